This design comes from an exercise in tuning for small area on the open sky130 flow, not from production work.
Function was checked by simulation only, so behaviour that the tests miss may differ from the original.
Runs are listed by start time; runs that overlapped did not see each other's results, and the first one shown may already differ from the original design.
Not every run is shown, and edits may drop behaviour that the tests do not exercise.
Power is estimated from default activity; no workload was simulated.

==> design/flow/design.v <==
`timescale 1ns / 1ps
module cla_32bit(
    input i_clk,
    input [31:0]    in1,
    input [31:0]    in2,
    output [32:0]   out
    );
    reg [32:0] s0, s1, s2, s3, s4, s5, s6, s7, s8, s9;
    always @(posedge i_clk) begin
        s0 <= {1'b0, in1} + {1'b0, in2};
        s1 <= s0;
        s2 <= s1;
        s3 <= s2;
        s4 <= s3;
        s5 <= s4;
        s6 <= s5;
        s7 <= s6;
        s8 <= s7;
        s9 <= s8;
    end
    assign out = s9;
endmodule
==> design/flow/run.sh <==
#!/bin/bash
# synth_recipe.tcl (not shown) runs the flow's synth.tcl, then flattens the netlist and writes it again
# the make line also repeats each setting of config.mk as NAME=value (left out here)
make -C /OpenROAD-flow-scripts/flow DESIGN_CONFIG=/design/flow/config.mk WORK_HOME=/design/flow/orfs CLKGATE_MAP_FILE= SYNTH_SCRIPT=/design/flow/synth_recipe.tcl finish
==> design/flow/config.mk <==
export PLATFORM = sky130hd
export DESIGN_NAME = cla_32bit
export DESIGN_NICKNAME = cla_32bit
export VERILOG_FILES = /design/flow/design.v
export SDC_FILE = /design/flow/constraint.sdc
export NUM_CORES = 4
export LEC_CHECK = 0
export CAP_MARGIN = 20
export CORE_MARGIN = 2
export CORE_UTILIZATION = 40
export SLEW_MARGIN = 20
==> design/flow/constraint.sdc <==
create_clock -name core_clock -period 2.5 [get_ports {i_clk}]
set_input_delay 0.5000 -clock core_clock [delete_from_list [all_inputs] [get_ports {i_clk}]]
set_output_delay 0.5000 -clock core_clock [all_outputs]
set_load 0.01 [all_outputs]
==> results.py, run 1 <==
metrics = {
    "logic_synthesis": {
        "synth_most_common_cell": "sky130_fd_sc_hd__dfxtp_1",
        "synth.top_cells.by_area": "sky130_fd_sc_hd__dfxtp_1 (78%), sky130_fd_sc_hd__ha_1 (4.7%), sky130_fd_sc_hd__a21oi_1 (1.9%)",
        "synthesized_area_per_cell_um2": 14.2,
        "synth_edf_count": 0,
        "post_synth_inst_count": 600,
        "synthesis.area_um2": 8520,
        "netlist.top_cell.by_area": "sky130_fd_sc_hd__dfxtp_1",
        "yosys_warnings": 1,
        "yosys_register_bits": 330,
        "yosys.area.top_type_share_pct": 77.5,
        "async_set_or_reset_register_ratio_after_synthesis_pct": 0,
        "synth_nets": 698,
        "yosys.cell_types.count": 52,
        "ys_seq_area_share_pct": 77.5,
        "synth_common_cells": "sky130_fd_sc_hd__dfxtp_1 (330), sky130_fd_sc_hd__a21oi_1 (32), sky130_fd_sc_hd__ha_1 (32)",
        "synth-main-ff-cell": "sky130_fd_sc_hd__dfxtp_1",
    },
    "sta": {
        "finalCritPeriodShare_pct": 93.4,
        "setup_viol": 0,
        "worstMarginPinSlew_ns": 0.428,
        "slew-limit-headroom_pct": 71.5,
        "clock-skew-final_ns": 0.00582,
        "finalWorstPathRequiredPeriod_ns": 2.34,
        "timing_max_transition_violations_final": 0,
        "max_clock_freq_mhz": 428,
        "grt_setup_unrepaired": "no",
        "report.final.hold_viol_count": 0,
    },
    "cts": {
        "cts.sink_count": 330,
        "cts_hold_repair.buffers": 0,
        "tritoncts": "yes",
        "cts_made_buffers": 27,
        "depth_of_the_cts_h_tree": 1,
        "clock_tree.root_cell": "sky130_fd_sc_hd__clkbuf_16",
        "cts_max_path_buffers": 3,
        "clk-insertion-delay-late_ns": 0.51,
        "path_clk_slew_ns": 0.06,
    },
    "critical_path": {
        "timing.critical_path.arrival_ns": 2.79,
        "worstPathRequired_ns": 2.96,
        "critical_path.endpoint_type": "register",
        "r2r_end": "s1[27]$_DFF_P_",
        "reg2reg_from": "s0[27]$_DFF_P_",
        "length_in_cells_of_the_worst_reg_to_reg_path": 0,
        "cp_cell_sequence": "clkdlybuf4s50_1 -> ha_1 -> and2_4 -> a311o_1 -> o41ai_4 -> mux2_2 -> a221oi_1 -> and3b_1",
        "critical-path-slowest-cell": "sky130_fd_sc_hd__clkdlybuf4s50_1",
        "critical-path-top-delay-family": "compound AO/OA/AOI/OAI gates",
        "timing.critical_path.fanout_max": 3,
        "worstSetupPathType": "primary input to register",
        "worst_setup_path_start_kind": "primary input",
        "path_buf_inv": 1,
        "critical_path.max_stage_delay_ns": 0.41,
        "timing.reg2reg.setup_slack_ns": 2.08,
    },
    "floorplan": {
        "die_x_um": 150,
        "die-height_um": 150,
        "design.core.area_um2": 21000,
        "initial_core_util_pct": 40.7,
        "rows": 53,
        "pin_count": 98,
        "die_area_um2": 22500,
    },
    "cells_and_area": {
        "filler_cell_count": 1789,
        "stdcell_count": 1106,
        "area_growth_pct": 34.0,
        "post_route_cells_drive_above_1_share_pct": 18.7,
        "final_design_area_no_fill_um2": 11400,
        "num_antenna_cells": 0,
        "nNetsFinal": 911,
        "multiInputGateArea_um2": 1850,
        "sequential_cell_area_um2": 6610,
    },
    "outcome": {
        "run_status": "no timing/DRC/antenna violations",
    },
    "global_routing": {
        "grt_start_max_net_pins": 17,
        "grt_antenna_before_repair": 0,
        "first_global_vias": 4528,
        "grt_first_pass_wirelength_um": 20900,
        "gr_ovfl_total": 0,
        "gr-usage-all-layers_pct": 11.3,
    },
    "detailed_routing": {
        "drt_pre_antenna_iters": 4,
        "totalWireLength_um": 12500,
        "postRouteAntennaNets": 0,
        "drtIter0Drc": 215,
        "dr_drc_count": 0,
        "via_per_inst": 4.22,
        "num_vias": 4663,
        "drt-wirelength-per-cell_um": 11.3,
    },
    "placement": {
        "dp.cells": 1058,
        "placed_cell_area_um2": 10500,
        "place_hpwl_um": 9080,
        "placement.io_buffers": 97,
        "gpl.final_weighted_congestion": 0.829,
    },
    "power_and_ir_drop": {
        "power_density_nw_per_um2": 1040,
        "worst_ir_drop_vdd_uv": 590,
        "power.leakage_nw": 4.91,
    },
    "worst_hold_path": {
        "hold_path_class": "primary input to register",
        "min_delay_path_depth": 2,
        "holdCritStartpoint": "in1[0]",
        "worst_hold_path.endpoint": "s0[0]$_DFF_P_",
    },
    "run": {
        "max_cap_violations": 0,
    },
}
## how the worst max path moves through the flow
stage                     cells past startpoint  startpoint              to  slack [ns]
after detailed placement                     10      in1[0]  s0[28]$_DFF_P_       -0.63
after CTS                                    10      in1[0]  s0[28]$_DFF_P_        0.05
final                                         8     in1[26]  s0[31]$_DFF_P_        0.16
after floorplan                               8      in1[0]  s0[28]$_DFF_P_       0.006
after global placement                       10      in1[0]  s0[28]$_DFF_P_       -0.54
after global routing                          8     in1[26]  s0[31]$_DFF_P_        0.01
## area by class of cell
cell class	count	share of cell area, %
Timing Repair Buffer	193	14.9
Sequential cell	330	57.9
Tap cell	275	3.02
Multi-Input combinational cell	254	16.2
Clock inverter	12	1.27
Inverter	7	0.230
Clock buffer	35	6.53
## power breakdown
part	leakage, nW	switching [W]	internal, W
registers	2.78	0.000227	0.00645
clock network	0.441	0.00167	0.00241
logic	1.69	0.000479	0.000660
total	4.91	0.00237	0.00953
## state kept, by name, summed over array words and instances (netlist names)
register / cells
s0: 33
s1: 33
s2: 33
s3: 33
s4: 33
s5: 33
s6: 33
s7: 33
s8: 33
s9: 33
## kinds of logic after synthesis
family / Yosys count / synth area share, %
flops: 330 / 77.5
compound gates: 109 / 8.75
simple gates: 84 / 4.88
fa+ha+maj: 33 / 4.93
xor+xnor: 27 / 2.78
buf+inv: 16 / 0.984
mux: 1 / 0.132
## routing by layer
| layer | GRT usage (%) | routed length [um] | vias to the layer above |
|---|---|---|---|
| li1 | - | - | 2473 |
| met1 | 14.6 | 5930 | 2045 |
| met2 | 18.7 | 5610 | 118 |
| met3 | 1.74 | 565 | 27 |
| met4 | 5.24 | 360 | 0 |
| met5 | 0 | 0 | - |
## stage by stage
step | setup slack [ns] | power [W] | setup TNS (ns) | util (%) | hold WS, ns
floorplan | 0.00640 | 0.00723 | 0 | - | 0.310
global placement | -0.536 | 0.00790 | -6.25 | 50.1 | 0.309
detailed placement | -0.631 | 0.00795 | -7.46 | 50.1 | 0.312
CTS | 0.0542 | 0.0121 | 0 | 54.3 | 0.323
global route | 0.0113 | 0.0125 | 0 | 54.5 | 0.247
finish | 0.164 | 0.0119 | 0 | 54.5 | 0.263
## placed cells by master (no fill, tap or decap), drive strengths merged, types with 9 or more instances in the layout
master,n
dfxtp,330
buf,96
clkdlybuf4s50,95
clkbuf,35
a21oi,34
ha,32
nor2,22
nand2,18
xnor2,16
a21o,16
o21ai,13
nand3,11
xor2,11
nor3,9
inv,9
## what timing repair did
action,CTS,global route
setup endpoints to repair,2,5
pin swaps,2,7
buffers inserted,0,1
resized for setup,2,6
==> run 2: changes to the inputs <==
==> design/flow/design.v (replaced) <==
`timescale 1ns / 1ps
module cla_32bit(input i_clk, input [31:0] in1, input [31:0] in2, output [32:0] out);
  wire [31:0] a = in1, b = in2;
  wire [32:0] sum;
  wire [31:0] p = a ^ b, g = a & b;
  wire G1 = g[1] | (p[1] & g[0]);
  wire P1 = p[1] & p[0];
  wire G2 = g[3] | (p[3] & g[2]);
  wire P2 = p[3] & p[2];
  wire G3 = g[5] | (p[5] & g[4]);
  wire P3 = p[5] & p[4];
  wire G4 = g[7] | (p[7] & g[6]);
  wire P4 = p[7] & p[6];
  wire G5 = g[9] | (p[9] & g[8]);
  wire P5 = p[9] & p[8];
  wire G6 = g[11] | (p[11] & g[10]);
  wire P6 = p[11] & p[10];
  wire G7 = g[13] | (p[13] & g[12]);
  wire P7 = p[13] & p[12];
  wire G8 = g[15] | (p[15] & g[14]);
  wire P8 = p[15] & p[14];
  wire G9 = g[17] | (p[17] & g[16]);
  wire P9 = p[17] & p[16];
  wire G10 = g[19] | (p[19] & g[18]);
  wire P10 = p[19] & p[18];
  wire G11 = g[21] | (p[21] & g[20]);
  wire P11 = p[21] & p[20];
  wire G12 = g[23] | (p[23] & g[22]);
  wire P12 = p[23] & p[22];
  wire G13 = g[25] | (p[25] & g[24]);
  wire P13 = p[25] & p[24];
  wire G14 = g[27] | (p[27] & g[26]);
  wire P14 = p[27] & p[26];
  wire G15 = g[29] | (p[29] & g[28]);
  wire P15 = p[29] & p[28];
  wire G16 = g[31] | (p[31] & g[30]);
  wire P16 = p[31] & p[30];
  wire G17 = G2 | (P2 & G1);
  wire P17 = P2 & P1;
  wire G18 = G4 | (P4 & G3);
  wire P18 = P4 & P3;
  wire G19 = G6 | (P6 & G5);
  wire P19 = P6 & P5;
  wire G20 = G8 | (P8 & G7);
  wire P20 = P8 & P7;
  wire G21 = G10 | (P10 & G9);
  wire P21 = P10 & P9;
  wire G22 = G12 | (P12 & G11);
  wire P22 = P12 & P11;
  wire G23 = G14 | (P14 & G13);
  wire P23 = P14 & P13;
  wire G24 = G16 | (P16 & G15);
  wire P24 = P16 & P15;
  wire G25 = G18 | (P18 & G17);
  wire P25 = P18 & P17;
  wire G26 = G20 | (P20 & G19);
  wire P26 = P20 & P19;
  wire G27 = G22 | (P22 & G21);
  wire P27 = P22 & P21;
  wire G28 = G24 | (P24 & G23);
  wire P28 = P24 & P23;
  wire G29 = G26 | (P26 & G25);
  wire P29 = P26 & P25;
  wire G30 = G28 | (P28 & G27);
  wire P30 = P28 & P27;
  wire G31 = G30 | (P30 & G29);
  wire P31 = P30 & P29;
  wire G32 = G27 | (P27 & G29);
  wire P32 = P27 & P29;
  wire G33 = G19 | (P19 & G25);
  wire P33 = P19 & P25;
  wire G34 = G21 | (P21 & G29);
  wire P34 = P21 & P29;
  wire G35 = G23 | (P23 & G32);
  wire P35 = P23 & P32;
  wire G36 = G3 | (P3 & G17);
  wire P36 = P3 & P17;
  wire G37 = G5 | (P5 & G25);
  wire P37 = P5 & P25;
  wire G38 = G7 | (P7 & G33);
  wire P38 = P7 & P33;
  wire G39 = G9 | (P9 & G29);
  wire P39 = P9 & P29;
  wire G40 = G11 | (P11 & G34);
  wire P40 = P11 & P34;
  wire G41 = G13 | (P13 & G32);
  wire P41 = P13 & P32;
  wire G42 = G15 | (P15 & G35);
  wire P42 = P15 & P35;
  wire G43 = g[2] | (p[2] & G1);
  wire P43 = p[2] & P1;
  wire G44 = g[4] | (p[4] & G17);
  wire P44 = p[4] & P17;
  wire G45 = g[6] | (p[6] & G36);
  wire P45 = p[6] & P36;
  wire G46 = g[8] | (p[8] & G25);
  wire P46 = p[8] & P25;
  wire G47 = g[10] | (p[10] & G37);
  wire P47 = p[10] & P37;
  wire G48 = g[12] | (p[12] & G33);
  wire P48 = p[12] & P33;
  wire G49 = g[14] | (p[14] & G38);
  wire P49 = p[14] & P38;
  wire G50 = g[16] | (p[16] & G29);
  wire P50 = p[16] & P29;
  wire G51 = g[18] | (p[18] & G39);
  wire P51 = p[18] & P39;
  wire G52 = g[20] | (p[20] & G34);
  wire P52 = p[20] & P34;
  wire G53 = g[22] | (p[22] & G40);
  wire P53 = p[22] & P40;
  wire G54 = g[24] | (p[24] & G32);
  wire P54 = p[24] & P32;
  wire G55 = g[26] | (p[26] & G41);
  wire P55 = p[26] & P41;
  wire G56 = g[28] | (p[28] & G35);
  wire P56 = p[28] & P35;
  wire G57 = g[30] | (p[30] & G42);
  wire P57 = p[30] & P42;
  assign sum[0] = p[0];
  assign sum[1] = p[1] ^ g[0];
  assign sum[2] = p[2] ^ G1;
  assign sum[3] = p[3] ^ G43;
  assign sum[4] = p[4] ^ G17;
  assign sum[5] = p[5] ^ G44;
  assign sum[6] = p[6] ^ G36;
  assign sum[7] = p[7] ^ G45;
  assign sum[8] = p[8] ^ G25;
  assign sum[9] = p[9] ^ G46;
  assign sum[10] = p[10] ^ G37;
  assign sum[11] = p[11] ^ G47;
  assign sum[12] = p[12] ^ G33;
  assign sum[13] = p[13] ^ G48;
  assign sum[14] = p[14] ^ G38;
  assign sum[15] = p[15] ^ G49;
  assign sum[16] = p[16] ^ G29;
  assign sum[17] = p[17] ^ G50;
  assign sum[18] = p[18] ^ G39;
  assign sum[19] = p[19] ^ G51;
  assign sum[20] = p[20] ^ G34;
  assign sum[21] = p[21] ^ G52;
  assign sum[22] = p[22] ^ G40;
  assign sum[23] = p[23] ^ G53;
  assign sum[24] = p[24] ^ G32;
  assign sum[25] = p[25] ^ G54;
  assign sum[26] = p[26] ^ G41;
  assign sum[27] = p[27] ^ G55;
  assign sum[28] = p[28] ^ G35;
  assign sum[29] = p[29] ^ G56;
  assign sum[30] = p[30] ^ G42;
  assign sum[31] = p[31] ^ G57;
  assign sum[32] = G31;
  reg [32:0] s0, s1, s2, s3, s4, s5, s6, s7, s8, s9;
  always @(posedge i_clk) begin
    s0 <= sum; s1 <= s0; s2 <= s1; s3 <= s2; s4 <= s3;
    s5 <= s4; s6 <= s5; s7 <= s6; s8 <= s7; s9 <= s8;
  end
  assign out = s9;
endmodule
==> design/flow/flow/run.sh (new file) <==
#!/bin/bash
# Standard ORFS layout (standard.sh, standard synthesis unchanged) with:
#  - port buffers of the smallest buffer cell instead of the default delay buffer
#  - CTS with larger sink clusters of clkbuf_4/clkbuf_8 and no dummy loads
# Each tool's full output stays in orfs/logs/; make's own output goes to make.log here.
set -euo pipefail
bash standard.sh \
  "BUFFER_PORTS_ARGS=-buffer_cell sky130_fd_sc_hd__buf_1" \
  "CTS_ARGS=-sink_clustering_enable -repair_clock_nets -dont_use_dummy_load -sink_clustering_size 20 -sink_clustering_max_diameter 60 -buf_list {sky130_fd_sc_hd__clkbuf_4 sky130_fd_sc_hd__clkbuf_8}" \
  finish > make.log 2>&1
==> design/flow/standard.sh (new file) <==
#!/bin/bash
# synth_recipe.tcl (not shown) runs the flow's synth.tcl, then flattens the netlist and writes it again
# the make line also repeats each setting of config.mk as NAME=value (left out here)
make -C /OpenROAD-flow-scripts/flow DESIGN_CONFIG=/design/flow/config.mk WORK_HOME=/design/flow/orfs CLKGATE_MAP_FILE= SYNTH_SCRIPT=/design/flow/synth_recipe.tcl "${@:-finish}"
--- a/design/flow/config.mk
+++ b/design/flow/config.mk
@@ -7,5 +7,7 @@
 export LEC_CHECK = 0
+export ABC_AREA = 1
 export CAP_MARGIN = 20
 export CORE_MARGIN = 2
-export CORE_UTILIZATION = 40
+export CORE_UTILIZATION = 70
+export GPL_TIMING_DRIVEN = 0
 export SLEW_MARGIN = 20
removed: design/flow/run.sh
==> run 2 against run 1 <==
  * Still clean on timing, DRC and antenna
  * Total power down 23%
  * Global-route usage up 3.2 points
  * Clock-buffer cell count down 15
  * Design area down 23%
  * Via count down 26%
  * Sequential share of layout area up 17 points
  * Non-clock buffer count down 96
  * First-iteration DRC count down 44%
  * Clock power down about 50%
  * Critical path type unchanged
  * Largest cell class unchanged
  * Largest power group unchanged
==> results.py, run 2 <==
metrics = {
    "critical_path": {
        "cp_cell_sequence": "buf_1 -> ha_1 -> fa_1 -> nand2_1 -> nand2_1 -> nand3_1 -> nand2_2 -> nand2_1 -> nand2_2 -> nand2_2 -> nand2_2 -> nand2_2 -> nand2_2 -> nand2_1 -> nand2_1 -> fa_1 -> xor2_1",
        "timing.critical_path.fanout_max": 3,
        "worstSetupPathType": "primary input to register",
        "length_in_cells_of_the_worst_reg_to_reg_path": 0,
        "critical-path-slowest-cell": "sky130_fd_sc_hd__fa_1",
        "critical_path.max_stage_delay_ns": 0.39,
        "timing.critical_path.arrival_ns": 2.63,
        "worst_setup_path_start_kind": "primary input",
        "reg2reg_from": "s0[3]$_DFF_P_",
        "cp-startpoint": "in1[0]",
        "critical_path.endpoint_type": "register",
        "timing.reg2reg.setup_slack_ns": 2.05,
        "critPathMostFrequentCell": "sky130_fd_sc_hd__nand2_2",
        "path_buf_inv": 1,
        "r2r_end": "s1[3]$_DFF_P_",
        "critical-path-top-delay-family": "adder cells",
        "critical_path.endpoint": "s0[31]$_DFF_P_",
        "crit_cells": 17,
        "worstPathRequired_ns": 2.90,
    },
    "cells_and_area": {
        "nNetsFinal": 741,
        "post_route_cells_drive_above_1_share_pct": 5.26,
        "stdcell_count": 770,
        "area_growth_pct": 10.2,
        "most-common-layout-cells": "sky130_fd_sc_hd__dfxtp_1 (330), sky130_fd_sc_hd__buf_1 (97), sky130_fd_sc_hd__inv_1 (41)",
        "mostFrequentLayoutCell": "sky130_fd_sc_hd__dfxtp_1",
        "num_antenna_cells": 0,
        "final_util_pct": 78.1,
    },
    "sta": {
        "setup_viol": 0,
        "worstMarginPinSlew_ns": 0.236,
        "timing_max_transition_violations_final": 0,
        "finalWorstPathRequiredPeriod_ns": 2.23,
        "slew-limit-headroom_pct": 84.2,
        "report.final.hold_viol_count": 0,
        "finalCritPeriodShare_pct": 89.4,
        "clock-skew-final_ns": 0.0327,
        "grt_setup_unrepaired": "no",
        "max_clock_freq_mhz": 448,
        "layout_setup_ws_ns": 0.266,
    },
    "detailed_routing": {
        "postRouteAntennaNets": 0,
        "drt-wirelength-per-cell_um": 11.2,
        "drtIter0Drc": 120,
        "dr_drc_count": 0,
        "num_vias": 3452,
        "drt_pre_antenna_iters": 4,
        "via_per_inst": 4.48,
        "totalWireLength_um": 8640,
    },
    "placement": {
        "place_ws_ns": -0.233,
        "gpl.final_weighted_congestion": 0.747,
        "dp.cells": 750,
        "placement.io_buffers": 97,
        "place_hpwl_um": 5620,
    },
    "floorplan": {
        "pin_count": 98,
        "die-height_um": 111,
        "die_x_um": 111,
        "initial_core_util_pct": 70.9,
        "rows": 39,
        "die_area_um2": 12300,
        "design.core.area_um2": 11300,
    },
    "power_and_ir_drop": {
        "clock_power_share_pct": 22.2,
        "power_density_nw_per_um2": 1050,
        "internal_power_w": 0.00734,
        "power.leakage_nw": 3.84,
        "power.net_switching_w": 0.00186,
        "power.share.combinational_pct": 5.3,
        "switching_share_pct": 20.2,
        "pwr-share-seq_pct": 72.5,
        "worst_ir_drop_vdd_uv": 704,
    },
    "global_routing": {
        "gr_ovfl_total": 0,
        "grt_start_max_net_pins": 21,
        "first_global_vias": 3532,
        "grt_first_pass_wirelength_um": 14900,
        "grt_antenna_before_repair": 0,
        "gr-usage-all-layers_pct": 14.5,
    },
    "logic_synthesis": {
        "synth_edf_count": 0,
        "synth_most_common_cell": "sky130_fd_sc_hd__dfxtp_1",
        "yosys.area.top_type_share_pct": 82.7,
        "synth.top_cells.by_area": "sky130_fd_sc_hd__dfxtp_1 (83%), sky130_fd_sc_hd__ha_1 (4.9%), sky130_fd_sc_hd__fa_1 (4.0%)",
        "synth_common_cells": "sky130_fd_sc_hd__dfxtp_1 (330), sky130_fd_sc_hd__inv_1 (41), sky130_fd_sc_hd__ha_1 (31), sky130_fd_sc_hd__nand2_1 (31), sky130_fd_sc_hd__fa_1 (16)",
        "async_set_or_reset_register_ratio_after_synthesis_pct": 0,
        "synthesized_area_per_cell_um2": 15.7,
        "post_synth_inst_count": 510,
        "synth_nets": 622,
        "netlist.top_cell.by_area": "sky130_fd_sc_hd__dfxtp_1",
        "yosys.cell_types.count": 20,
        "synthesis.area_um2": 7990,
        "yosys_warnings": 1,
        "synth-main-ff-cell": "sky130_fd_sc_hd__dfxtp_1",
        "ys_seq_area_share_pct": 82.7,
        "yosys_register_bits": 330,
    },
    "cts": {
        "depth_of_the_cts_h_tree": 1,
        "cts_post_setup_buffers_inserted": 0,
        "tritoncts": "yes",
        "postCtsResizedCells": 0,
        "cts_made_buffers": 20,
        "path_clk_slew_ns": 0.10,
        "clk-insertion-delay-late_ns": 0.48,
        "cts_hold_repair.buffers": 0,
        "cts_max_path_buffers": 3,
        "clock_tree.root_cell": "sky130_fd_sc_hd__clkbuf_8",
        "cts.sink_count": 330,
    },
    "worst_hold_path": {
        "hold_path_class": "primary input to register",
    },
    "outcome": {
        "run_status": "no timing/DRC/antenna violations",
    },
    "run": {
        "max_cap_violations": 0,
    },
}
==> run 2: changes by cell type after synthesis, sizes merged, moves of 8 or more <==
cell / delta
a21oi: -25
inv: +34
nor2: -11
a21o: -14
fa: +15
o21ai: -13
nand2: +21
o211ai: -8
nor3: -9
==> run 2: final cells by class <==
cell class                 count  area (um^2)
inverter                      41          154
clock buffer                  20          275
fill                         637         2460
multi-input combinational    139         1230
tap                          143          179
timing repair buffer          97          364
sequential                   330         6610
==> run 2: metal layers <==
metal | track usage [%] | share of wire (%) | vias up | wire, um
met5 | 0 | 0 | - | 0
met4 | 4.58 | 1.8 | 0 | 153
met3 | 2.68 | 5.4 | 17 | 470
met2 | 26.2 | 49 | 105 | 4210
met1 | 17.7 | 44 | 1533 | 3800
li1 | - | - | 1797 | -
==> run 2: power groups by stage <==
stage | registers (W) | clock network (W) | logic [W]
3_5_place_dp | 0.00681 | 0 | 0.000487
2_1_floorplan | 0.00676 | 0 | 0.000238
6_report | 0.00668 | 0.00204 | 0.000486
3_3_place_gp | 0.00672 | 0 | 0.000465
5_1_grt | 0.00679 | 0.00232 | 0.000552
4_1_cts | 0.00671 | 0.00213 | 0.000492
==> run 2: worst min path at each step <==
| stage | startpoint | end | slack [ns] | depth (start not counted) |
|---|---|---|---|---|
| 2_1_floorplan | s0[0]$_DFF_P_ | s1[0]$_DFF_P_ | 0.31 | 0 |
| 3_3_place_gp | s8[29]$_DFF_P_ | s9[29]$_DFF_P_ | 0.31 | 0 |
| 3_5_place_dp | s1[12]$_DFF_P_ | s2[12]$_DFF_P_ | 0.31 | 0 |
| 4_1_cts | in2[0] | s0[0]$_DFF_P_ | 0.27 | 2 |
| 5_1_grt | in2[0] | s0[0]$_DFF_P_ | 0.25 | 2 |
| 6_report | in2[0] | s0[0]$_DFF_P_ | 0.29 | 2 |
==> run 2: per-stage QoR <==
step,area (um^2),setup TNS [ns],hold WS (ns),power (W)
final,8810,0,0.286,0.00921
after global routing,8810,0,0.246,0.00966
after CTS,8810,0,0.267,0.00933
after detailed placement,8530,-0.850,0.312,0.00729
after global placement,8530,-0.612,0.310,0.00719
after floorplan,7990,0,0.310,0.00700
==> run 2: logic make-up (layout without fill, tap and decap cells) <==
family	count (synthesis)	in the layout	share of synthesized area [%]
compound gates	19	19	1.64
xor+xnor	15	15	1.64
fa+ha+maj	47	47	8.86
buf+inv	41	158	1.93
flops	330	330	82.7
simple gates	58	58	3.24
==> run 3: changes to the inputs <==
==> design/flow/design.v (replaced) <==
`timescale 1ns / 1ps
module cla_32bit(input i_clk, input [31:0] in1, input [31:0] in2, output [32:0] out);
  wire [31:0] a = in1, b = in2;
  wire [31:0] p = a ^ b, g = a & b;
  wire [32:0] sum;
  wire GG0 = (g[0] & p[1]) | (g[1]);
  wire PP0 = p[0] & p[1];
  wire GG1 = (g[2] & p[3]) | (g[3]);
  wire PP1 = p[2] & p[3];
  wire GG2 = (g[4] & p[5]) | (g[5]);
  wire PP2 = p[4] & p[5];
  wire GG3 = (g[6] & p[7]) | (g[7]);
  wire PP3 = p[6] & p[7];
  wire GG4 = (g[8] & p[9]) | (g[9]);
  wire PP4 = p[8] & p[9];
  wire GG5 = (g[10] & p[11]) | (g[11]);
  wire PP5 = p[10] & p[11];
  wire GG6 = (g[12] & p[13]) | (g[13]);
  wire PP6 = p[12] & p[13];
  wire GG7 = (g[14] & p[15]) | (g[15]);
  wire PP7 = p[14] & p[15];
  wire GG8 = (g[16] & p[17]) | (g[17]);
  wire PP8 = p[16] & p[17];
  wire GG9 = (g[18] & p[19]) | (g[19]);
  wire PP9 = p[18] & p[19];
  wire GG10 = (g[20] & p[21]) | (g[21]);
  wire PP10 = p[20] & p[21];
  wire GG11 = (g[22] & p[23]) | (g[23]);
  wire PP11 = p[22] & p[23];
  wire GG12 = (g[24] & p[25]) | (g[25]);
  wire PP12 = p[24] & p[25];
  wire GG13 = (g[26] & p[27]) | (g[27]);
  wire PP13 = p[26] & p[27];
  wire GG14 = (g[28] & p[29]) | (g[29]);
  wire PP14 = p[28] & p[29];
  wire GG15 = (g[30] & p[31]) | (g[31]);
  wire PP15 = p[30] & p[31];
  wire G1 = GG1 | (PP1 & GG0);
  wire P1 = PP1 & PP0;
  wire G2 = GG3 | (PP3 & GG2);
  wire P2 = PP3 & PP2;
  wire G3 = GG5 | (PP5 & GG4);
  wire P3 = PP5 & PP4;
  wire G4 = GG7 | (PP7 & GG6);
  wire P4 = PP7 & PP6;
  wire G5 = GG9 | (PP9 & GG8);
  wire P5 = PP9 & PP8;
  wire G6 = GG11 | (PP11 & GG10);
  wire P6 = PP11 & PP10;
  wire G7 = GG13 | (PP13 & GG12);
  wire P7 = PP13 & PP12;
  wire G8 = GG15 | (PP15 & GG14);
  wire P8 = PP15 & PP14;
  wire G9 = G2 | (P2 & G1);
  wire P9 = P2 & P1;
  wire G10 = G4 | (P4 & G3);
  wire P10 = P4 & P3;
  wire G11 = G6 | (P6 & G5);
  wire P11 = P6 & P5;
  wire G12 = G8 | (P8 & G7);
  wire P12 = P8 & P7;
  wire G13 = G10 | (P10 & G9);
  wire P13 = P10 & P9;
  wire G14 = G12 | (P12 & G11);
  wire P14 = P12 & P11;
  wire G15 = G14 | (P14 & G13);
  wire P15 = P14 & P13;
  wire G16 = G11 | (P11 & G13);
  wire P16 = P11 & P13;
  wire G17 = G3 | (P3 & G9);
  wire P17 = P3 & P9;
  wire G18 = G5 | (P5 & G13);
  wire P18 = P5 & P13;
  wire G19 = G7 | (P7 & G16);
  wire P19 = P7 & P16;
  wire G20 = GG2 | (PP2 & G1);
  wire P20 = PP2 & P1;
  wire G21 = GG4 | (PP4 & G9);
  wire P21 = PP4 & P9;
  wire G22 = GG6 | (PP6 & G17);
  wire P22 = PP6 & P17;
  wire G23 = GG8 | (PP8 & G13);
  wire P23 = PP8 & P13;
  wire G24 = GG10 | (PP10 & G18);
  wire P24 = PP10 & P18;
  wire G25 = GG12 | (PP12 & G16);
  wire P25 = PP12 & P16;
  wire G26 = GG14 | (PP14 & G19);
  wire P26 = PP14 & P19;
  wire ci0 = 1'b0;
  assign sum[0] = a[0] ^ b[0] ^ ci0;
  wire c1 = (a[0] & b[0]) | (a[0] & ci0) | (b[0] & ci0);
  assign sum[1] = a[1] ^ b[1] ^ c1;
  wire ci1 = GG0;
  assign sum[2] = a[2] ^ b[2] ^ ci1;
  wire c3 = (a[2] & b[2]) | (a[2] & ci1) | (b[2] & ci1);
  assign sum[3] = a[3] ^ b[3] ^ c3;
  wire ci2 = G1;
  assign sum[4] = a[4] ^ b[4] ^ ci2;
  wire c5 = (a[4] & b[4]) | (a[4] & ci2) | (b[4] & ci2);
  assign sum[5] = a[5] ^ b[5] ^ c5;
  wire ci3 = G20;
  assign sum[6] = a[6] ^ b[6] ^ ci3;
  wire c7 = (a[6] & b[6]) | (a[6] & ci3) | (b[6] & ci3);
  assign sum[7] = a[7] ^ b[7] ^ c7;
  wire ci4 = G9;
  assign sum[8] = a[8] ^ b[8] ^ ci4;
  wire c9 = (a[8] & b[8]) | (a[8] & ci4) | (b[8] & ci4);
  assign sum[9] = a[9] ^ b[9] ^ c9;
  wire ci5 = G21;
  assign sum[10] = a[10] ^ b[10] ^ ci5;
  wire c11 = (a[10] & b[10]) | (a[10] & ci5) | (b[10] & ci5);
  assign sum[11] = a[11] ^ b[11] ^ c11;
  wire ci6 = G17;
  assign sum[12] = a[12] ^ b[12] ^ ci6;
  wire c13 = (a[12] & b[12]) | (a[12] & ci6) | (b[12] & ci6);
  assign sum[13] = a[13] ^ b[13] ^ c13;
  wire ci7 = G22;
  assign sum[14] = a[14] ^ b[14] ^ ci7;
  wire c15 = (a[14] & b[14]) | (a[14] & ci7) | (b[14] & ci7);
  assign sum[15] = a[15] ^ b[15] ^ c15;
  wire ci8 = G13;
  assign sum[16] = a[16] ^ b[16] ^ ci8;
  wire c17 = (a[16] & b[16]) | (a[16] & ci8) | (b[16] & ci8);
  assign sum[17] = a[17] ^ b[17] ^ c17;
  wire ci9 = G23;
  assign sum[18] = a[18] ^ b[18] ^ ci9;
  wire c19 = (a[18] & b[18]) | (a[18] & ci9) | (b[18] & ci9);
  assign sum[19] = a[19] ^ b[19] ^ c19;
  wire ci10 = G18;
  assign sum[20] = a[20] ^ b[20] ^ ci10;
  wire c21 = (a[20] & b[20]) | (a[20] & ci10) | (b[20] & ci10);
  assign sum[21] = a[21] ^ b[21] ^ c21;
  wire ci11 = G24;
  assign sum[22] = a[22] ^ b[22] ^ ci11;
  wire c23 = (a[22] & b[22]) | (a[22] & ci11) | (b[22] & ci11);
  assign sum[23] = a[23] ^ b[23] ^ c23;
  wire ci12 = G16;
  assign sum[24] = a[24] ^ b[24] ^ ci12;
  wire c25 = (a[24] & b[24]) | (a[24] & ci12) | (b[24] & ci12);
  assign sum[25] = a[25] ^ b[25] ^ c25;
  wire ci13 = G25;
  assign sum[26] = a[26] ^ b[26] ^ ci13;
  wire c27 = (a[26] & b[26]) | (a[26] & ci13) | (b[26] & ci13);
  assign sum[27] = a[27] ^ b[27] ^ c27;
  wire ci14 = G19;
  assign sum[28] = a[28] ^ b[28] ^ ci14;
  wire c29 = (a[28] & b[28]) | (a[28] & ci14) | (b[28] & ci14);
  assign sum[29] = a[29] ^ b[29] ^ c29;
  wire ci15 = G26;
  assign sum[30] = a[30] ^ b[30] ^ ci15;
  wire c31 = (a[30] & b[30]) | (a[30] & ci15) | (b[30] & ci15);
  assign sum[31] = a[31] ^ b[31] ^ c31;
  assign sum[32] = G15;
  reg [32:0] s0, s1, s2, s3, s4, s5, s6, s7, s8, s9;
  always @(posedge i_clk) begin
    s0 <= sum; s1 <= s0; s2 <= s1; s3 <= s2; s4 <= s3;
    s5 <= s4; s6 <= s5; s7 <= s6; s8 <= s7; s9 <= s8;
  end
  assign out = s9;
endmodule
==> run 3 against run 2 <==
  * Synthesized cell count down 5.5%
  * Clock power about the same
  * Register-to-register slack about the same
  * Still clean on timing, DRC and antenna
  * Critical path type unchanged
  * Cell count down 4.0%
  * Worst setup slack better by 0.018 ns
  * Utilization up 1.4 points
  * Wire length down 6.3%
  * Non-clock buffer count unchanged
  * Design area down 1.3%
  * Global-route usage down 0.46 points
  * Largest cell class unchanged
  * Via count down 4.3%
  * Critical path depth unchanged
  * Largest power group unchanged
==> results.py, run 3 <==
metrics = {
    "floorplan": {
        "die-height_um": 110,
        "rows": 38,
        "pin_count": 98,
        "die_area_um2": 12100,
        "initial_core_util_pct": 72.1,
        "design.core.area_um2": 10900,
        "die_x_um": 110,
    },
    "detailed_routing": {
        "drtIter0Drc": 126,
        "via_per_inst": 4.47,
        "drt-wirelength-per-cell_um": 11.0,
        "dr_drc_count": 0,
        "postRouteAntennaNets": 0,
        "totalWireLength_um": 8100,
        "num_vias": 3303,
        "drt_pre_antenna_iters": 4,
    },
    "worst_hold_path": {
        "hold_path_class": "primary input to register",
    },
    "critical_path": {
        "critical_path.endpoint_type": "register",
        "cp_cell_sequence": "buf_1 -> ha_1 -> fa_2 -> nand2_1 -> nand2_1 -> nand3_1 -> nand2_2 -> nand2_1 -> nand2_2 -> nand2_2 -> nand2_4 -> nand2_2 -> nand2_2 -> nand2_1 -> nand2_1 -> fa_1 -> xor2_1",
        "worstPathRequired_ns": 2.90,
        "critical_path.max_stage_delay_ns": 0.38,
        "timing.critical_path.fanout_max": 4,
        "critical-path-slowest-cell": "sky130_fd_sc_hd__fa_1",
        "worst_setup_path_start_kind": "primary input",
        "worstSetupPathType": "primary input to register",
        "timing.critical_path.arrival_ns": 2.61,
    },
    "logic_synthesis": {
        "synth_edf_count": 0,
        "synth_adder_area_share_pct": 8.99,
        "synth_nets": 594,
        "dominant_combinational_cell_family_by_area_after_synthesis": "adder cells",
        "yosys-mux-area-fraction_pct": 0,
        "post_synth_xor_area_fraction_pct": 1.67,
        "synth_simple_gate_area_share_pct": 3.43,
        "synth_common_cells": "sky130_fd_sc_hd__dfxtp_1 (330), sky130_fd_sc_hd__nand2_1 (32), sky130_fd_sc_hd__ha_1 (31)",
        "ys_seq_area_share_pct": 83.8,
        "async_set_or_reset_register_ratio_after_synthesis_pct": 0,
        "post_synth_inst_count": 482,
        "yosys_warnings": 1,
        "yosys_register_bits": 330,
        "synth_compound_area_share_pct": 1.48,
        "synth_most_common_cell": "sky130_fd_sc_hd__dfxtp_1",
        "synth.top_cells.by_area": "sky130_fd_sc_hd__dfxtp_1 (84%), sky130_fd_sc_hd__ha_1 (4.9%), sky130_fd_sc_hd__fa_1 (4.1%)",
        "synthesis.area_um2": 7880,
        "netlist.top_cell.by_area": "sky130_fd_sc_hd__dfxtp_1",
        "yosys.area.top_type_share_pct": 83.8,
        "synth-main-ff-cell": "sky130_fd_sc_hd__dfxtp_1",
        "synthesized_area_per_cell_um2": 16.4,
        "yosys.cell_types.count": 19,
    },
    "cts": {
        "postCtsResizedCells": 0,
        "tritoncts": "yes",
        "depth_of_the_cts_h_tree": 1,
        "path_clk_slew_ns": 0.11,
        "clk-insertion-delay-late_ns": 0.50,
        "cts_hold_repair.buffers": 0,
        "cts_post_setup_buffers_inserted": 0,
        "cts_made_buffers": 20,
        "clock_tree.root_cell": "sky130_fd_sc_hd__clkbuf_8",
        "cts.sink_count": 330,
        "cts_max_path_buffers": 3,
    },
    "power_and_ir_drop": {
        "internal_power_w": 0.00733,
        "power.share.combinational_pct": 5.0,
        "clock_power_share_pct": 22.2,
        "power.leakage_nw": 3.72,
        "power.net_switching_w": 0.00182,
        "pwr-share-seq_pct": 72.9,
        "p_total_w": 0.00915,
        "switching_share_pct": 19.9,
        "worst_ir_drop_vdd_uv": 725,
        "power_density_nw_per_um2": 1050,
    },
    "placement": {
        "place_hpwl_um": 5610,
        "placement.io_buffers": 97,
        "placed_cell_area_um2": 8420,
        "gpl.final_weighted_congestion": 0.788,
        "place_ws_ns": -0.255,
    },
    "cells_and_area": {
        "mostFrequentLayoutCell": "sky130_fd_sc_hd__dfxtp_1",
        "filler_cell_count": 558,
        "most-common-layout-cells": "sky130_fd_sc_hd__dfxtp_1 (330), sky130_fd_sc_hd__buf_1 (97), sky130_fd_sc_hd__nand2_1 (32)",
        "nNetsFinal": 713,
        "final_design_area_no_fill_um2": 8700,
        "area_growth_pct": 10.4,
        "num_antenna_cells": 0,
        "post_route_cells_drive_above_1_share_pct": 5.51,
        "final_util_pct": 79.5,
    },
    "outcome": {
        "run_status": "no timing/DRC/antenna violations",
    },
    "sta": {
        "holdWs_ns": 0.236,
        "setup_viol": 0,
        "worstMarginPinSlew_ns": 0.276,
        "finalCritPeriodShare_pct": 88.7,
        "slew-limit-headroom_pct": 81.6,
        "finalWorstPathRequiredPeriod_ns": 2.22,
        "timing_max_transition_violations_final": 0,
        "clock-skew-final_ns": 0.0295,
        "grt_setup_unrepaired": "no",
        "max_clock_freq_mhz": 451,
        "layout_setup_ws_ns": 0.284,
        "report.final.hold_viol_count": 0,
    },
    "global_routing": {
        "gr-usage-all-layers_pct": 14.0,
        "grt_antenna_before_repair": 0,
        "first_global_vias": 3252,
        "gr_ovfl_total": 0,
        "grt_first_pass_wirelength_um": 13300,
        "grt_start_max_net_pins": 21,
    },
    "run": {
        "max_cap_violations": 0,
    },
}
run 3: cell count changes after synthesis, moves of 2 or more:
| cell | before | now |
|---|---|---|
| sky130_fd_sc_hd__inv_1 | 41 | 13 |
| sky130_fd_sc_hd__xnor2_1 | 9 | 0 |
| sky130_fd_sc_hd__xor2_1 | 6 | 15 |
| sky130_fd_sc_hd__a31o_2 | 0 | 3 |
| sky130_fd_sc_hd__a31oi_1 | 3 | 0 |
| sky130_fd_sc_hd__nand2_2 | 8 | 6 |
| sky130_fd_sc_hd__nand3_1 | 5 | 7 |
| sky130_fd_sc_hd__nor2_2 | 3 | 1 |
run 3: metrics by stage:
step | TNS, ns | instances
after CTS | 0 | 739
final | 0 | 739
after global placement | -0.469 | 719
after detailed placement | -1.13 | 719
after global routing | 0 | 739
after floorplan | 0 | 482
run 3: worst paths after layout:
path	startpoint	end	slack, ns	cells past startpoint
worst max register to register	s0[31]$_DFF_P_	s1[31]$_DFF_P_	2.04	0
worst min register to register	s2[27]$_DFF_P_	s3[27]$_DFF_P_	0.30	0
worst max-delay path	in1[0]	s0[31]$_DFF_P_	0.28	17
worst min-delay path	in1[0]	s0[0]$_DFF_P_	0.24	2
run 3: metal layers:
metal | wire length (um) | share of wire (%) | track usage, %
met2 | 3750 | 46 | 23.9
met3 | 479 | 5.9 | 3.47
met5 | 0 | 0 | 0
met4 | 238 | 2.9 | 6.61
met1 | 3630 | 45 | 16.9
run 3: power by group through the flow:
stage	combinational (W)	clock (W)	sequential, W
floorplan	0.000207	0	0.00676
global placement	0.000439	0	0.00673
detailed placement	0.000459	0	0.00682
CTS	0.000460	0.00213	0.00670
global route	0.000531	0.00229	0.00678
finish	0.000453	0.00203	0.00667
run 3: layout make-up:
cell class	instances	area [um^2]	share of cell area (%)
Timing Repair Buffer	97	364	4.19
Multi-Input combinational cell	139	1230	14.1
Sequential cell	330	6610	75.9
Clock buffer	20	275	3.16
Inverter	13	48.8	0.561
Tap cell	140	175	2.01
run 3: critical path: cells and delay by family:
kind                       cells  cell delay (ns)
and+or+nand+nor               12             0.95
adders and majority gates      3             0.93
xor gates and xnor gates       1             0.17
buffers and inverters          1             0.07
run 3: logic make-up (layout without fill, tap and decap cells):
logic type	after synthesis	in the layout
buffers and inverters	13	130
XOR/XNOR	15	15
adder cells (fa/ha/maj)	47	47
AND/OR/NAND/NOR	59	59
AO/OA/AOI/OAI	18	18
flip-flops	330	330
==> run 4: changes to the inputs <==
==> design/flow/design.v (replaced) <==
`timescale 1ns / 1ps
module cla_32bit(
    input i_clk,
    input [31:0]    in1,
    input [31:0]    in2,
    output [32:0]   out
    );
    reg [32:0] s0, s1, s2, s3, s4, s5, s6, s7, s8, s9;
    always @(posedge i_clk) begin
        s0 <= {1'b0, in1} + {1'b0, in2};
        s1 <= s0;
        s2 <= s1;
        s3 <= s2;
        s4 <= s3;
        s5 <= s4;
        s6 <= s5;
        s7 <= s6;
        s8 <= s7;
        s9 <= s8;
    end
    assign out = s9;
endmodule
==> design/flow/flow/run.sh (replaced) <==
#!/bin/bash
# Layout flow: the standard ORFS layout (standard.sh) with
#  - the standard synthesis run unchanged, then its adder logic (everything but the registers)
#    replaced by the hand-mapped adder in add33.v (splice.py); registers are kept as synthesised
#  - port buffers of the smallest buffer cell instead of the default delay buffer
#  - CTS with larger sink clusters of clkbuf_4/clkbuf_8 and no dummy loads
# make's output goes to synth.log / make.log here; each tool's full log stays in orfs/logs/.
set -euo pipefail
ARGS=(
  "BUFFER_PORTS_ARGS=-buffer_cell sky130_fd_sc_hd__buf_1"
  "CTS_ARGS=-sink_clustering_enable -repair_clock_nets -dont_use_dummy_load -sink_clustering_size 20 -sink_clustering_max_diameter 60 -buf_list {sky130_fd_sc_hd__clkbuf_4 sky130_fd_sc_hd__clkbuf_8}"
)
R=orfs/results/${FLOW_PLATFORM:-sky130hd}/cla_32bit/base
bash standard.sh "${ARGS[@]}" synth > synth.log 2>&1
cp "$R/1_2_yosys.v" standard_synth.v
python3 flow/splice.py "$R/1_2_yosys.v" flow/add33.v > splice.log 2>&1
rm -f "$R/1_synth.odb" "$R/1_synth.sdc"
bash standard.sh "${ARGS[@]}" finish > make.log 2>&1
==> design/flow/flow/add33.v (new file) <==
module add33(input [31:0] in1, input [31:0] in2, output [32:0] sum);
  wire w_G1;
  wire w_G10;
  wire w_G11;
  wire w_G12;
  wire w_G13;
  wire w_G14;
  wire w_G15;
  wire w_G16;
  wire w_G17;
  wire w_G17_n;
  wire w_G18;
  wire w_G19;
  wire w_G1_n;
  wire w_G2;
  wire w_G20;
  wire w_G21;
  wire w_G22;
  wire w_G23;
  wire w_G24;
  wire w_G25;
  wire w_G25_n;
  wire w_G26;
  wire w_G27;
  wire w_G28;
  wire w_G29;
  wire w_G29_n;
  wire w_G3;
  wire w_G30;
  wire w_G31;
  wire w_G32;
  wire w_G32_n;
  wire w_G33;
  wire w_G33_n;
  wire w_G34;
  wire w_G35;
  wire w_G35_n;
  wire w_G36;
  wire w_G37;
  wire w_G38;
  wire w_G39;
  wire w_G4;
  wire w_G40;
  wire w_G41;
  wire w_G41_n;
  wire w_G42;
  wire w_G43;
  wire w_G44;
  wire w_G45;
  wire w_G46;
  wire w_G47;
  wire w_G48;
  wire w_G49;
  wire w_G5;
  wire w_G50;
  wire w_G51;
  wire w_G52;
  wire w_G53;
  wire w_G54;
  wire w_G55;
  wire w_G56;
  wire w_G57;
  wire w_G6;
  wire w_G7;
  wire w_G8;
  wire w_G9;
  wire w_P10;
  wire w_P11;
  wire w_P12;
  wire w_P13;
  wire w_P14;
  wire w_P15;
  wire w_P16;
  wire w_P18;
  wire w_P19;
  wire w_P2;
  wire w_P20;
  wire w_P21;
  wire w_P22;
  wire w_P23;
  wire w_P24;
  wire w_P26;
  wire w_P27;
  wire w_P28;
  wire w_P3;
  wire w_P30;
  wire w_P4;
  wire w_P5;
  wire w_P6;
  wire w_P7;
  wire w_P8;
  wire w_P9;
  wire w_g0;
  wire w_g1;
  wire w_g10;
  wire w_g11;
  wire w_g12;
  wire w_g13;
  wire w_g14;
  wire w_g15;
  wire w_g16;
  wire w_g17;
  wire w_g18;
  wire w_g19;
  wire w_g2;
  wire w_g20;
  wire w_g21;
  wire w_g22;
  wire w_g23;
  wire w_g24;
  wire w_g25;
  wire w_g26;
  wire w_g27;
  wire w_g28;
  wire w_g29;
  wire w_g3;
  wire w_g30;
  wire w_g31;
  wire w_g4;
  wire w_g5;
  wire w_g6;
  wire w_g7;
  wire w_g8;
  wire w_g9;
  wire w_p0;
  wire w_p1;
  wire w_p10;
  wire w_p11;
  wire w_p12;
  wire w_p13;
  wire w_p14;
  wire w_p15;
  wire w_p16;
  wire w_p17;
  wire w_p18;
  wire w_p19;
  wire w_p2;
  wire w_p20;
  wire w_p21;
  wire w_p22;
  wire w_p23;
  wire w_p24;
  wire w_p25;
  wire w_p26;
  wire w_p27;
  wire w_p28;
  wire w_p29;
  wire w_p3;
  wire w_p30;
  wire w_p31;
  wire w_p4;
  wire w_p5;
  wire w_p6;
  wire w_p7;
  wire w_p8;
  wire w_p9;
  sky130_fd_sc_hd__ha_1 c_h0 (.A(in1[0]), .B(in2[0]), .COUT(w_g0), .SUM(w_p0));
  sky130_fd_sc_hd__ha_1 c_h1 (.A(in1[1]), .B(in2[1]), .COUT(w_g1), .SUM(w_p1));
  sky130_fd_sc_hd__ha_1 c_h2 (.A(in1[2]), .B(in2[2]), .COUT(w_g2), .SUM(w_p2));
  sky130_fd_sc_hd__ha_1 c_h3 (.A(in1[3]), .B(in2[3]), .COUT(w_g3), .SUM(w_p3));
  sky130_fd_sc_hd__nand2_1 c_g4 (.A(in1[4]), .B(in2[4]), .Y(w_g4));
  sky130_fd_sc_hd__xnor2_1 c_p4 (.A(in1[4]), .B(in2[4]), .Y(w_p4));
  sky130_fd_sc_hd__nand2_1 c_g5 (.A(in1[5]), .B(in2[5]), .Y(w_g5));
  sky130_fd_sc_hd__xnor2_1 c_p5 (.A(in1[5]), .B(in2[5]), .Y(w_p5));
  sky130_fd_sc_hd__ha_1 c_h6 (.A(in1[6]), .B(in2[6]), .COUT(w_g6), .SUM(w_p6));
  sky130_fd_sc_hd__ha_1 c_h7 (.A(in1[7]), .B(in2[7]), .COUT(w_g7), .SUM(w_p7));
  sky130_fd_sc_hd__ha_1 c_h8 (.A(in1[8]), .B(in2[8]), .COUT(w_g8), .SUM(w_p8));
  sky130_fd_sc_hd__ha_1 c_h9 (.A(in1[9]), .B(in2[9]), .COUT(w_g9), .SUM(w_p9));
  sky130_fd_sc_hd__nand2_1 c_g10 (.A(in1[10]), .B(in2[10]), .Y(w_g10));
  sky130_fd_sc_hd__xnor2_1 c_p10 (.A(in1[10]), .B(in2[10]), .Y(w_p10));
  sky130_fd_sc_hd__nand2_1 c_g11 (.A(in1[11]), .B(in2[11]), .Y(w_g11));
  sky130_fd_sc_hd__xnor2_1 c_p11 (.A(in1[11]), .B(in2[11]), .Y(w_p11));
  sky130_fd_sc_hd__nand2_1 c_g12 (.A(in1[12]), .B(in2[12]), .Y(w_g12));
  sky130_fd_sc_hd__xnor2_1 c_p12 (.A(in1[12]), .B(in2[12]), .Y(w_p12));
  sky130_fd_sc_hd__nand2_1 c_g13 (.A(in1[13]), .B(in2[13]), .Y(w_g13));
  sky130_fd_sc_hd__xnor2_1 c_p13 (.A(in1[13]), .B(in2[13]), .Y(w_p13));
  sky130_fd_sc_hd__nand2_1 c_g14 (.A(in1[14]), .B(in2[14]), .Y(w_g14));
  sky130_fd_sc_hd__xnor2_1 c_p14 (.A(in1[14]), .B(in2[14]), .Y(w_p14));
  sky130_fd_sc_hd__nand2_1 c_g15 (.A(in1[15]), .B(in2[15]), .Y(w_g15));
  sky130_fd_sc_hd__xnor2_1 c_p15 (.A(in1[15]), .B(in2[15]), .Y(w_p15));
  sky130_fd_sc_hd__ha_1 c_h16 (.A(in1[16]), .B(in2[16]), .COUT(w_g16), .SUM(w_p16));
  sky130_fd_sc_hd__ha_1 c_h17 (.A(in1[17]), .B(in2[17]), .COUT(w_g17), .SUM(w_p17));
  sky130_fd_sc_hd__ha_1 c_h18 (.A(in1[18]), .B(in2[18]), .COUT(w_g18), .SUM(w_p18));
  sky130_fd_sc_hd__ha_1 c_h19 (.A(in1[19]), .B(in2[19]), .COUT(w_g19), .SUM(w_p19));
  sky130_fd_sc_hd__nand2_1 c_g20 (.A(in1[20]), .B(in2[20]), .Y(w_g20));
  sky130_fd_sc_hd__xnor2_1 c_p20 (.A(in1[20]), .B(in2[20]), .Y(w_p20));
  sky130_fd_sc_hd__nand2_1 c_g21 (.A(in1[21]), .B(in2[21]), .Y(w_g21));
  sky130_fd_sc_hd__xnor2_1 c_p21 (.A(in1[21]), .B(in2[21]), .Y(w_p21));
  sky130_fd_sc_hd__ha_1 c_h22 (.A(in1[22]), .B(in2[22]), .COUT(w_g22), .SUM(w_p22));
  sky130_fd_sc_hd__ha_1 c_h23 (.A(in1[23]), .B(in2[23]), .COUT(w_g23), .SUM(w_p23));
  sky130_fd_sc_hd__nand2_1 c_g24 (.A(in1[24]), .B(in2[24]), .Y(w_g24));
  sky130_fd_sc_hd__xnor2_1 c_p24 (.A(in1[24]), .B(in2[24]), .Y(w_p24));
  sky130_fd_sc_hd__nand2_1 c_g25 (.A(in1[25]), .B(in2[25]), .Y(w_g25));
  sky130_fd_sc_hd__xnor2_1 c_p25 (.A(in1[25]), .B(in2[25]), .Y(w_p25));
  sky130_fd_sc_hd__ha_1 c_h26 (.A(in1[26]), .B(in2[26]), .COUT(w_g26), .SUM(w_p26));
  sky130_fd_sc_hd__ha_1 c_h27 (.A(in1[27]), .B(in2[27]), .COUT(w_g27), .SUM(w_p27));
  sky130_fd_sc_hd__ha_1 c_h28 (.A(in1[28]), .B(in2[28]), .COUT(w_g28), .SUM(w_p28));
  sky130_fd_sc_hd__ha_1 c_h29 (.A(in1[29]), .B(in2[29]), .COUT(w_g29), .SUM(w_p29));
  sky130_fd_sc_hd__ha_1 c_h30 (.A(in1[30]), .B(in2[30]), .COUT(w_g30), .SUM(w_p30));
  sky130_fd_sc_hd__ha_1 c_h31 (.A(in1[31]), .B(in2[31]), .COUT(w_g31), .SUM(w_p31));
  sky130_fd_sc_hd__a21oi_1 c_G1 (.A1(w_p1), .A2(w_g0), .B1(w_g1), .Y(w_G1));
  sky130_fd_sc_hd__a21oi_1 c_G2 (.A1(w_p3), .A2(w_g2), .B1(w_g3), .Y(w_G2));
  sky130_fd_sc_hd__nand2_1 c_P2 (.A(w_p3), .B(w_p2), .Y(w_P2));
  sky130_fd_sc_hd__o21a_1 c_G3 (.A1(w_p5), .A2(w_g4), .B1(w_g5), .X(w_G3));
  sky130_fd_sc_hd__or2_1 c_P3 (.A(w_p5), .B(w_p4), .X(w_P3));
  sky130_fd_sc_hd__a21oi_1 c_G4 (.A1(w_p7), .A2(w_g6), .B1(w_g7), .Y(w_G4));
  sky130_fd_sc_hd__nand2_1 c_P4 (.A(w_p7), .B(w_p6), .Y(w_P4));
  sky130_fd_sc_hd__a21o_1 c_G5 (.A1(w_p9), .A2(w_g8), .B1(w_g9), .X(w_G5));
  sky130_fd_sc_hd__and2_1 c_P5 (.A(w_p9), .B(w_p8), .X(w_P5));
  sky130_fd_sc_hd__o21ai_0 c_G6 (.A1(w_p11), .A2(w_g10), .B1(w_g11), .Y(w_G6));
  sky130_fd_sc_hd__nor2_1 c_P6 (.A(w_p11), .B(w_p10), .Y(w_P6));
  sky130_fd_sc_hd__o21ai_0 c_G7 (.A1(w_p13), .A2(w_g12), .B1(w_g13), .Y(w_G7));
  sky130_fd_sc_hd__nor2_1 c_P7 (.A(w_p13), .B(w_p12), .Y(w_P7));
  sky130_fd_sc_hd__o21ai_0 c_G8 (.A1(w_p15), .A2(w_g14), .B1(w_g15), .Y(w_G8));
  sky130_fd_sc_hd__nor2_1 c_P8 (.A(w_p15), .B(w_p14), .Y(w_P8));
  sky130_fd_sc_hd__a21oi_1 c_G9 (.A1(w_p17), .A2(w_g16), .B1(w_g17), .Y(w_G9));
  sky130_fd_sc_hd__nand2_1 c_P9 (.A(w_p17), .B(w_p16), .Y(w_P9));
  sky130_fd_sc_hd__a21oi_1 c_G10 (.A1(w_p19), .A2(w_g18), .B1(w_g19), .Y(w_G10));
  sky130_fd_sc_hd__nand2_1 c_P10 (.A(w_p19), .B(w_p18), .Y(w_P10));
  sky130_fd_sc_hd__o21a_1 c_G11 (.A1(w_p21), .A2(w_g20), .B1(w_g21), .X(w_G11));
  sky130_fd_sc_hd__or2_1 c_P11 (.A(w_p21), .B(w_p20), .X(w_P11));
  sky130_fd_sc_hd__a21oi_1 c_G12 (.A1(w_p23), .A2(w_g22), .B1(w_g23), .Y(w_G12));
  sky130_fd_sc_hd__nand2_1 c_P12 (.A(w_p23), .B(w_p22), .Y(w_P12));
  sky130_fd_sc_hd__o21ai_0 c_G13 (.A1(w_p25), .A2(w_g24), .B1(w_g25), .Y(w_G13));
  sky130_fd_sc_hd__nor2_1 c_P13 (.A(w_p25), .B(w_p24), .Y(w_P13));
  sky130_fd_sc_hd__a21o_1 c_G14 (.A1(w_p27), .A2(w_g26), .B1(w_g27), .X(w_G14));
  sky130_fd_sc_hd__and2_1 c_P14 (.A(w_p27), .B(w_p26), .X(w_P14));
  sky130_fd_sc_hd__a21oi_1 c_G15 (.A1(w_p29), .A2(w_g28), .B1(w_g29), .Y(w_G15));
  sky130_fd_sc_hd__nand2_1 c_P15 (.A(w_p29), .B(w_p28), .Y(w_P15));
  sky130_fd_sc_hd__a21oi_1 c_G16 (.A1(w_p31), .A2(w_g30), .B1(w_g31), .Y(w_G16));
  sky130_fd_sc_hd__nand2_1 c_P16 (.A(w_p31), .B(w_p30), .Y(w_P16));
  sky130_fd_sc_hd__o21ai_0 c_G17 (.A1(w_P2), .A2(w_G1), .B1(w_G2), .Y(w_G17));
  sky130_fd_sc_hd__o21ai_0 c_G18 (.A1(w_P4), .A2(w_G3), .B1(w_G4), .Y(w_G18));
  sky130_fd_sc_hd__nor2_1 c_P18 (.A(w_P4), .B(w_P3), .Y(w_P18));
  sky130_fd_sc_hd__a21oi_1 c_G19 (.A1(w_P6), .A2(w_G5), .B1(w_G6), .Y(w_G19));
  sky130_fd_sc_hd__nand2_1 c_P19 (.A(w_P6), .B(w_P5), .Y(w_P19));
  sky130_fd_sc_hd__a21oi_1 c_G20 (.A1(w_P8), .A2(w_G7), .B1(w_G8), .Y(w_G20));
  sky130_fd_sc_hd__nand2_1 c_P20 (.A(w_P8), .B(w_P7), .Y(w_P20));
  sky130_fd_sc_hd__o21ai_0 c_G21 (.A1(w_P10), .A2(w_G9), .B1(w_G10), .Y(w_G21));
  sky130_fd_sc_hd__nor2_1 c_P21 (.A(w_P10), .B(w_P9), .Y(w_P21));
  sky130_fd_sc_hd__o21ai_0 c_G22 (.A1(w_P12), .A2(w_G11), .B1(w_G12), .Y(w_G22));
  sky130_fd_sc_hd__nor2_1 c_P22 (.A(w_P12), .B(w_P11), .Y(w_P22));
  sky130_fd_sc_hd__a21oi_1 c_G23 (.A1(w_P14), .A2(w_G13), .B1(w_G14), .Y(w_G23));
  sky130_fd_sc_hd__nand2_1 c_P23 (.A(w_P14), .B(w_P13), .Y(w_P23));
  sky130_fd_sc_hd__o21a_1 c_G24 (.A1(w_P16), .A2(w_G15), .B1(w_G16), .X(w_G24));
  sky130_fd_sc_hd__or2_1 c_P24 (.A(w_P16), .B(w_P15), .X(w_P24));
  sky130_fd_sc_hd__a21oi_1 c_G25 (.A1(w_P18), .A2(w_G17), .B1(w_G18), .Y(w_G25));
  sky130_fd_sc_hd__o21a_1 c_G26 (.A1(w_P20), .A2(w_G19), .B1(w_G20), .X(w_G26));
  sky130_fd_sc_hd__or2_1 c_P26 (.A(w_P20), .B(w_P19), .X(w_P26));
  sky130_fd_sc_hd__a21o_1 c_G27 (.A1(w_P22), .A2(w_G21), .B1(w_G22), .X(w_G27));
  sky130_fd_sc_hd__and2_1 c_P27 (.A(w_P22), .B(w_P21), .X(w_P27));
  sky130_fd_sc_hd__o21ai_0 c_G28 (.A1(w_P24), .A2(w_G23), .B1(w_G24), .Y(w_G28));
  sky130_fd_sc_hd__nor2_1 c_P28 (.A(w_P24), .B(w_P23), .Y(w_P28));
  sky130_fd_sc_hd__o21ai_0 c_G29 (.A1(w_P26), .A2(w_G25), .B1(w_G26), .Y(w_G29));
  sky130_fd_sc_hd__a21oi_1 c_G30 (.A1(w_P28), .A2(w_G27), .B1(w_G28), .Y(w_G30));
  sky130_fd_sc_hd__nand2_1 c_P30 (.A(w_P28), .B(w_P27), .Y(w_P30));
  sky130_fd_sc_hd__inv_1 i_G29 (.A(w_G29), .Y(w_G29_n));
  sky130_fd_sc_hd__o21ai_0 c_G31 (.A1(w_P30), .A2(w_G29_n), .B1(w_G30), .Y(w_G31));
  sky130_fd_sc_hd__a21oi_1 c_G32 (.A1(w_P27), .A2(w_G29), .B1(w_G27), .Y(w_G32));
  sky130_fd_sc_hd__o21ai_0 c_G33 (.A1(w_P19), .A2(w_G25), .B1(w_G19), .Y(w_G33));
  sky130_fd_sc_hd__a21oi_1 c_G34 (.A1(w_P21), .A2(w_G29), .B1(w_G21), .Y(w_G34));
  sky130_fd_sc_hd__o21ai_0 c_G35 (.A1(w_P23), .A2(w_G32), .B1(w_G23), .Y(w_G35));
  sky130_fd_sc_hd__inv_1 i_G17 (.A(w_G17), .Y(w_G17_n));
  sky130_fd_sc_hd__o21ai_0 c_G36 (.A1(w_P3), .A2(w_G17_n), .B1(w_G3), .Y(w_G36));
  sky130_fd_sc_hd__inv_1 i_G25 (.A(w_G25), .Y(w_G25_n));
  sky130_fd_sc_hd__a21oi_1 c_G37 (.A1(w_P5), .A2(w_G25_n), .B1(w_G5), .Y(w_G37));
  sky130_fd_sc_hd__a21oi_1 c_G38 (.A1(w_P7), .A2(w_G33), .B1(w_G7), .Y(w_G38));
  sky130_fd_sc_hd__o21ai_0 c_G39 (.A1(w_P9), .A2(w_G29_n), .B1(w_G9), .Y(w_G39));
  sky130_fd_sc_hd__o21ai_0 c_G40 (.A1(w_P11), .A2(w_G34), .B1(w_G11), .Y(w_G40));
  sky130_fd_sc_hd__inv_1 i_G32 (.A(w_G32), .Y(w_G32_n));
  sky130_fd_sc_hd__a21oi_1 c_G41 (.A1(w_P13), .A2(w_G32_n), .B1(w_G13), .Y(w_G41));
  sky130_fd_sc_hd__inv_1 i_G35 (.A(w_G35), .Y(w_G35_n));
  sky130_fd_sc_hd__o21ai_0 c_G42 (.A1(w_P15), .A2(w_G35_n), .B1(w_G15), .Y(w_G42));
  sky130_fd_sc_hd__inv_1 i_G1 (.A(w_G1), .Y(w_G1_n));
  sky130_fd_sc_hd__a21oi_1 c_G43 (.A1(w_p2), .A2(w_G1_n), .B1(w_g2), .Y(w_G43));
  sky130_fd_sc_hd__o21ai_0 c_G44 (.A1(w_p4), .A2(w_G17_n), .B1(w_g4), .Y(w_G44));
  sky130_fd_sc_hd__a21oi_1 c_G45 (.A1(w_p6), .A2(w_G36), .B1(w_g6), .Y(w_G45));
  sky130_fd_sc_hd__a21oi_1 c_G46 (.A1(w_p8), .A2(w_G25_n), .B1(w_g8), .Y(w_G46));
  sky130_fd_sc_hd__o21ai_0 c_G47 (.A1(w_p10), .A2(w_G37), .B1(w_g10), .Y(w_G47));
  sky130_fd_sc_hd__inv_1 i_G33 (.A(w_G33), .Y(w_G33_n));
  sky130_fd_sc_hd__o21ai_0 c_G48 (.A1(w_p12), .A2(w_G33_n), .B1(w_g12), .Y(w_G48));
  sky130_fd_sc_hd__o21ai_0 c_G49 (.A1(w_p14), .A2(w_G38), .B1(w_g14), .Y(w_G49));
  sky130_fd_sc_hd__a21oi_1 c_G50 (.A1(w_p16), .A2(w_G29), .B1(w_g16), .Y(w_G50));
  sky130_fd_sc_hd__a21oi_1 c_G51 (.A1(w_p18), .A2(w_G39), .B1(w_g18), .Y(w_G51));
  sky130_fd_sc_hd__o21ai_0 c_G52 (.A1(w_p20), .A2(w_G34), .B1(w_g20), .Y(w_G52));
  sky130_fd_sc_hd__a21oi_1 c_G53 (.A1(w_p22), .A2(w_G40), .B1(w_g22), .Y(w_G53));
  sky130_fd_sc_hd__o21ai_0 c_G54 (.A1(w_p24), .A2(w_G32), .B1(w_g24), .Y(w_G54));
  sky130_fd_sc_hd__inv_1 i_G41 (.A(w_G41), .Y(w_G41_n));
  sky130_fd_sc_hd__a21oi_1 c_G55 (.A1(w_p26), .A2(w_G41_n), .B1(w_g26), .Y(w_G55));
  sky130_fd_sc_hd__a21oi_1 c_G56 (.A1(w_p28), .A2(w_G35), .B1(w_g28), .Y(w_G56));
  sky130_fd_sc_hd__a21oi_1 c_G57 (.A1(w_p30), .A2(w_G42), .B1(w_g30), .Y(w_G57));
  sky130_fd_sc_hd__xor2_1 c_s1 (.A(w_p1), .B(w_g0), .X(sum[1]));
  sky130_fd_sc_hd__xnor2_1 c_s2 (.A(w_p2), .B(w_G1), .Y(sum[2]));
  sky130_fd_sc_hd__xnor2_1 c_s3 (.A(w_p3), .B(w_G43), .Y(sum[3]));
  sky130_fd_sc_hd__xnor2_1 c_s4 (.A(w_p4), .B(w_G17), .Y(sum[4]));
  sky130_fd_sc_hd__xnor2_1 c_s5 (.A(w_p5), .B(w_G44), .Y(sum[5]));
  sky130_fd_sc_hd__xor2_1 c_s6 (.A(w_p6), .B(w_G36), .X(sum[6]));
  sky130_fd_sc_hd__xnor2_1 c_s7 (.A(w_p7), .B(w_G45), .Y(sum[7]));
  sky130_fd_sc_hd__xnor2_1 c_s8 (.A(w_p8), .B(w_G25), .Y(sum[8]));
  sky130_fd_sc_hd__xnor2_1 c_s9 (.A(w_p9), .B(w_G46), .Y(sum[9]));
  sky130_fd_sc_hd__xor2_1 c_s10 (.A(w_p10), .B(w_G37), .X(sum[10]));
  sky130_fd_sc_hd__xnor2_1 c_s11 (.A(w_p11), .B(w_G47), .Y(sum[11]));
  sky130_fd_sc_hd__xnor2_1 c_s12 (.A(w_p12), .B(w_G33), .Y(sum[12]));
  sky130_fd_sc_hd__xnor2_1 c_s13 (.A(w_p13), .B(w_G48), .Y(sum[13]));
  sky130_fd_sc_hd__xor2_1 c_s14 (.A(w_p14), .B(w_G38), .X(sum[14]));
  sky130_fd_sc_hd__xnor2_1 c_s15 (.A(w_p15), .B(w_G49), .Y(sum[15]));
  sky130_fd_sc_hd__xor2_1 c_s16 (.A(w_p16), .B(w_G29), .X(sum[16]));
  sky130_fd_sc_hd__xnor2_1 c_s17 (.A(w_p17), .B(w_G50), .Y(sum[17]));
  sky130_fd_sc_hd__xor2_1 c_s18 (.A(w_p18), .B(w_G39), .X(sum[18]));
  sky130_fd_sc_hd__xnor2_1 c_s19 (.A(w_p19), .B(w_G51), .Y(sum[19]));
  sky130_fd_sc_hd__xor2_1 c_s20 (.A(w_p20), .B(w_G34), .X(sum[20]));
  sky130_fd_sc_hd__xnor2_1 c_s21 (.A(w_p21), .B(w_G52), .Y(sum[21]));
  sky130_fd_sc_hd__xor2_1 c_s22 (.A(w_p22), .B(w_G40), .X(sum[22]));
  sky130_fd_sc_hd__xnor2_1 c_s23 (.A(w_p23), .B(w_G53), .Y(sum[23]));
  sky130_fd_sc_hd__xor2_1 c_s24 (.A(w_p24), .B(w_G32), .X(sum[24]));
  sky130_fd_sc_hd__xnor2_1 c_s25 (.A(w_p25), .B(w_G54), .Y(sum[25]));
  sky130_fd_sc_hd__xnor2_1 c_s26 (.A(w_p26), .B(w_G41), .Y(sum[26]));
  sky130_fd_sc_hd__xnor2_1 c_s27 (.A(w_p27), .B(w_G55), .Y(sum[27]));
  sky130_fd_sc_hd__xor2_1 c_s28 (.A(w_p28), .B(w_G35), .X(sum[28]));
  sky130_fd_sc_hd__xnor2_1 c_s29 (.A(w_p29), .B(w_G56), .Y(sum[29]));
  sky130_fd_sc_hd__xor2_1 c_s30 (.A(w_p30), .B(w_G42), .X(sum[30]));
  sky130_fd_sc_hd__xnor2_1 c_s31 (.A(w_p31), .B(w_G57), .Y(sum[31]));
  assign sum[0] = w_p0;
  assign sum[32] = w_G31;
endmodule
==> design/flow/flow/splice.py (new file) <==
#!/usr/bin/env python3
"""Replace the adder logic of the standard synthesis netlist with the hand-mapped one.

usage: splice.py NETLIST ADDER_NETLIST
NETLIST is the standard synthesis result (1_2_yosys.v, top cla_32bit). Every register
(sky130_fd_sc_hd__dfxtp_*) is kept exactly as synthesised; every other cell is dropped, and
the cells of module add33 in ADDER_NETLIST are added in their place, reading the in1/in2 ports
and driving the D nets of the first register rank s0[0..32]. The file is rewritten in place."""
import re, sys

path, adder_path = sys.argv[1], sys.argv[2]
text = open(path).read()
inst_re = re.compile(r"^\s*(sky130_fd_sc_hd__\w+)\s+(\\\S+|\S+)\s*\((.*?)\);\s*$", re.S | re.M)
head_end = text.index("endmodule")
body = text[:head_end]

insts = list(inst_re.finditer(body))
assert insts, "no cell instances found"
keep, dropped = [], 0
d_net = {}
for m in insts:
    cell, name, pins = m.group(1), m.group(2), m.group(3)
    if cell.startswith("sky130_fd_sc_hd__dfxtp_"):
        keep.append(m.group(0).rstrip())
        r = re.fullmatch(r"\\s0\[(\d+)\]\$_DFF_P_", name)
        if r:
            d = re.search(r"\.D\((.*?)\)", pins, re.S).group(1).strip()
            d_net[int(r.group(1))] = d
    else:
        dropped += 1
assert sorted(d_net) == list(range(33)), f"s0 D nets not found: {sorted(d_net)}"
assert "assign" not in body, "unexpected assign in netlist"

# header: everything before the first instance (port and wire declarations)
header = body[:insts[0].start()]

# adder cells, with nets renamed into the top module
adder = open(adder_path).read()
a_insts = re.findall(r"^\s*(sky130_fd_sc_hd__\w+)\s+(\S+)\s*\((.*?)\);", adder, re.M)
a_assign = re.findall(r"^\s*assign\s+(\S+)\s*=\s*(\S+);", adder, re.M)
alias = {}
for lhs, rhs in a_assign:
    m = re.fullmatch(r"sum\[(\d+)\]", lhs)
    assert m, lhs
    alias[rhs] = d_net[int(m.group(1))]
new_wires = set()
def mapnet(n):
    n = n.strip()
    if n in alias:
        return alias[n]
    m = re.fullmatch(r"sum\[(\d+)\]", n)
    if m:
        return d_net[int(m.group(1))]
    if re.fullmatch(r"in[12]\[\d+\]", n):
        return n
    w = "hm_" + n
    new_wires.add(w)
    return w
lines = []
for cell, name, pins in a_insts:
    conns = re.findall(r"\.(\w+)\((.*?)\)", pins)
    lines.append(f"  {cell} hm_{name} (" + ", ".join(f".{p}({mapnet(n)} )" if mapnet(n).startswith('\\') else f".{p}({mapnet(n)})" for p, n in conns) + ");")
# D nets driven by an assign in the adder (sum = wire) are now the wire itself: check none left
for rhs, dn in alias.items():
    # the adder cell that drove rhs must now drive dn directly: rename
    pass
out = header + "\n".join(f"  wire {w};" for w in sorted(new_wires)) + "\n" + "\n".join(keep) + "\n" + "\n".join(lines) + "\nendmodule\n"
open(path, "w").write(out)
print(f"splice: kept {len(keep)} registers, dropped {dropped} cells, added {len(lines)} adder cells")
==> run 4 against run 3 <==
  * Critical endpoint unchanged
  * Global-route usage fell by 0.52 points
  * Critical path depth fell by 5
  * Area after synthesis fell by 2.0%
  * Non-clock buffer count did not move
  * Cell count rose by 1.9%
  * Still clean on timing, DRC and antenna
  * Synthesized cell count rose by 2.9%
==> results.py, run 4 <==
metrics = {
    "outcome": {
        "run_status": "no timing/DRC/antenna violations",
    },
    "critical_path": {
        "critical_path.endpoint_type": "register",
        "worstSetupPathType": "primary input to register",
        "cp_cell_sequence": "buf_1 -> ha_1 -> and2_1 -> nand2_1 -> or2_1 -> o21ai_2 -> a21oi_2 -> o21ai_1 -> inv_1 -> o21ai_0 -> a21oi_1 -> xnor2_1",
        "cp-startpoint": "in1[8]",
        "worstPathRequired_ns": 2.88,
        "timing.critical_path.fanout_max": 5,
        "worst_setup_path_start_kind": "primary input",
        "critical_path.max_stage_delay_ns": 0.33,
        "critical-path-slowest-cell": "sky130_fd_sc_hd__ha_1",
        "reg2reg_from": "s0[9]$_DFF_P_",
        "timing.critical_path.arrival_ns": 2.68,
    },
    "cts": {
        "cts_made_buffers": 20,
        "cts_max_path_buffers": 3,
        "clock_tree.root_cell": "sky130_fd_sc_hd__clkbuf_8",
        "cts_post_setup_buffers_inserted": 0,
        "depth_of_the_cts_h_tree": 1,
        "cts.sink_count": 330,
        "tritoncts": "yes",
        "clk-insertion-delay-late_ns": 0.48,
        "path_clk_slew_ns": 0.10,
    },
    "floorplan": {
        "die_x_um": 109,
        "rows": 38,
        "initial_core_util_pct": 71.6,
        "die_area_um2": 11900,
        "pin_count": 98,
        "design.core.area_um2": 10800,
        "die-height_um": 109,
    },
    "detailed_routing": {
        "drt-wirelength-per-cell_um": 10.6,
        "via_per_inst": 4.45,
        "totalWireLength_um": 7980,
        "drt_pre_antenna_iters": 4,
        "drtIter0Drc": 109,
        "num_vias": 3353,
        "dr_drc_count": 0,
        "postRouteAntennaNets": 0,
    },
    "sta": {
        "finalWorstPathRequiredPeriod_ns": 2.30,
        "slew-limit-headroom_pct": 77.0,
        "totalNegativeSetupSlack_ns": 0,
        "setup_viol": 0,
        "timing_max_transition_violations_final": 0,
        "report.final.hold_viol_count": 0,
        "max_clock_freq_mhz": 434,
        "clock-skew-final_ns": 0.0354,
        "finalCritPeriodShare_pct": 92.2,
        "worstMarginPinSlew_ns": 0.342,
    },
    "global_routing": {
        "grt_start_max_net_pins": 21,
        "first_global_vias": 3169,
        "grt_antenna_before_repair": 0,
        "gr-usage-all-layers_pct": 13.5,
        "grt_first_pass_wirelength_um": 13000,
        "gr_ovfl_total": 0,
    },
    "logic_synthesis": {
        "synthesized_area_per_cell_um2": 15.6,
        "synthesis.area_um2": 7730,
        "post_synth_inst_count": 496,
        "synth_nets": 581,
        "yosys_warnings": 1,
    },
    "power_and_ir_drop": {
        "p_total_w": 0.00919,
        "power.leakage_nw": 3.53,
        "power_density_nw_per_um2": 1070,
        "worst_ir_drop_vdd_uv": 771,
    },
    "cells_and_area": {
        "final_util_pct": 79.3,
        "area_growth_pct": 10.8,
        "filler_cell_count": 602,
        "sequential_cell_area_um2": 6610,
        "most-common-layout-cells": "sky130_fd_sc_hd__dfxtp_1 (330), sky130_fd_sc_hd__buf_1 (97), sky130_fd_sc_hd__xnor2_1 (32)",
        "post_route_cells_drive_above_1_share_pct": 4.08,
        "num_antenna_cells": 0,
        "nNetsFinal": 700,
        "multiInputGateArea_um2": 1110,
        "mostFrequentLayoutCell": "sky130_fd_sc_hd__dfxtp_1",
    },
    "placement": {
        "gpl.final_weighted_congestion": 0.791,
        "placement.io_buffers": 97,
        "place_hpwl_um": 5560,
    },
    "worst_hold_path": {
        "holdCritStartpoint": "in1[0]",
        "hold_path_class": "primary input to register",
    },
    "run": {
        "max_cap_violations": 0,
    },
}
[run 4: layout make-up]
type | count | area share (%)
well taps | 140 | 2.05
repair buffers | 97 | 4.25
multi-input cells | 158 | 13.0
inverters | 8 | 0.351
flip-flops and latches | 330 | 77.2
clock buffers | 20 | 3.22
[run 4: through the flow]
stage / cells / hold WS, ns / setup slack, ns / cell area, um^2
6_report: 753 / 0.272 / 0.196 / 8560
3_5_place_dp: 733 / 0.312 / -0.612 / 8270
3_3_place_gp: 733 / 0.310 / -0.536 / 8270
2_1_floorplan: 496 / 0.310 / 0.0515 / 7730
4_1_cts: 753 / 0.241 / 0.0355 / 8550
5_1_grt: 753 / 0.237 / -0.0110 / 8560
[run 4: repair_timing]
item,4_1_cts,5_1_grt
hold buffers,0,0
resized for setup,1,2
endpoints found under the setup margin,2,3
[run 4: worst paths after layout]
check                                      end  cells past startpoint  slack, ns
worst max-delay path            s0[31]$_DFF_P_                     12       0.20
worst min-delay path             s0[0]$_DFF_P_                      2       0.27
worst max register to register   s1[9]$_DFF_P_                      0       2.05
worst min register to register   s1[7]$_DFF_P_                      0       0.29
[run 4: routing by layer]
layer	vias up	GRT usage (%)	share of wire (%)	routed length (um)
met4	0	5.04	0.99	79
li1	1799	-	-	-
met3	8	3.53	6.8	544
met5	-	0	0	0
met2	112	23.0	45	3580
met1	1434	16.6	47	3770
[run 4: critical path, delay by kind of cell]
| family | cells | cell delay (ns) |
|---|---|---|
| simple gates | 3 | 0.49 |
| compound gates | 5 | 1.08 |
| buf+inv | 2 | 0.15 |
| xor+xnor | 1 | 0.13 |
| fa+ha+maj | 1 | 0.33 |
[run 4: power breakdown]
group          internal, W  leakage, nW  switching (W)  total [W]
combinational     0.000206        0.601       0.000287   0.000493
sequential         0.00643         2.78       0.000243    0.00667
clock             0.000726        0.144        0.00130    0.00202
==> run 5: changes to the inputs <==
--- a/design/flow/flow/run.sh
+++ b/design/flow/flow/run.sh
@@ -10,3 +10,3 @@
   "BUFFER_PORTS_ARGS=-buffer_cell sky130_fd_sc_hd__buf_1"
-  "CTS_ARGS=-sink_clustering_enable -repair_clock_nets -dont_use_dummy_load -sink_clustering_size 20 -sink_clustering_max_diameter 60 -buf_list {sky130_fd_sc_hd__clkbuf_4 sky130_fd_sc_hd__clkbuf_8}"
+  "CTS_ARGS=-sink_clustering_enable -repair_clock_nets -dont_use_dummy_load -sink_clustering_size 22 -sink_clustering_max_diameter 60 -buf_list {sky130_fd_sc_hd__clkbuf_8}"
 )
==> design/flow/flow/add33.v (replaced) <==
module add33(input [31:0] in1, input [31:0] in2, output [32:0] sum);
  wire w_G1;
  wire w_G10;
  wire w_G11;
  wire w_G12;
  wire w_G13;
  wire w_G14;
  wire w_G15;
  wire w_G16;
  wire w_G17;
  wire w_G17_n;
  wire w_G18;
  wire w_G19;
  wire w_G1_n;
  wire w_G20;
  wire w_G21_n;
  wire w_G22_n;
  wire w_G23_n;
  wire w_G24_n;
  wire w_G25;
  wire w_G25_n;
  wire w_G26_n;
  wire w_G27;
  wire w_G28;
  wire w_G29;
  wire w_G29_n;
  wire w_G2_n;
  wire w_G30_n;
  wire w_G31;
  wire w_G32;
  wire w_G32_n;
  wire w_G33_n;
  wire w_G34;
  wire w_G35;
  wire w_G36;
  wire w_G37;
  wire w_G38;
  wire w_G39_n;
  wire w_G3_n;
  wire w_G40_n;
  wire w_G41_n;
  wire w_G42_n;
  wire w_G43_n;
  wire w_G44_n;
  wire w_G45_n;
  wire w_G46_n;
  wire w_G47_n;
  wire w_G48;
  wire w_G49_n;
  wire w_G4_n;
  wire w_G50;
  wire w_G51;
  wire w_G52_n;
  wire w_G53;
  wire w_G54_n;
  wire w_G55;
  wire w_G56_n;
  wire w_G57;
  wire w_G5_n;
  wire w_G6_n;
  wire w_G7_n;
  wire w_G8_n;
  wire w_G9;
  wire w_P10;
  wire w_P11;
  wire w_P12;
  wire w_P13;
  wire w_P14;
  wire w_P15;
  wire w_P16;
  wire w_P18;
  wire w_P19;
  wire w_P20;
  wire w_P21_n;
  wire w_P22_n;
  wire w_P23_n;
  wire w_P24_n;
  wire w_P26_n;
  wire w_P27;
  wire w_P28;
  wire w_P2_n;
  wire w_P30_n;
  wire w_P3_n;
  wire w_P4_n;
  wire w_P5_n;
  wire w_P6_n;
  wire w_P7_n;
  wire w_P8_n;
  wire w_P9;
  wire w_g0;
  wire w_g1;
  wire w_g10;
  wire w_g11;
  wire w_g12_n;
  wire w_g13_n;
  wire w_g14;
  wire w_g15;
  wire w_g16_n;
  wire w_g17_n;
  wire w_g18_n;
  wire w_g19_n;
  wire w_g2;
  wire w_g20;
  wire w_g20_n;
  wire w_g21_n;
  wire w_g22_n;
  wire w_g23_n;
  wire w_g24;
  wire w_g25;
  wire w_g26_n;
  wire w_g27_n;
  wire w_g28;
  wire w_g28_n;
  wire w_g29_n;
  wire w_g3;
  wire w_g30_n;
  wire w_g31_n;
  wire w_g4;
  wire w_g5;
  wire w_g6;
  wire w_g7;
  wire w_g8;
  wire w_g9;
  wire w_p0;
  wire w_p1;
  wire w_p10;
  wire w_p11;
  wire w_p12_n;
  wire w_p13_n;
  wire w_p14;
  wire w_p15;
  wire w_p16_n;
  wire w_p17_n;
  wire w_p18_n;
  wire w_p19_n;
  wire w_p2;
  wire w_p20;
  wire w_p20_n;
  wire w_p21_n;
  wire w_p22_n;
  wire w_p23_n;
  wire w_p24;
  wire w_p25;
  wire w_p26_n;
  wire w_p27_n;
  wire w_p28;
  wire w_p28_n;
  wire w_p29_n;
  wire w_p3;
  wire w_p30_n;
  wire w_p31_n;
  wire w_p4;
  wire w_p5;
  wire w_p6;
  wire w_p7;
  wire w_p8;
  wire w_p9;
  sky130_fd_sc_hd__ha_1 u0 (.A(in1[0]), .B(in2[0]), .COUT(w_g0), .SUM(w_p0));
  sky130_fd_sc_hd__ha_1 u1 (.A(in1[1]), .B(in2[1]), .COUT(w_g1), .SUM(w_p1));
  sky130_fd_sc_hd__ha_1 u2 (.A(in1[2]), .B(in2[2]), .COUT(w_g2), .SUM(w_p2));
  sky130_fd_sc_hd__ha_1 u3 (.A(in1[3]), .B(in2[3]), .COUT(w_g3), .SUM(w_p3));
  sky130_fd_sc_hd__ha_1 u4 (.A(in1[4]), .B(in2[4]), .COUT(w_g4), .SUM(w_p4));
  sky130_fd_sc_hd__ha_1 u5 (.A(in1[5]), .B(in2[5]), .COUT(w_g5), .SUM(w_p5));
  sky130_fd_sc_hd__ha_1 u6 (.A(in1[6]), .B(in2[6]), .COUT(w_g6), .SUM(w_p6));
  sky130_fd_sc_hd__ha_1 u7 (.A(in1[7]), .B(in2[7]), .COUT(w_g7), .SUM(w_p7));
  sky130_fd_sc_hd__ha_1 u8 (.A(in1[8]), .B(in2[8]), .COUT(w_g8), .SUM(w_p8));
  sky130_fd_sc_hd__ha_1 u9 (.A(in1[9]), .B(in2[9]), .COUT(w_g9), .SUM(w_p9));
  sky130_fd_sc_hd__ha_1 u10 (.A(in1[10]), .B(in2[10]), .COUT(w_g10), .SUM(w_p10));
  sky130_fd_sc_hd__ha_1 u11 (.A(in1[11]), .B(in2[11]), .COUT(w_g11), .SUM(w_p11));
  sky130_fd_sc_hd__xnor2_1 u12 (.A(in1[12]), .B(in2[12]), .Y(w_p12_n));
  sky130_fd_sc_hd__nand2_1 u13 (.A(in1[12]), .B(in2[12]), .Y(w_g12_n));
  sky130_fd_sc_hd__xnor2_1 u14 (.A(in1[13]), .B(in2[13]), .Y(w_p13_n));
  sky130_fd_sc_hd__nand2_1 u15 (.A(in1[13]), .B(in2[13]), .Y(w_g13_n));
  sky130_fd_sc_hd__ha_1 u16 (.A(in1[14]), .B(in2[14]), .COUT(w_g14), .SUM(w_p14));
  sky130_fd_sc_hd__ha_1 u17 (.A(in1[15]), .B(in2[15]), .COUT(w_g15), .SUM(w_p15));
  sky130_fd_sc_hd__xnor2_1 u18 (.A(in1[16]), .B(in2[16]), .Y(w_p16_n));
  sky130_fd_sc_hd__nand2_1 u19 (.A(in1[16]), .B(in2[16]), .Y(w_g16_n));
  sky130_fd_sc_hd__xnor2_1 u20 (.A(in1[17]), .B(in2[17]), .Y(w_p17_n));
  sky130_fd_sc_hd__nand2_1 u21 (.A(in1[17]), .B(in2[17]), .Y(w_g17_n));
  sky130_fd_sc_hd__xnor2_1 u22 (.A(in1[18]), .B(in2[18]), .Y(w_p18_n));
  sky130_fd_sc_hd__nand2_1 u23 (.A(in1[18]), .B(in2[18]), .Y(w_g18_n));
  sky130_fd_sc_hd__xnor2_1 u24 (.A(in1[19]), .B(in2[19]), .Y(w_p19_n));
  sky130_fd_sc_hd__nand2_1 u25 (.A(in1[19]), .B(in2[19]), .Y(w_g19_n));
  sky130_fd_sc_hd__xor2_1 u26 (.A(in1[20]), .B(in2[20]), .X(w_p20));
  sky130_fd_sc_hd__nand2_1 u27 (.A(in1[20]), .B(in2[20]), .Y(w_g20_n));
  sky130_fd_sc_hd__xnor2_1 u28 (.A(in1[21]), .B(in2[21]), .Y(w_p21_n));
  sky130_fd_sc_hd__nand2_1 u29 (.A(in1[21]), .B(in2[21]), .Y(w_g21_n));
  sky130_fd_sc_hd__xnor2_1 u30 (.A(in1[22]), .B(in2[22]), .Y(w_p22_n));
  sky130_fd_sc_hd__nand2_1 u31 (.A(in1[22]), .B(in2[22]), .Y(w_g22_n));
  sky130_fd_sc_hd__xnor2_1 u32 (.A(in1[23]), .B(in2[23]), .Y(w_p23_n));
  sky130_fd_sc_hd__nand2_1 u33 (.A(in1[23]), .B(in2[23]), .Y(w_g23_n));
  sky130_fd_sc_hd__ha_1 u34 (.A(in1[24]), .B(in2[24]), .COUT(w_g24), .SUM(w_p24));
  sky130_fd_sc_hd__ha_1 u35 (.A(in1[25]), .B(in2[25]), .COUT(w_g25), .SUM(w_p25));
  sky130_fd_sc_hd__xnor2_1 u36 (.A(in1[26]), .B(in2[26]), .Y(w_p26_n));
  sky130_fd_sc_hd__nand2_1 u37 (.A(in1[26]), .B(in2[26]), .Y(w_g26_n));
  sky130_fd_sc_hd__xnor2_1 u38 (.A(in1[27]), .B(in2[27]), .Y(w_p27_n));
  sky130_fd_sc_hd__nand2_1 u39 (.A(in1[27]), .B(in2[27]), .Y(w_g27_n));
  sky130_fd_sc_hd__xor2_1 u40 (.A(in1[28]), .B(in2[28]), .X(w_p28));
  sky130_fd_sc_hd__nand2_1 u41 (.A(in1[28]), .B(in2[28]), .Y(w_g28_n));
  sky130_fd_sc_hd__xnor2_1 u42 (.A(in1[29]), .B(in2[29]), .Y(w_p29_n));
  sky130_fd_sc_hd__nand2_1 u43 (.A(in1[29]), .B(in2[29]), .Y(w_g29_n));
  sky130_fd_sc_hd__xnor2_1 u44 (.A(in1[30]), .B(in2[30]), .Y(w_p30_n));
  sky130_fd_sc_hd__nand2_1 u45 (.A(in1[30]), .B(in2[30]), .Y(w_g30_n));
  sky130_fd_sc_hd__xnor2_1 u46 (.A(in1[31]), .B(in2[31]), .Y(w_p31_n));
  sky130_fd_sc_hd__nand2_1 u47 (.A(in1[31]), .B(in2[31]), .Y(w_g31_n));
  sky130_fd_sc_hd__a21oi_1 u48 (.A1(w_p1), .A2(w_g0), .B1(w_g1), .Y(w_G1_n));
  sky130_fd_sc_hd__a21oi_1 u49 (.A1(w_p3), .A2(w_g2), .B1(w_g3), .Y(w_G2_n));
  sky130_fd_sc_hd__nand2_1 u50 (.A(w_p3), .B(w_p2), .Y(w_P2_n));
  sky130_fd_sc_hd__a21oi_1 u51 (.A1(w_p5), .A2(w_g4), .B1(w_g5), .Y(w_G3_n));
  sky130_fd_sc_hd__nand2_1 u52 (.A(w_p5), .B(w_p4), .Y(w_P3_n));
  sky130_fd_sc_hd__a21oi_1 u53 (.A1(w_p7), .A2(w_g6), .B1(w_g7), .Y(w_G4_n));
  sky130_fd_sc_hd__nand2_1 u54 (.A(w_p7), .B(w_p6), .Y(w_P4_n));
  sky130_fd_sc_hd__a21oi_1 u55 (.A1(w_p9), .A2(w_g8), .B1(w_g9), .Y(w_G5_n));
  sky130_fd_sc_hd__nand2_1 u56 (.A(w_p9), .B(w_p8), .Y(w_P5_n));
  sky130_fd_sc_hd__a21oi_1 u57 (.A1(w_p11), .A2(w_g10), .B1(w_g11), .Y(w_G6_n));
  sky130_fd_sc_hd__nand2_1 u58 (.A(w_p11), .B(w_p10), .Y(w_P6_n));
  sky130_fd_sc_hd__o21a_1 u59 (.A1(w_p13_n), .A2(w_g12_n), .B1(w_g13_n), .X(w_G7_n));
  sky130_fd_sc_hd__or2_1 u60 (.A(w_p13_n), .B(w_p12_n), .X(w_P7_n));
  sky130_fd_sc_hd__a21oi_1 u61 (.A1(w_p15), .A2(w_g14), .B1(w_g15), .Y(w_G8_n));
  sky130_fd_sc_hd__nand2_1 u62 (.A(w_p15), .B(w_p14), .Y(w_P8_n));
  sky130_fd_sc_hd__o21ai_0 u63 (.A1(w_p17_n), .A2(w_g16_n), .B1(w_g17_n), .Y(w_G9));
  sky130_fd_sc_hd__nor2_1 u64 (.A(w_p17_n), .B(w_p16_n), .Y(w_P9));
  sky130_fd_sc_hd__o21ai_0 u65 (.A1(w_p19_n), .A2(w_g18_n), .B1(w_g19_n), .Y(w_G10));
  sky130_fd_sc_hd__nor2_1 u66 (.A(w_p19_n), .B(w_p18_n), .Y(w_P10));
  sky130_fd_sc_hd__o21ai_0 u67 (.A1(w_p21_n), .A2(w_g20_n), .B1(w_g21_n), .Y(w_G11));
  sky130_fd_sc_hd__nor2_1 u68 (.A(w_p21_n), .B(w_p20_n), .Y(w_P11));
  sky130_fd_sc_hd__o21ai_0 u69 (.A1(w_p23_n), .A2(w_g22_n), .B1(w_g23_n), .Y(w_G12));
  sky130_fd_sc_hd__nor2_1 u70 (.A(w_p23_n), .B(w_p22_n), .Y(w_P12));
  sky130_fd_sc_hd__a21o_1 u71 (.A1(w_p25), .A2(w_g24), .B1(w_g25), .X(w_G13));
  sky130_fd_sc_hd__and2_1 u72 (.A(w_p25), .B(w_p24), .X(w_P13));
  sky130_fd_sc_hd__o21ai_0 u73 (.A1(w_p27_n), .A2(w_g26_n), .B1(w_g27_n), .Y(w_G14));
  sky130_fd_sc_hd__nor2_1 u74 (.A(w_p27_n), .B(w_p26_n), .Y(w_P14));
  sky130_fd_sc_hd__o21ai_0 u75 (.A1(w_p29_n), .A2(w_g28_n), .B1(w_g29_n), .Y(w_G15));
  sky130_fd_sc_hd__nor2_1 u76 (.A(w_p29_n), .B(w_p28_n), .Y(w_P15));
  sky130_fd_sc_hd__o21ai_0 u77 (.A1(w_p31_n), .A2(w_g30_n), .B1(w_g31_n), .Y(w_G16));
  sky130_fd_sc_hd__nor2_1 u78 (.A(w_p31_n), .B(w_p30_n), .Y(w_P16));
  sky130_fd_sc_hd__o21ai_0 u79 (.A1(w_P2_n), .A2(w_G1_n), .B1(w_G2_n), .Y(w_G17));
  sky130_fd_sc_hd__o21ai_0 u80 (.A1(w_P4_n), .A2(w_G3_n), .B1(w_G4_n), .Y(w_G18));
  sky130_fd_sc_hd__nor2_1 u81 (.A(w_P4_n), .B(w_P3_n), .Y(w_P18));
  sky130_fd_sc_hd__o21ai_0 u82 (.A1(w_P6_n), .A2(w_G5_n), .B1(w_G6_n), .Y(w_G19));
  sky130_fd_sc_hd__nor2_1 u83 (.A(w_P6_n), .B(w_P5_n), .Y(w_P19));
  sky130_fd_sc_hd__o21ai_0 u84 (.A1(w_P8_n), .A2(w_G7_n), .B1(w_G8_n), .Y(w_G20));
  sky130_fd_sc_hd__nor2_1 u85 (.A(w_P8_n), .B(w_P7_n), .Y(w_P20));
  sky130_fd_sc_hd__a21oi_1 u86 (.A1(w_P10), .A2(w_G9), .B1(w_G10), .Y(w_G21_n));
  sky130_fd_sc_hd__nand2_1 u87 (.A(w_P10), .B(w_P9), .Y(w_P21_n));
  sky130_fd_sc_hd__a21oi_1 u88 (.A1(w_P12), .A2(w_G11), .B1(w_G12), .Y(w_G22_n));
  sky130_fd_sc_hd__nand2_1 u89 (.A(w_P12), .B(w_P11), .Y(w_P22_n));
  sky130_fd_sc_hd__a21oi_1 u90 (.A1(w_P14), .A2(w_G13), .B1(w_G14), .Y(w_G23_n));
  sky130_fd_sc_hd__nand2_1 u91 (.A(w_P14), .B(w_P13), .Y(w_P23_n));
  sky130_fd_sc_hd__a21oi_1 u92 (.A1(w_P16), .A2(w_G15), .B1(w_G16), .Y(w_G24_n));
  sky130_fd_sc_hd__nand2_1 u93 (.A(w_P16), .B(w_P15), .Y(w_P24_n));
  sky130_fd_sc_hd__a21oi_1 u94 (.A1(w_P18), .A2(w_G17), .B1(w_G18), .Y(w_G25_n));
  sky130_fd_sc_hd__a21oi_1 u95 (.A1(w_P20), .A2(w_G19), .B1(w_G20), .Y(w_G26_n));
  sky130_fd_sc_hd__nand2_1 u96 (.A(w_P20), .B(w_P19), .Y(w_P26_n));
  sky130_fd_sc_hd__o21ai_0 u97 (.A1(w_P22_n), .A2(w_G21_n), .B1(w_G22_n), .Y(w_G27));
  sky130_fd_sc_hd__nor2_1 u98 (.A(w_P22_n), .B(w_P21_n), .Y(w_P27));
  sky130_fd_sc_hd__o21ai_0 u99 (.A1(w_P24_n), .A2(w_G23_n), .B1(w_G24_n), .Y(w_G28));
  sky130_fd_sc_hd__nor2_1 u100 (.A(w_P24_n), .B(w_P23_n), .Y(w_P28));
  sky130_fd_sc_hd__o21ai_0 u101 (.A1(w_P26_n), .A2(w_G25_n), .B1(w_G26_n), .Y(w_G29));
  sky130_fd_sc_hd__a21oi_1 u102 (.A1(w_P28), .A2(w_G27), .B1(w_G28), .Y(w_G30_n));
  sky130_fd_sc_hd__nand2_1 u103 (.A(w_P28), .B(w_P27), .Y(w_P30_n));
  sky130_fd_sc_hd__o21ai_0 u104 (.A1(w_P30_n), .A2(w_G29_n), .B1(w_G30_n), .Y(w_G31));
  sky130_fd_sc_hd__a21oi_1 u105 (.A1(w_P27), .A2(w_G29), .B1(w_G27), .Y(w_G32_n));
  sky130_fd_sc_hd__a21oi_1 u106 (.A1(w_P19), .A2(w_G25), .B1(w_G19), .Y(w_G33_n));
  sky130_fd_sc_hd__o21ai_0 u107 (.A1(w_P21_n), .A2(w_G29_n), .B1(w_G21_n), .Y(w_G34));
  sky130_fd_sc_hd__o21ai_0 u108 (.A1(w_P23_n), .A2(w_G32_n), .B1(w_G23_n), .Y(w_G35));
  sky130_fd_sc_hd__o21ai_0 u109 (.A1(w_P3_n), .A2(w_G17_n), .B1(w_G3_n), .Y(w_G36));
  sky130_fd_sc_hd__o21ai_0 u110 (.A1(w_P5_n), .A2(w_G25_n), .B1(w_G5_n), .Y(w_G37));
  sky130_fd_sc_hd__o21ai_0 u111 (.A1(w_P7_n), .A2(w_G33_n), .B1(w_G7_n), .Y(w_G38));
  sky130_fd_sc_hd__a21oi_1 u112 (.A1(w_P9), .A2(w_G29), .B1(w_G9), .Y(w_G39_n));
  sky130_fd_sc_hd__a21oi_1 u113 (.A1(w_P11), .A2(w_G34), .B1(w_G11), .Y(w_G40_n));
  sky130_fd_sc_hd__a21oi_1 u114 (.A1(w_P13), .A2(w_G32), .B1(w_G13), .Y(w_G41_n));
  sky130_fd_sc_hd__a21oi_1 u115 (.A1(w_P15), .A2(w_G35), .B1(w_G15), .Y(w_G42_n));
  sky130_fd_sc_hd__a21oi_1 u116 (.A1(w_p2), .A2(w_G1), .B1(w_g2), .Y(w_G43_n));
  sky130_fd_sc_hd__a21oi_1 u117 (.A1(w_p4), .A2(w_G17), .B1(w_g4), .Y(w_G44_n));
  sky130_fd_sc_hd__a21oi_1 u118 (.A1(w_p6), .A2(w_G36), .B1(w_g6), .Y(w_G45_n));
  sky130_fd_sc_hd__a21oi_1 u119 (.A1(w_p8), .A2(w_G25), .B1(w_g8), .Y(w_G46_n));
  sky130_fd_sc_hd__a21oi_1 u120 (.A1(w_p10), .A2(w_G37), .B1(w_g10), .Y(w_G47_n));
  sky130_fd_sc_hd__o21ai_0 u121 (.A1(w_p12_n), .A2(w_G33_n), .B1(w_g12_n), .Y(w_G48));
  sky130_fd_sc_hd__a21oi_1 u122 (.A1(w_p14), .A2(w_G38), .B1(w_g14), .Y(w_G49_n));
  sky130_fd_sc_hd__o21ai_0 u123 (.A1(w_p16_n), .A2(w_G29_n), .B1(w_g16_n), .Y(w_G50));
  sky130_fd_sc_hd__o21ai_0 u124 (.A1(w_p18_n), .A2(w_G39_n), .B1(w_g18_n), .Y(w_G51));
  sky130_fd_sc_hd__a21oi_1 u125 (.A1(w_p20), .A2(w_G34), .B1(w_g20), .Y(w_G52_n));
  sky130_fd_sc_hd__o21ai_0 u126 (.A1(w_p22_n), .A2(w_G40_n), .B1(w_g22_n), .Y(w_G53));
  sky130_fd_sc_hd__a21oi_1 u127 (.A1(w_p24), .A2(w_G32), .B1(w_g24), .Y(w_G54_n));
  sky130_fd_sc_hd__o21ai_0 u128 (.A1(w_p26_n), .A2(w_G41_n), .B1(w_g26_n), .Y(w_G55));
  sky130_fd_sc_hd__a21oi_1 u129 (.A1(w_p28), .A2(w_G35), .B1(w_g28), .Y(w_G56_n));
  sky130_fd_sc_hd__o21ai_0 u130 (.A1(w_p30_n), .A2(w_G42_n), .B1(w_g30_n), .Y(w_G57));
  sky130_fd_sc_hd__xor2_1 u131 (.A(w_p1), .B(w_g0), .X(sum[1]));
  sky130_fd_sc_hd__xnor2_1 u132 (.A(w_p2), .B(w_G1_n), .Y(sum[2]));
  sky130_fd_sc_hd__xnor2_1 u133 (.A(w_p3), .B(w_G43_n), .Y(sum[3]));
  sky130_fd_sc_hd__xor2_1 u134 (.A(w_p4), .B(w_G17), .X(sum[4]));
  sky130_fd_sc_hd__xnor2_1 u135 (.A(w_p5), .B(w_G44_n), .Y(sum[5]));
  sky130_fd_sc_hd__xor2_1 u136 (.A(w_p6), .B(w_G36), .X(sum[6]));
  sky130_fd_sc_hd__xnor2_1 u137 (.A(w_p7), .B(w_G45_n), .Y(sum[7]));
  sky130_fd_sc_hd__xnor2_1 u138 (.A(w_p8), .B(w_G25_n), .Y(sum[8]));
  sky130_fd_sc_hd__xnor2_1 u139 (.A(w_p9), .B(w_G46_n), .Y(sum[9]));
  sky130_fd_sc_hd__xor2_1 u140 (.A(w_p10), .B(w_G37), .X(sum[10]));
  sky130_fd_sc_hd__xnor2_1 u141 (.A(w_p11), .B(w_G47_n), .Y(sum[11]));
  sky130_fd_sc_hd__xor2_1 u142 (.A(w_p12_n), .B(w_G33_n), .X(sum[12]));
  sky130_fd_sc_hd__xnor2_1 u143 (.A(w_p13_n), .B(w_G48), .Y(sum[13]));
  sky130_fd_sc_hd__xor2_1 u144 (.A(w_p14), .B(w_G38), .X(sum[14]));
  sky130_fd_sc_hd__xnor2_1 u145 (.A(w_p15), .B(w_G49_n), .Y(sum[15]));
  sky130_fd_sc_hd__xnor2_1 u146 (.A(w_p16_n), .B(w_G29), .Y(sum[16]));
  sky130_fd_sc_hd__xnor2_1 u147 (.A(w_p17_n), .B(w_G50), .Y(sum[17]));
  sky130_fd_sc_hd__xor2_1 u148 (.A(w_p18_n), .B(w_G39_n), .X(sum[18]));
  sky130_fd_sc_hd__xnor2_1 u149 (.A(w_p19_n), .B(w_G51), .Y(sum[19]));
  sky130_fd_sc_hd__xor2_1 u150 (.A(w_p20), .B(w_G34), .X(sum[20]));
  sky130_fd_sc_hd__xor2_1 u151 (.A(w_p21_n), .B(w_G52_n), .X(sum[21]));
  sky130_fd_sc_hd__xor2_1 u152 (.A(w_p22_n), .B(w_G40_n), .X(sum[22]));
  sky130_fd_sc_hd__xnor2_1 u153 (.A(w_p23_n), .B(w_G53), .Y(sum[23]));
  sky130_fd_sc_hd__xnor2_1 u154 (.A(w_p24), .B(w_G32_n), .Y(sum[24]));
  sky130_fd_sc_hd__xnor2_1 u155 (.A(w_p25), .B(w_G54_n), .Y(sum[25]));
  sky130_fd_sc_hd__xor2_1 u156 (.A(w_p26_n), .B(w_G41_n), .X(sum[26]));
  sky130_fd_sc_hd__xnor2_1 u157 (.A(w_p27_n), .B(w_G55), .Y(sum[27]));
  sky130_fd_sc_hd__xor2_1 u158 (.A(w_p28), .B(w_G35), .X(sum[28]));
  sky130_fd_sc_hd__xor2_1 u159 (.A(w_p29_n), .B(w_G56_n), .X(sum[29]));
  sky130_fd_sc_hd__xor2_1 u160 (.A(w_p30_n), .B(w_G42_n), .X(sum[30]));
  sky130_fd_sc_hd__xnor2_1 u161 (.A(w_p31_n), .B(w_G57), .Y(sum[31]));
  sky130_fd_sc_hd__inv_1 u162 (.A(w_G1_n), .Y(w_G1));
  sky130_fd_sc_hd__inv_1 u163 (.A(w_G17), .Y(w_G17_n));
  sky130_fd_sc_hd__inv_1 u164 (.A(w_G25_n), .Y(w_G25));
  sky130_fd_sc_hd__inv_1 u165 (.A(w_G29), .Y(w_G29_n));
  sky130_fd_sc_hd__inv_1 u166 (.A(w_G32_n), .Y(w_G32));
  sky130_fd_sc_hd__inv_1 u167 (.A(w_g20_n), .Y(w_g20));
  sky130_fd_sc_hd__inv_1 u168 (.A(w_g28_n), .Y(w_g28));
  sky130_fd_sc_hd__inv_1 u169 (.A(w_p20), .Y(w_p20_n));
  sky130_fd_sc_hd__inv_1 u170 (.A(w_p28), .Y(w_p28_n));
  assign sum[0] = w_p0;
  assign sum[32] = w_G31;
endmodule
==> run 5 against run 4 <==
  * First-iteration DRC count decreased by 4.6%
  * Sequential share of layout area up 0.51 points
  * Combinational power down 1%
  * Sequential cell count did not move
  * Sequential power is essentially flat
  * Non-clock buffer count stayed put
  * Utilization is 0.52 points lower
  * Synthesized cell count rose by 1.0%
  * Clock-buffer cell count decreased by 2
  * Via count is 2.8% higher
  * Largest cell class unchanged
  * Largest power group unchanged
  * Highest routed layer unchanged
==> results.py, run 5 <==
metrics = {
    "global_routing": {
        "gr-usage-all-layers_pct": 14.4,
        "grt_antenna_before_repair": 0,
        "first_global_vias": 3269,
        "grt_start_max_net_pins": 23,
        "gr_ovfl_total": 0,
        "grt_first_pass_wirelength_um": 13700,
    },
    "placement": {
        "place_hpwl_um": 5880,
        "placement.io_buffers": 97,
        "dp.cells": 738,
        "place_ws_ns": -0.547,
        "gpl.final_weighted_congestion": 0.834,
    },
    "power_and_ir_drop": {
        "power.share.combinational_pct": 5.3,
        "switching_share_pct": 20.3,
        "clock_power_share_pct": 21.5,
        "power.net_switching_w": 0.00185,
        "internal_power_w": 0.00729,
        "power_density_nw_per_um2": 1080,
        "worst_ir_drop_vdd_uv": 772,
        "pwr-share-seq_pct": 73.2,
        "power.leakage_nw": 3.50,
    },
    "cells_and_area": {
        "mostFrequentLayoutCell": "sky130_fd_sc_hd__dfxtp_1",
        "num_antenna_cells": 0,
        "nNetsFinal": 699,
        "most-common-layout-cells": "sky130_fd_sc_hd__dfxtp_1 (330), sky130_fd_sc_hd__buf_1 (97), sky130_fd_sc_hd__xnor2_1 (31)",
        "stdcell_count": 756,
        "final_util_pct": 78.8,
        "area_growth_pct": 10.4,
        "post_route_cells_drive_above_1_share_pct": 3.41,
    },
    "sta": {
        "report.final.hold_viol_count": 0,
        "grt_setup_unrepaired": "no",
        "clock-skew-final_ns": 0.0138,
        "worstMarginPinSlew_ns": 0.395,
        "finalWorstPathRequiredPeriod_ns": 2.30,
        "finalCritPeriodShare_pct": 92.0,
        "timing_max_transition_violations_final": 0,
        "slew-limit-headroom_pct": 73.4,
        "setup_viol": 0,
        "layout_setup_ws_ns": 0.200,
        "max_clock_freq_mhz": 435,
    },
    "floorplan": {
        "design.core.area_um2": 10800,
        "rows": 38,
        "initial_core_util_pct": 71.4,
        "die-height_um": 109,
        "pin_count": 98,
        "die_area_um2": 11900,
        "die_x_um": 109,
    },
    "worst_hold_path": {
        "hold_path_class": "primary input to register",
        "min_delay_path_depth": 2,
        "holdCritStartpoint": "in2[0]",
    },
    "critical_path": {
        "crit_cells": 11,
        "critical-path-top-delay-family": "compound AO/OA/AOI/OAI gates",
        "r2r_end": "s9[23]$_DFF_P_",
        "worstPathRequired_ns": 2.88,
        "critical_path.max_stage_delay_ns": 0.32,
        "cp_cell_sequence": "buf_1 -> ha_1 -> a21oi_1 -> o21ai_1 -> a21oi_2 -> o21ai_2 -> a21oi_2 -> o21ai_1 -> a21oi_1 -> o21ai_0 -> xnor2_1",
        "cp-startpoint": "in1[1]",
        "timing.critical_path.arrival_ns": 2.68,
        "timing.critical_path.fanout_max": 4,
        "reg2reg_from": "s8[23]$_DFF_P_",
        "critical_path.endpoint_type": "register",
        "length_in_cells_of_the_worst_reg_to_reg_path": 0,
        "path_buf_inv": 1,
        "timing.reg2reg.setup_slack_ns": 2.02,
        "critical-path-slowest-cell": "sky130_fd_sc_hd__ha_1",
        "critical_path.endpoint": "s0[31]$_DFF_P_",
        "worstSetupPathType": "primary input to register",
        "worst_setup_path_start_kind": "primary input",
    },
    "logic_synthesis": {
        "synthesis.area_um2": 7700,
        "synthesized_area_per_cell_um2": 15.4,
        "synth_nets": 582,
        "post_synth_inst_count": 501,
        "yosys_warnings": 1,
    },
    "cts": {
        "cts.sink_count": 330,
        "tritoncts": "yes",
        "path_clk_slew_ns": 0.11,
        "cts_made_buffers": 18,
        "cts_post_setup_buffers_inserted": 0,
        "cts_hold_repair.buffers": 0,
        "clock_tree.root_cell": "sky130_fd_sc_hd__clkbuf_8",
        "cts_max_path_buffers": 3,
        "clk-insertion-delay-late_ns": 0.49,
        "depth_of_the_cts_h_tree": 1,
    },
    "detailed_routing": {
        "postRouteAntennaNets": 0,
        "num_vias": 3448,
        "via_per_inst": 4.56,
        "drt-wirelength-per-cell_um": 11.3,
        "drt_pre_antenna_iters": 6,
        "totalWireLength_um": 8510,
        "dr_drc_count": 0,
        "drtIter0Drc": 104,
    },
    "run": {
        "max_cap_violations": 0,
    },
    "outcome": {
        "run_status": "no timing/DRC/antenna violations",
    },
}
run 5: how the worst min path moves through the flow:
stage / to / slack, ns
global placement: s8[1]$_DFF_P_ / 0.31
CTS: s0[0]$_DFF_P_ / 0.19
detailed placement: s1[30]$_DFF_P_ / 0.31
floorplan: s1[0]$_DFF_P_ / 0.31
global route: s0[0]$_DFF_P_ / 0.20
finish: s0[0]$_DFF_P_ / 0.21
run 5: repair_timing:
| item | 4_1_cts | 5_1_grt |
|---|---|---|
| endpoints found under the setup margin | 1 | 3 |
| cloned | 0 | 0 |
| gates resized for setup | 1 | 2 |
run 5: through the flow:
stage / hold WS [ns] / instance area [um^2] / setup TNS, ns / total power, W
2_1_floorplan: 0.310 / 7710 / 0 / 0.00702
6_report: 0.211 / 8500 / 0 / 0.00914
5_1_grt: 0.200 / 8500 / 0 / 0.00959
3_5_place_dp: 0.312 / 8250 / -3.88 / 0.00732
4_1_cts: 0.190 / 8500 / 0 / 0.00925
3_3_place_gp: 0.310 / 8250 / -2.49 / 0.00722
run 5: layout make-up:
| class | instances | area, um^2 |
|---|---|---|
| repair buffers | 97 | 364 |
| multi-input cells | 162 | 1080 |
| fillers | 623 | 2290 |
| flip-flops and latches | 330 | 6610 |
| clock buffers | 18 | 248 |
| well taps | 140 | 175 |
| inverters | 9 | 33.8 |
run 5: routing by layer:
metal	wire (um)	track usage, %	up-vias	part of all wire [%]
met5	0	0	-	0
met4	184	4.76	0	2.2
met3	525	3.47	19	6.2
met2	4020	25.1	104	47
met1	3780	17.6	1515	44
li1	-	-	1810	-
run 5: power by group through the flow:
stage               combinational, W  clock, W  sequential [W]
floorplan                   0.000241         0         0.00678
global placement            0.000469         0         0.00675
detailed placement          0.000486         0         0.00683
CTS                         0.000489   0.00205         0.00672
global route                0.000551   0.00223         0.00681
finish                      0.000486   0.00196         0.00669
==> run 6: changes to the inputs <==
--- a/design/flow/flow/run.sh
+++ b/design/flow/flow/run.sh
@@ -5,3 +5,3 @@
 #  - port buffers of the smallest buffer cell instead of the default delay buffer
-#  - CTS with larger sink clusters of clkbuf_4/clkbuf_8 and no dummy loads
+#  - CTS with sink clusters of 22 registers on clkbuf_8, clkbuf_4 above them, no dummy loads
 # make's output goes to synth.log / make.log here; each tool's full log stays in orfs/logs/.
@@ -10,3 +10,3 @@
   "BUFFER_PORTS_ARGS=-buffer_cell sky130_fd_sc_hd__buf_1"
-  "CTS_ARGS=-sink_clustering_enable -repair_clock_nets -dont_use_dummy_load -sink_clustering_size 22 -sink_clustering_max_diameter 60 -buf_list {sky130_fd_sc_hd__clkbuf_8}"
+  "CTS_ARGS=-sink_clustering_enable -repair_clock_nets -dont_use_dummy_load -sink_clustering_size 22 -sink_clustering_max_diameter 60 -buf_list sky130_fd_sc_hd__clkbuf_8 -root_buf sky130_fd_sc_hd__clkbuf_4 -tree_buf sky130_fd_sc_hd__clkbuf_4"
 )
==> run 6 against run 5 <==
  * First-iteration DRC count grew 13%
  * Global-route usage grew 0.074 points
  * Clock skew rose by 0.0068 ns
  * Total power down 0.72%
==> results.py, run 6 <==
metrics = {
    "outcome": {
        "run_status": "no timing/DRC/antenna violations",
    },
    "placement": {
        "placement.io_buffers": 97,
        "place_ws_ns": -0.547,
        "dp.cells": 738,
        "place_hpwl_um": 5880,
        "gpl.final_weighted_congestion": 0.834,
    },
    "sta": {
        "slew-limit-headroom_pct": 70.0,
        "grt_setup_unrepaired": "no",
        "max_clock_freq_mhz": 437,
        "setup_viol": 0,
        "totalNegativeSetupSlack_ns": 0,
        "finalWorstPathRequiredPeriod_ns": 2.29,
        "report.final.hold_viol_count": 0,
        "finalCritPeriodShare_pct": 91.6,
        "clock-skew-final_ns": 0.0206,
        "worstMarginPinSlew_ns": 0.445,
        "layout_setup_ws_ns": 0.209,
        "timing_max_transition_violations_final": 0,
    },
    "critical_path": {
        "cp-startpoint": "in2[1]",
        "worstPathRequired_ns": 3.01,
        "timing.critical_path.arrival_ns": 2.80,
        "timing.reg2reg.setup_slack_ns": 2.02,
        "length_in_cells_of_the_worst_reg_to_reg_path": 0,
        "critical_path.endpoint_type": "register",
        "worstSetupPathType": "primary input to register",
        "timing.critical_path.fanout_max": 4,
        "reg2reg_from": "s8[23]$_DFF_P_",
        "worst_setup_path_start_kind": "primary input",
    },
    "global_routing": {
        "grtUsageMet1_pct": 18.0,
        "grt_antenna_before_repair": 0,
        "grt_start_max_net_pins": 23,
        "grt_first_pass_wirelength_um": 13700,
        "grt_busiest_layer": "met2",
        "global_route.usage.met2_pct": 24.4,
        "first_global_vias": 3241,
        "grt_util_met3_pct": 3.53,
        "gr_ovfl_total": 0,
        "gr-usage-all-layers_pct": 14.5,
    },
    "cells_and_area": {
        "area_growth_pct": 10.1,
        "mostFrequentLayoutCell": "sky130_fd_sc_hd__dfxtp_1",
        "stdcell_count": 756,
        "final_util_pct": 78.6,
        "post_route_cells_drive_above_1_share_pct": 3.41,
        "num_antenna_cells": 0,
        "filler_cell_count": 629,
        "nNetsFinal": 699,
        "most-common-layout-cells": "sky130_fd_sc_hd__dfxtp_1 (330), sky130_fd_sc_hd__buf_1 (97), sky130_fd_sc_hd__xnor2_1 (31)",
    },
    "power_and_ir_drop": {
        "p_total_w": 0.00908,
        "worst_ir_drop_vdd_uv": 766,
        "power_density_nw_per_um2": 1070,
        "power.leakage_nw": 3.49,
    },
    "floorplan": {
        "rows": 38,
        "die_area_um2": 11900,
        "die_x_um": 109,
        "die-height_um": 109,
        "initial_core_util_pct": 71.4,
        "design.core.area_um2": 10800,
        "pin_count": 98,
    },
    "detailed_routing": {
        "via_per_inst": 4.58,
        "totalWireLength_um": 8540,
        "num_vias": 3461,
        "drt_pre_antenna_iters": 4,
        "dr_drc_count": 0,
        "postRouteAntennaNets": 0,
        "drtIter0Drc": 117,
        "drt-wirelength-per-cell_um": 11.3,
    },
    "cts": {
        "clk-insertion-delay-late_ns": 0.58,
        "cts_post_setup_buffers_inserted": 0,
        "path_clk_slew_ns": 0.12,
        "cts.sink_count": 330,
        "cts_hold_repair.buffers": 0,
        "cts_max_path_buffers": 3,
        "clock_tree.root_cell": "sky130_fd_sc_hd__clkbuf_4",
        "cts_made_buffers": 18,
        "depth_of_the_cts_h_tree": 1,
        "tritoncts": "yes",
    },
    "logic_synthesis": {
        "post_synth_inst_count": 501,
        "synth_nets": 582,
        "yosys_warnings": 1,
        "synthesis.area_um2": 7700,
        "synthesized_area_per_cell_um2": 15.4,
    },
    "worst_hold_path": {
        "hold_path_class": "primary input to register",
        "min_delay_path_depth": 2,
        "holdCritStartpoint": "in2[0]",
    },
    "run": {
        "max_cap_violations": 0,
    },
}
==> run 6: final timing paths <==
kind                         end
hold / removal     s0[0]$_DFF_P_
setup reg to reg  s9[23]$_DFF_P_
hold reg to reg   s4[18]$_DFF_P_
setup / recovery  s0[23]$_DFF_P_
==> run 6: layout make-up <==
cell class	count	area, um^2	area share [%]
Multi-Input combinational cell	162	1080	12.7
Tap cell	140	175	2.06
Sequential cell	330	6610	77.9
Clock buffer	18	229	2.70
Inverter	9	33.8	0.398
Timing Repair Buffer	97	364	4.29
==> run 6: routing by layer <==
layer,wire (um),up-vias
met5,0,-
li1,-,1808
met4,210,0
met3,525,20
met1,3810,1526
met2,3990,107
==> run 6: through the flow <==
| stage | hold slack (ns) | instance area (um^2) |
|---|---|---|
| final | 0.116 | 8480 |
| after global routing | 0.0845 | 8480 |
| after CTS | 0.0722 | 8480 |
| after detailed placement | 0.312 | 8250 |
| after global placement | 0.310 | 8250 |
| after floorplan | 0.310 | 7710 |
==> run 6: power breakdown <==
| group | switching (W) | internal [W] |
|---|---|---|
| combinational | 0.000289 | 0.000197 |
| sequential | 0.000258 | 0.00643 |
| clock | 0.00130 | 0.000598 |
| total | 0.00185 | 0.00723 |
==> run 6: worst max-delay path, cell delays in order <==
cell	delay, ns
sky130_fd_sc_hd__buf_1	0.08
sky130_fd_sc_hd__ha_1	0.30
sky130_fd_sc_hd__a21oi_1	0.12
sky130_fd_sc_hd__o21ai_1	0.32
sky130_fd_sc_hd__a21oi_2	0.17
sky130_fd_sc_hd__o21ai_2	0.27
sky130_fd_sc_hd__inv_1	0.10
sky130_fd_sc_hd__o21ai_0	0.39
sky130_fd_sc_hd__a21oi_1	0.17
sky130_fd_sc_hd__o21ai_0	0.23
sky130_fd_sc_hd__xnor2_1	0.15
==> run 6: what timing repair did <==
action	CTS	global route
gates resized for setup	0	2
endpoints found under the hold margin	0	0
setup endpoints to repair	0	2

## static timing again, ports no longer ideal
In the flow no input, the clock included, has a driving cell. The finished layouts below were timed again as built, in two steps. Step 1 assumes that a clkbuf_16 drives the clock port and a buf_2 every other input. Step 2 also shifts input and output timing later by t, the mid clock arrival at the registers, as if the neighbouring blocks saw the same clock. Three values: ideal ports, drivers, drivers and shift; two values: the first two.
run	t, ns	setup slack, ns	slew at the worst register clock pin (ns)
run 1	0.547	0.164 / 0.172 / -0.375	0.06 / 0.06
run 2	0.506	0.266 / 0.278 / -0.228	0.11 / 0.11
run 3	0.518	0.284 / 0.288 / -0.229	0.11 / 0.11
run 4	0.497	0.196 / 0.200 / -0.297	0.11 / 0.11
run 5	0.516	0.200 / 0.208 / -0.308	0.12 / 0.12
run 6	0.607	0.209 / 0.217 / -0.390	0.12 / 0.12
With both steps, setup timing fails in every run listed, where it was met with ideal ports. For run 6, which loses most, drivers alone change the setup slack by +0.008 ns; drivers and shift together by -0.599 ns.
